This is an optimization exercise on Yosys and OpenROAD, whose aim is small area, a short achievable clock period and few clock cycles per item, not a production implementation.
In this exercise RTL edits were held to simulation tests only and were not proved equivalent to the original.
Order is by start time. A run may have started before the one above it ended, and the first run may already hold edits.
The series may have gaps, and a smaller design here may also do less where the tests do not look.
Power is estimated from default activity; no workload was simulated.

<file path="design/flow/design.v">
module controller
(
	input start, reset, clk,
	input divisor_is_zero, divisor_msb, cnt_is_zero, dvsr_less_than_dvnd,
	output done, error,
	output init, left, right, sub
);
reg out_init;
reg out_left;
reg out_right;
reg out_sub;
reg out_error;
reg out_done;
parameter [3-1:0]
	ST_WAIT_FOR_START = 3'd0,
	ST_CHECK_DIVIDE_BY_0 = 3'd1,
	ST_ERROR = 3'd2,
	ST_SHIFT_LEFT = 3'd3,
	ST_SHIFT_RIGHT = 3'd4,
	ST_NO_ERROR = 3'd5;
reg [3-1:0] state, next_state;  
always @(posedge clk) begin
	if(reset)
		state <= ST_WAIT_FOR_START;
	else
		state <= next_state;  
end
always @(*)
begin
	out_init = 1'b0;
	out_left = 1'b0;
	out_right = 1'b0;
	out_sub = 1'b0;
	out_done = 1'b0;
	out_error = 1'b0;
	case(state)
	ST_WAIT_FOR_START:
	begin
		if(start)
		begin
			next_state <= ST_CHECK_DIVIDE_BY_0;
			out_init  <= 1;
		end
		else 
			next_state <= ST_WAIT_FOR_START;
	end
	ST_CHECK_DIVIDE_BY_0:
	begin
		if(divisor_is_zero)
			next_state <= ST_ERROR;
		else
			next_state <= ST_SHIFT_LEFT;
	end
	ST_ERROR:
	begin
		out_done <= 1;
		out_error <= 1;
		next_state <= ST_WAIT_FOR_START;
	end
	ST_SHIFT_LEFT:
	begin
		if(divisor_msb)
			next_state <= ST_SHIFT_RIGHT;
		else
		begin
			next_state <= ST_SHIFT_LEFT;
			out_left <= 1;
		end
	end
	ST_SHIFT_RIGHT:
	begin
		if(cnt_is_zero)
		begin
			next_state <= ST_NO_ERROR;
			out_right <= 0;
		end
		else 
		begin
			if ((dvsr_less_than_dvnd))
				out_sub	<= 1;
			out_right <= 1;
			next_state <= ST_SHIFT_RIGHT;
		end
	end
	ST_NO_ERROR:	
	begin
		out_error <= 0;
		out_done <= 1;
		next_state <= ST_WAIT_FOR_START;
	end
	default:
		next_state = ST_WAIT_FOR_START;
	endcase
end
	assign init = out_init;
	assign left = out_left;
	assign right = out_right;
	assign sub = out_sub;
	assign error = out_error;
	assign done = out_done;
endmodule
module datapath #(parameter size = 32)
(
	input init, left, right, sub, reset, clk,
	input [size-1:0] divisor,
	input [size-1:0] dividend,
	output [size-1:0] quotient,
	output [size-1:0] remainder,
	output cnt_is_zero, divisor_msb, divisor_is_zero, dvsr_less_than_dvnd
);
reg [$clog2(size):0] cnt;
wire out_divisor_msb;
reg [size-1:0] out_divisor;
reg [size-1:0] out_dividend;
reg [size-1:0] out_quotient;
reg [size-1:0] out_remainder;
assign cnt_is_zero = (cnt==0)?1:0;
assign divisor_is_zero = (out_divisor==0)?1:0;
assign divisor_msb = out_divisor[31];
assign dvsr_less_than_dvnd = (out_divisor<=out_dividend)?1:0;
assign quotient = out_quotient;
assign remainder = out_dividend;
always @(posedge clk)  
begin
	if(init)  
		out_divisor <= divisor;
	else if(left)
		out_divisor <= out_divisor << 1;
	else if(right)
		out_divisor <= out_divisor >> 1;
end
always @(posedge clk)  
begin
	if(init)  
		out_dividend <= dividend;
	else if(sub)
		out_dividend <= out_dividend - out_divisor;
end
always @(posedge clk)  
begin
	if(init)
		out_quotient <= 0;
	else if (sub)
		out_quotient <= (out_quotient << 1) + 1;
	else if (right)
		out_quotient <= out_quotient << 1;
end
always @(posedge clk)  
begin
	if(init)
		cnt <= 1;
	else if(left)
		cnt <= cnt + 1;
	else if(right)
		cnt <= cnt - 1;
end
endmodule
module divider #(parameter size=32)
(
	input [size-1:0] dividend, 
	input [size-1:0] divisor,
	input clk, reset, start,
	output [size-1:0] quotient, 
	output [size-1:0] remainder, 
	output error, 
	output done
);
wire divisor_is_zero, divisor_msb, cnt_is_zero, dvsr_less_than_dvnd, init, left, right, sub;
controller Controller (
	.start(start),
	.reset(reset),
	.clk(clk),
	.divisor_is_zero(divisor_is_zero),
	.divisor_msb(divisor_msb),
	.cnt_is_zero(cnt_is_zero),
	.dvsr_less_than_dvnd(dvsr_less_than_dvnd),
	.init(init),
	.left(left),
	.right(right),
	.sub(sub),
	.done(done),
	.error(error)
);
datapath Datapath (
	.reset(reset),
	.clk(clk),
	.divisor_is_zero(divisor_is_zero),
	.divisor_msb(divisor_msb),
	.cnt_is_zero(cnt_is_zero),
	.dvsr_less_than_dvnd(dvsr_less_than_dvnd),
	.init(init),
	.left(left),
	.right(right),
	.sub(sub),
	.divisor(divisor),
	.dividend(dividend),
	.quotient(quotient),
	.remainder(remainder)
);
endmodule
</file>
<file path="design/flow/run.sh">
#!/bin/bash
# synth_recipe.tcl (not shown) runs the flow's synth.tcl, then flattens the netlist and writes it again
# the make line also repeats each setting of config.mk as NAME=value (left out here)
make -C /OpenROAD-flow-scripts/flow DESIGN_CONFIG=/design/flow/config.mk WORK_HOME=/design/flow/orfs CLKGATE_MAP_FILE= SYNTH_SCRIPT=/design/flow/synth_recipe.tcl finish
</file>
<file path="design/flow/config.mk">
export PLATFORM = sky130hd
export DESIGN_NAME = divider
export DESIGN_NICKNAME = divider
export VERILOG_FILES = /design/flow/design.v
export SDC_FILE = /design/flow/constraint.sdc
export NUM_CORES = 4
export LEC_CHECK = 0
export CAP_MARGIN = 20
export CORE_MARGIN = 2
export CORE_UTILIZATION = 40
export SLEW_MARGIN = 20
</file>
<file path="design/flow/constraint.sdc">
create_clock -name core_clock -period 5.0 [get_ports {clk}]
set_input_delay 1.0000 -clock core_clock [delete_from_list [all_inputs] [get_ports {clk}]]
set_output_delay 1.0000 -clock core_clock [all_outputs]
set_load 0.01 [all_outputs]
</file>
==> out/results.txt, run 1 <==
Clock transition at the registers of the reported paths -> 0.07 ns
Synthesized instance count -> 761
Total global routing overflow -> 0
Slew margin rel. -> 30.0%
Initial antenna violation count -> 0
R2R setup slack -> 1.61 ns
Antenna cells -> 0
Post-CTS Setup Inserts -> 0
NetSw -> 0.00114 W
First-pass iteration count of the detailed router -> 5
H-tree Lvls -> 3
CTS tree -> done
Hold Fails Final Rpt -> 0
NumNets Final -> 972
Clock Power Share -> 21.0%
Via Count -> 5858
CTS hold repair buffers -> 0
Period minus WS final -> 3.39 ns
Max_cap viols -> 0
Largest net degree at the start of global routing -> 107
Syn nets -> 866
Critical path type -> reg2reg
Worst hold path class -> reg2reg
Internal Dissipation -> 0.00200 W
Outcome -> timing/DRC/antenna clean
Site Rows -> 46
Initial Util -> 41.1%
Total power -> 0.00314 W
Post-DP HPWL -> 13300 um
Cts bufs inserted -> 9
CTS Sinks -> 105
Combinational Power Share -> 41.7%
Total GRT Usage -> 21.0%
Layout Skew -> 0.00988 ns
Mean Syn Cell Area -> 8.57 um^2
Fraction of power spent switching nets -> 36.4%
Register share of total power -> 37.3%
Ys Warns -> 2
Crit share post-route -> 67.8%
Actual slew at the worst max-slew pin -> 1.05 ns
Register area share after synthesis -> 42.0%
Area Overhead vs Synth -> 26.0%
Fmax -> 295 MHz
Power per cell area -> 382 nW/um^2
WL final -> 18200 um
Resized Gates After CTS -> 0
Peak supply drop -> 0.188 mV
Antenna violation net count after detailed routing -> 0
Cell area after layout -> 8220 um^2
CP startpoint kind -> register
Most frequent cells in the layout -> nand2_1, clkdlybuf4s50_1, a21oi_1
Fin cells -> 1088
Max clock buf depth -> 2
Flops & latches, synth -> 105
Placed Instances -> 1072
Top_reg_cell synth -> edfxtp_1
Worst Path Arrival -> 3.46 ns
I/O Buffers -> 132
CP endpoint kind -> register
Synth unique cells -> 66
Global-route wire length before repair -> 29700 um
Final Max Slew Viols -> 0
Lkg Pwr -> 3.14 nW
Cell Area, Synth -> 6520 um^2
Data required, critical path -> 5.07 ns
Horiz. Die Dim -> 132 um
RSZ-0062 raised after global routing -> false
Die area -> 17300 um^2
Post-DP Area -> 7960 um^2
Vias per cell -> 5.38
Vias in the first global route -> 5770
# DRC -> 0
Die H -> 132 um
Most common cell after layout, fill and taps aside -> nand2_1
Hold Slack -> 0.470 ns
Root Buffer Master -> clkbuf_16
Io pins -> 133
Core Box Area -> 15900 um^2
Layout cell share with drive strength beyond 1 -> 4.93%
Routability-driven placement congestion ratio -> 0.895
CP Max Fanout -> 24
Routed len/inst -> 16.7 um
Final Setup Violations -> 0
DRT iter0 DRCs -> 412
Worst skew pair latency -> 0.35 ns
EDFF count, synth -> 64
Setup TNS -> 0 ns
Share of synthesized registers carrying an async set or reset -> 0%
==> layout make-up <==
class,count,area [um^2]
Fill cell,1559,7660
Clock inverter,6,35.0
Sequential cell,105,2740
Tap cell,216,270
Inverter,35,131
Clock buffer,10,229
Timing Repair Buffer,139,1370
Multi-Input combinational cell,577,3440
==> cell usage after synthesis, drive strengths merged, types with 8 or more instances <==
library cell | n | area share, %
a21oi | 83 | 6.7
buf | 11 | 1.2
clkbuf | 33 | 2.2
nand2 | 159 | 9.2
edfxtp | 64 | 29
nand2b | 8 | 0.77
xor2 | 13 | 1.7
ha | 36 | 6.9
inv | 35 | 2.0
o21ai | 31 | 2.4
nand3 | 11 | 0.84
a21o | 24 | 2.8
dfxtp | 41 | 13
nand4 | 11 | 1.1
xnor2 | 17 | 2.3
nor2 | 72 | 4.1
nor4 | 10 | 0.96
a31oi | 39 | 4.0
==> state kept, by name (all words and copies together) (netlist names) <==
signal,count
Datapath.cnt,6
Datapath.out_dividend,32
Datapath.out_divisor,32
Controller.state,3
Datapath.out_quotient,32
==> worst max-delay path: stages (launching register included) <==
cell	delay, ns
edfxtp_1	0.39
inv_1	0.07
ha_1	0.16
inv_1	0.06
fa_1	0.40
a21o_2	0.25
a221oi_2	0.34
nand2b_1	0.24
a31oi_1	0.13
o21ai_1	0.13
a21o_1	0.14
a21oi_1	0.08
or2_1	0.38
buf_4	0.32
==> routing by layer <==
| layer | GRT usage [%] | wire length (um) |
|---|---|---|
| met1 | 28.2 | 8470 |
| met2 | 33.7 | 8370 |
| met3 | 4.75 | 1120 |
| met4 | 6.40 | 261 |
| met5 | 0 | 0 |
==> logic make-up after synthesis <==
logic type | count (synthesis) | synth area share [%]
adder cells (fa/ha/maj) | 38 | 7.52
multiplexers | 2 | 0.307
flip-flops | 105 | 42.0
XOR/XNOR | 30 | 4.03
AO/OA/AOI/OAI | 209 | 20.9
buffers and inverters | 79 | 5.37
AND/OR/NAND/NOR | 298 | 19.9
==> power groups by stage <==
| stage | clock, W | combinational, W | sequential, W |
|---|---|---|---|
| after CTS | 0.000673 | 0.00131 | 0.00117 |
| after global placement | 0 | 0.00128 | 0.00119 |
| after global routing | 0.000713 | 0.00145 | 0.00119 |
| after detailed placement | 0 | 0.00130 | 0.00119 |
| final | 0.000659 | 0.00131 | 0.00117 |
| after floorplan | 0 | 0.000907 | 0.00119 |
==> path summary, 6_finish.rpt <==
| kind | startpoint | endpoint | cells after the start |
|---|---|---|---|
| hold / removal | Datapath.out_quotient[31]$_SDFFE_PP0P_ | Datapath.out_quotient[31]$_SDFFE_PP0P_ | 2 |
| setup / recovery | Datapath.out_dividend[0]$_DFFE_PP_ | Datapath.out_dividend[28]$_DFFE_PP_ | 13 |
| hold reg to reg | Datapath.out_quotient[31]$_SDFFE_PP0P_ | Datapath.out_quotient[31]$_SDFFE_PP0P_ | 2 |
| setup reg to reg | Datapath.out_dividend[0]$_DFFE_PP_ | Datapath.out_dividend[28]$_DFFE_PP_ | 13 |
==> through the flow <==
stage                     utilization, %  setup WS [ns]
final                               51.7           1.61
after floorplan                        -           1.85
after global routing                51.7           1.39
after global placement              50.1           1.43
after CTS                           51.7           1.58
after detailed placement            50.1           1.39
Testbench counts, summed over its fixed seeds: cycles 90,540, items 2,400.
==> run 2: changes to the inputs <==
==> design/flow/design.v (replaced) <==
module divider #(parameter size=32)
(
	input [size-1:0] dividend,
	input [size-1:0] divisor,
	input clk, reset, start,
	output [size-1:0] quotient,
	output [size-1:0] remainder,
	output error,
	output done
);
localparam [2:0] ST_IDLE = 3'd0, ST_ALIGN = 3'd1, ST_ITER = 3'd2,
                 ST_DONE = 3'd3, ST_ERR = 3'd4;
reg [2:0] state;
reg [31:0] rem_r, dvs_r, quo_r;
reg [4:0] cnt;
function [2:0] lz4(input [3:0] v);
	begin
		lz4[2] = ~|v;
		lz4[1] = ~|v[3:2];
		lz4[0] = v[3] ? 1'b0 : v[2] ? 1'b1 : ~v[1];
	end
endfunction
function [3:0] lz8(input [7:0] v);
	reg [2:0] h, l;
	begin
		h = lz4(v[7:4]);
		l = lz4(v[3:0]);
		lz8 = {h[2] & l[2], h[2], h[2] ? l[1:0] : h[1:0]};
	end
endfunction
function [4:0] lz16(input [15:0] v);
	reg [3:0] h, l;
	begin
		h = lz8(v[15:8]);
		l = lz8(v[7:0]);
		lz16 = {h[3] & l[3], h[3], h[3] ? l[2:0] : h[2:0]};
	end
endfunction
function [5:0] lz32(input [31:0] v);
	reg [4:0] h, l;
	begin
		h = lz16(v[31:16]);
		l = lz16(v[15:0]);
		lz32 = {h[4] & l[4], h[4], h[4] ? l[3:0] : h[3:0]};
	end
endfunction
wire [5:0] lz_a = lz32(dividend);
wire [5:0] lz_b = lz32(divisor);
wire [5:0] dsh  = {1'b0, lz_b[4:0]} - {1'b0, lz_a[4:0]};  
wire       b_zero = lz_b[5];
wire       q_zero = lz_a[5] | dsh[5];    
wire [32:0] diff = {1'b0, rem_r} - {1'b0, dvs_r};
wire        fits = ~diff[32];
always @(posedge clk) begin
	if (reset)
		state <= ST_IDLE;
	else case (state)
		ST_IDLE:  if (start) state <= b_zero ? ST_ERR : q_zero ? ST_DONE : ST_ALIGN;
		ST_ALIGN: state <= ST_ITER;
		ST_ITER:  if (cnt == 5'd0) state <= ST_DONE;
		default:  state <= ST_IDLE;
	endcase
end
always @(posedge clk) begin
	case (state)
	ST_IDLE: begin
		rem_r <= dividend;
		dvs_r <= divisor;
		quo_r <= 32'd0;
		cnt <= dsh[4:0];
	end
	ST_ALIGN:
		dvs_r <= dvs_r << cnt;
	ST_ITER: begin
		if (fits) rem_r <= diff[31:0];
		dvs_r <= dvs_r >> 1;
		quo_r <= {quo_r[30:0], fits};
		cnt <= cnt - 5'd1;
	end
	default: ;
	endcase
end
assign quotient  = quo_r;
assign remainder = rem_r;
assign error     = (state == ST_ERR);
assign done      = (state == ST_DONE) | (state == ST_ERR);
endmodule
==> run 2 against run 1 <==
  * Hold slack better by 0.12 ns
  * Largest cell class unchanged
  * Global-route usage rose by 5.4 points
  * Setup slack worse by 0.98 ns
  * Flip-flop and latch count fell by 1
  * Critical path type is now in2reg
==> out/results.txt, run 2 <==
Site Rows -> 53 (+15%)
Total global routing overflow -> 0 (unchanged)
Cts bufs inserted -> 9 (unchanged)
Final core utilization -> 49.5% (-2.3 points)
Worst skew pair latency -> 0.37 ns (+0.02 ns)
Top_reg_cell synth -> edfxtp_1
Peak supply drop -> 0.199 mV (+5.7%)
Antenna cells -> 0 (unchanged)
Ys Warns -> 1 (-1)
Horiz. Die Dim -> 151 um (+15%)
Slew margin rel. -> 29.8% (-0.21 points)
Core Box Area -> 21100 um^2 (+33%)
Flops & latches, synth -> 104 (-0.95%)
Lkg Pwr -> 4.11 nW (+31%)
First-pass iteration count of the detailed router -> 8 (+3)
Final Max Slew Viols -> 0 (unchanged)
Global-route wire length before repair -> 45300 um (+52%)
Max_cap viols -> 0 (unchanged)
Post-CTS Setup Inserts -> 0 (unchanged)
Hold Slack -> 0.586 ns (+0.117 ns)
Routed len/inst -> 22.3 um (+33%)
Synthesized instance count -> 968 (+27%)
Clock transition at the registers of the reported paths -> 0.08 ns (about the same)
CP startpoint kind -> input pin
# DRC -> 0 (unchanged)
Routability-driven placement congestion ratio -> 0.916 (+2.3%)
Layout Skew -> 0.0105 ns (+0.000640 ns)
Cell area after layout -> 10400 um^2 (+27%)
Io pins -> 133 (unchanged)
Area Overhead vs Synth -> 20.9%
Most frequent cell after synthesis -> nand2_1
Largest cells by area after synthesis -> edfxtp_1, mux4_2, ha_1, nand2_1, a21oi_1
DRT iter0 DRCs -> 903 (+120%)
Slowest CP cell -> clkdlybuf4s50_1
Setup TNS -> 0 ns (unchanged)
Most common cell after layout, fill and taps aside -> clkdlybuf4s50_1
Fmax -> 229 MHz (-22%)
CTS tree -> done
Critical path type -> in2reg
Cell Area, Synth -> 8640 um^2 (+32%)
Share of synthesized registers carrying an async set or reset -> 0% (unchanged)
I/O Buffers -> 132 (unchanged)
Critical Path, Cell by Cell -> clkdlybuf4s50_1, nor4_1, nand2_1, a21oi_1, o41ai_1, a211oi_1, o41ai_1, ha_1, nor2b_1, o21ai_0, a21boi_0, o21a_1, o22ai_1, nand3_1, a221oi_1
NumNets Final -> 1166 (+20%)
Die area -> 22800 um^2 (+31%)
Actual slew at the worst max-slew pin -> 1.05 ns (+0.00200 ns)
Period minus WS final -> 4.37 ns (+0.978 ns)
Post-DP HPWL -> 22700 um (+71%)
H-tree Lvls -> 3 (unchanged)
CTS Sinks -> 104 (-0.95%)
CP endpoint kind -> register
Mean Syn Cell Area -> 8.92 um^2 (+4.1%)
CTS hold repair buffers -> 0 (unchanged)
Resized Gates After CTS -> 0 (unchanged)
RSZ-0062 raised after global routing -> false
EDFF count, synth -> 101 (+58%)
Layout cell share with drive strength beyond 1 -> 7.81% (+2.9 points)
Total GRT Usage -> 26.5% (+5.4 points)
Biggest regs -> dvs_r (32), quo_r (32), rem_r (32)
Vias in the first global route -> 7821 (+36%)
Post-synth top cells -> nand2_1, edfxtp_1, a21oi_1
Synth unique cells -> 76 (+15%)
Initial Util -> 41.0% (-0.11 points)
Worst hold path class -> reg2reg
Register area share after synthesis -> 35.8% (-6.2 points)
Syn nets -> 1076 (+24%)
WL final -> 29900 um (+64%)
Post-synth top area share -> 35.1% (+5.7 points)
Max clock buf depth -> 2 (unchanged)
Crit share post-route -> 87.3% (+20 points)
Largest net degree at the start of global routing -> 69 (-36%)
Worst Path Arrival -> 4.64 ns (+1.18 ns)
Post-DP Area -> 10100 um^2 (+28%)
Final Setup Violations -> 0 (unchanged)
Die H -> 151 um (+15%)
Most frequent cells in the layout -> clkdlybuf4s50_1, nand2_1, edfxtp_1
Vias per cell -> 6.10 (+13%)
Antenna violation net count after detailed routing -> 0 (unchanged)
CP Max Fanout -> 4 (-83%)
Max stage delay on crit path -> 0.59 ns (+0.19 ns)
Initial antenna violation count -> 0 (unchanged)
Outcome -> timing/DRC/antenna clean
Root Buffer Master -> clkbuf_16
Most common cell type on the critical path -> o41ai_1
Fillers -> 2036 (+31%)
Cell taking the most area after synthesis -> edfxtp_1
Data required, critical path -> 5.27 ns (+0.20 ns)
Power per cell area -> 488 nW/um^2 (+28%)
Via Count -> 8168 (+39%)
Hold Fails Final Rpt -> 0 (unchanged)
==> run 2: cell count changes after synthesis, sizes merged, moves of 18 or more <==
cell,before,now
o21ai,31,82
dfxtp,41,3
nand2,159,121
edfxtp,64,101
a31oi,39,5
and3,7,38
inv,35,64
mux4,0,22
nor3,1,19
==> run 2: cell type report <==
| class | instances | area [um^2] | area share [%] |
|---|---|---|---|
| multi-input combinational | 732 | 5040 | 48.3 |
| sequential | 104 | 3090 | 29.6 |
| timing repair buffer | 146 | 1430 | 13.7 |
| tap | 275 | 344 | 3.30 |
| inverter | 65 | 244 | 2.34 |
| clock buffer | 9 | 225 | 2.16 |
| clock inverter | 7 | 65.1 | 0.623 |
==> run 2: kinds of logic after synthesis <==
group           Yosys count  share of synthesized area, %
compound gates          296                          22.9
xor+xnor                 29                          2.94
fa+ha+maj                41                          6.11
buf+inv                 132                          6.19
flops                   104                          35.8
mux                      42                          8.11
simple gates            324                          17.9
==> run 2: power breakdown <==
group	leakage, nW	total (W)	switching, W	internal [W]
clock	0.137	0.000736	0.000386	0.000350
combinational	2.86	0.00289	0.00168	0.00121
sequential	1.12	0.00147	0.000257	0.00121
==> run 2: routing by layer <==
layer	wire [um]	track usage [%]	share of wire, %
met1	13000	37.1	43
met4	918	10.5	3.1
met2	14000	42.0	47
met3	1940	2.86	6.5
met5	0	0	0
==> run 2: worst paths after layout <==
check / from / depth (start not counted) / slack (ns) / end
setup / recovery: divisor[15] / 15 / 0.63 / state[1]$_SDFFE_PP0P_
hold / removal: quo_r[28]$_SDFFCE_PN0P_ / 1 / 0.59 / quo_r[29]$_SDFFCE_PN0P_
setup reg to reg: dvs_r[10]$_DFFE_PP_ / 10 / 1.26 / rem_r[17]$_DFFE_PP_
hold reg to reg: quo_r[28]$_SDFFCE_PN0P_ / 1 / 0.59 / quo_r[29]$_SDFFCE_PN0P_
==> run 2: through the flow <==
stage / cells / worst slack [ns] / power [W]
2_1_floorplan: 968 / 0.977 / 0.00338
6_report: 1338 / 0.633 / 0.00509
4_1_cts: 1338 / 0.786 / 0.00506
3_5_place_dp: 1322 / 0.416 / 0.00431
5_1_grt: 1338 / 0.450 / 0.00542
3_3_place_gp: 1322 / 0.505 / 0.00431
==> run 2: worst max-delay path, delay by kind of cell <==
| family | cells | cell delay [ns] |
|---|---|---|
| adder cells (fa/ha/maj) | 1 | 0.33 |
| AND/OR/NAND/NOR | 4 | 0.44 |
| AO/OA/AOI/OAI | 9 | 2.26 |
| buffers and inverters | 1 | 0.59 |
Testbench counts for the RTL of run 2, summed over its fixed seeds: cycles 20,476, items 2,400.
==> run 3: changes to the inputs <==
==> design/flow/design.v (replaced) <==
module sub32 (input [31:0] a, input [31:0] b, output [31:0] d, output cout);
wire [31:0] nb = ~b;
wire [31:0] x = a ^ nb;
wire [31:0] g0 = a & nb;
wire [31:0] p0 = a | nb;
wire G_s0_1 = g0[1] | (p0[1] & p0[0]);
wire G_s0_3 = g0[3] | (p0[3] & g0[2]);
wire P_s0_3 = p0[3] & p0[2];
wire G_s0_5 = g0[5] | (p0[5] & g0[4]);
wire P_s0_5 = p0[5] & p0[4];
wire G_s0_7 = g0[7] | (p0[7] & g0[6]);
wire P_s0_7 = p0[7] & p0[6];
wire G_s0_9 = g0[9] | (p0[9] & g0[8]);
wire P_s0_9 = p0[9] & p0[8];
wire G_s0_11 = g0[11] | (p0[11] & g0[10]);
wire P_s0_11 = p0[11] & p0[10];
wire G_s0_13 = g0[13] | (p0[13] & g0[12]);
wire P_s0_13 = p0[13] & p0[12];
wire G_s0_15 = g0[15] | (p0[15] & g0[14]);
wire P_s0_15 = p0[15] & p0[14];
wire G_s0_17 = g0[17] | (p0[17] & g0[16]);
wire P_s0_17 = p0[17] & p0[16];
wire G_s0_19 = g0[19] | (p0[19] & g0[18]);
wire P_s0_19 = p0[19] & p0[18];
wire G_s0_21 = g0[21] | (p0[21] & g0[20]);
wire P_s0_21 = p0[21] & p0[20];
wire G_s0_23 = g0[23] | (p0[23] & g0[22]);
wire P_s0_23 = p0[23] & p0[22];
wire G_s0_25 = g0[25] | (p0[25] & g0[24]);
wire P_s0_25 = p0[25] & p0[24];
wire G_s0_27 = g0[27] | (p0[27] & g0[26]);
wire P_s0_27 = p0[27] & p0[26];
wire G_s0_29 = g0[29] | (p0[29] & g0[28]);
wire P_s0_29 = p0[29] & p0[28];
wire G_s0_31 = g0[31] | (p0[31] & g0[30]);
wire P_s0_31 = p0[31] & p0[30];
wire G_s1_2 = g0[2] | (p0[2] & G_s0_1);
wire G_s1_3 = G_s0_3 | (P_s0_3 & G_s0_1);
wire G_s1_6 = g0[6] | (p0[6] & G_s0_5);
wire P_s1_6 = p0[6] & P_s0_5;
wire G_s1_7 = G_s0_7 | (P_s0_7 & G_s0_5);
wire P_s1_7 = P_s0_7 & P_s0_5;
wire G_s1_10 = g0[10] | (p0[10] & G_s0_9);
wire P_s1_10 = p0[10] & P_s0_9;
wire G_s1_11 = G_s0_11 | (P_s0_11 & G_s0_9);
wire P_s1_11 = P_s0_11 & P_s0_9;
wire G_s1_14 = g0[14] | (p0[14] & G_s0_13);
wire P_s1_14 = p0[14] & P_s0_13;
wire G_s1_15 = G_s0_15 | (P_s0_15 & G_s0_13);
wire P_s1_15 = P_s0_15 & P_s0_13;
wire G_s1_18 = g0[18] | (p0[18] & G_s0_17);
wire P_s1_18 = p0[18] & P_s0_17;
wire G_s1_19 = G_s0_19 | (P_s0_19 & G_s0_17);
wire P_s1_19 = P_s0_19 & P_s0_17;
wire G_s1_22 = g0[22] | (p0[22] & G_s0_21);
wire P_s1_22 = p0[22] & P_s0_21;
wire G_s1_23 = G_s0_23 | (P_s0_23 & G_s0_21);
wire P_s1_23 = P_s0_23 & P_s0_21;
wire G_s1_26 = g0[26] | (p0[26] & G_s0_25);
wire P_s1_26 = p0[26] & P_s0_25;
wire G_s1_27 = G_s0_27 | (P_s0_27 & G_s0_25);
wire P_s1_27 = P_s0_27 & P_s0_25;
wire G_s1_30 = g0[30] | (p0[30] & G_s0_29);
wire P_s1_30 = p0[30] & P_s0_29;
wire G_s1_31 = G_s0_31 | (P_s0_31 & G_s0_29);
wire P_s1_31 = P_s0_31 & P_s0_29;
wire G_s2_4 = g0[4] | (p0[4] & G_s1_3);
wire G_s2_5 = G_s0_5 | (P_s0_5 & G_s1_3);
wire G_s2_6 = G_s1_6 | (P_s1_6 & G_s1_3);
wire G_s2_7 = G_s1_7 | (P_s1_7 & G_s1_3);
wire G_s2_12 = g0[12] | (p0[12] & G_s1_11);
wire P_s2_12 = p0[12] & P_s1_11;
wire G_s2_13 = G_s0_13 | (P_s0_13 & G_s1_11);
wire P_s2_13 = P_s0_13 & P_s1_11;
wire G_s2_14 = G_s1_14 | (P_s1_14 & G_s1_11);
wire P_s2_14 = P_s1_14 & P_s1_11;
wire G_s2_15 = G_s1_15 | (P_s1_15 & G_s1_11);
wire P_s2_15 = P_s1_15 & P_s1_11;
wire G_s2_20 = g0[20] | (p0[20] & G_s1_19);
wire P_s2_20 = p0[20] & P_s1_19;
wire G_s2_21 = G_s0_21 | (P_s0_21 & G_s1_19);
wire P_s2_21 = P_s0_21 & P_s1_19;
wire G_s2_22 = G_s1_22 | (P_s1_22 & G_s1_19);
wire P_s2_22 = P_s1_22 & P_s1_19;
wire G_s2_23 = G_s1_23 | (P_s1_23 & G_s1_19);
wire P_s2_23 = P_s1_23 & P_s1_19;
wire G_s2_28 = g0[28] | (p0[28] & G_s1_27);
wire P_s2_28 = p0[28] & P_s1_27;
wire G_s2_29 = G_s0_29 | (P_s0_29 & G_s1_27);
wire P_s2_29 = P_s0_29 & P_s1_27;
wire G_s2_30 = G_s1_30 | (P_s1_30 & G_s1_27);
wire P_s2_30 = P_s1_30 & P_s1_27;
wire G_s2_31 = G_s1_31 | (P_s1_31 & G_s1_27);
wire P_s2_31 = P_s1_31 & P_s1_27;
wire G_s3_8 = g0[8] | (p0[8] & G_s2_7);
wire G_s3_9 = G_s0_9 | (P_s0_9 & G_s2_7);
wire G_s3_10 = G_s1_10 | (P_s1_10 & G_s2_7);
wire G_s3_11 = G_s1_11 | (P_s1_11 & G_s2_7);
wire G_s3_12 = G_s2_12 | (P_s2_12 & G_s2_7);
wire G_s3_13 = G_s2_13 | (P_s2_13 & G_s2_7);
wire G_s3_14 = G_s2_14 | (P_s2_14 & G_s2_7);
wire G_s3_15 = G_s2_15 | (P_s2_15 & G_s2_7);
wire G_s3_24 = g0[24] | (p0[24] & G_s2_23);
wire P_s3_24 = p0[24] & P_s2_23;
wire G_s3_25 = G_s0_25 | (P_s0_25 & G_s2_23);
wire P_s3_25 = P_s0_25 & P_s2_23;
wire G_s3_26 = G_s1_26 | (P_s1_26 & G_s2_23);
wire P_s3_26 = P_s1_26 & P_s2_23;
wire G_s3_27 = G_s1_27 | (P_s1_27 & G_s2_23);
wire P_s3_27 = P_s1_27 & P_s2_23;
wire G_s3_28 = G_s2_28 | (P_s2_28 & G_s2_23);
wire P_s3_28 = P_s2_28 & P_s2_23;
wire G_s3_29 = G_s2_29 | (P_s2_29 & G_s2_23);
wire P_s3_29 = P_s2_29 & P_s2_23;
wire G_s3_30 = G_s2_30 | (P_s2_30 & G_s2_23);
wire P_s3_30 = P_s2_30 & P_s2_23;
wire G_s3_31 = G_s2_31 | (P_s2_31 & G_s2_23);
wire P_s3_31 = P_s2_31 & P_s2_23;
wire G_s4_16 = g0[16] | (p0[16] & G_s3_15);
wire G_s4_17 = G_s0_17 | (P_s0_17 & G_s3_15);
wire G_s4_18 = G_s1_18 | (P_s1_18 & G_s3_15);
wire G_s4_19 = G_s1_19 | (P_s1_19 & G_s3_15);
wire G_s4_20 = G_s2_20 | (P_s2_20 & G_s3_15);
wire G_s4_21 = G_s2_21 | (P_s2_21 & G_s3_15);
wire G_s4_22 = G_s2_22 | (P_s2_22 & G_s3_15);
wire G_s4_23 = G_s2_23 | (P_s2_23 & G_s3_15);
wire G_s4_24 = G_s3_24 | (P_s3_24 & G_s3_15);
wire G_s4_25 = G_s3_25 | (P_s3_25 & G_s3_15);
wire G_s4_26 = G_s3_26 | (P_s3_26 & G_s3_15);
wire G_s4_27 = G_s3_27 | (P_s3_27 & G_s3_15);
wire G_s4_28 = G_s3_28 | (P_s3_28 & G_s3_15);
wire G_s4_29 = G_s3_29 | (P_s3_29 & G_s3_15);
wire G_s4_30 = G_s3_30 | (P_s3_30 & G_s3_15);
wire G_s4_31 = G_s3_31 | (P_s3_31 & G_s3_15);
assign d[0] = ~x[0];
assign d[1] = x[1] ^ p0[0];
assign d[2] = x[2] ^ G_s0_1;
assign d[3] = x[3] ^ G_s1_2;
assign d[4] = x[4] ^ G_s1_3;
assign d[5] = x[5] ^ G_s2_4;
assign d[6] = x[6] ^ G_s2_5;
assign d[7] = x[7] ^ G_s2_6;
assign d[8] = x[8] ^ G_s2_7;
assign d[9] = x[9] ^ G_s3_8;
assign d[10] = x[10] ^ G_s3_9;
assign d[11] = x[11] ^ G_s3_10;
assign d[12] = x[12] ^ G_s3_11;
assign d[13] = x[13] ^ G_s3_12;
assign d[14] = x[14] ^ G_s3_13;
assign d[15] = x[15] ^ G_s3_14;
assign d[16] = x[16] ^ G_s3_15;
assign d[17] = x[17] ^ G_s4_16;
assign d[18] = x[18] ^ G_s4_17;
assign d[19] = x[19] ^ G_s4_18;
assign d[20] = x[20] ^ G_s4_19;
assign d[21] = x[21] ^ G_s4_20;
assign d[22] = x[22] ^ G_s4_21;
assign d[23] = x[23] ^ G_s4_22;
assign d[24] = x[24] ^ G_s4_23;
assign d[25] = x[25] ^ G_s4_24;
assign d[26] = x[26] ^ G_s4_25;
assign d[27] = x[27] ^ G_s4_26;
assign d[28] = x[28] ^ G_s4_27;
assign d[29] = x[29] ^ G_s4_28;
assign d[30] = x[30] ^ G_s4_29;
assign d[31] = x[31] ^ G_s4_30;
assign cout = G_s4_31;
endmodule
module divider #(parameter size=32)
(
	input [size-1:0] dividend,
	input [size-1:0] divisor,
	input clk, reset, start,
	output [size-1:0] quotient,
	output [size-1:0] remainder,
	output error,
	output done
);
localparam [2:0] ST_IDLE = 3'b000, ST_ALIGN = 3'b001, ST_ITER = 3'b010,
                 ST_DONE = 3'b100, ST_ERR = 3'b101;
reg [2:0] state;
reg [31:0] rem_r, dvs_r, quo_r;
reg [4:0] cnt;    
reg [4:0] lza_r;  
function [2:0] lz4(input [3:0] v);
	begin
		lz4[2] = ~|v;
		lz4[1] = ~|v[3:2];
		lz4[0] = v[3] ? 1'b0 : v[2] ? 1'b1 : ~v[1];
	end
endfunction
function [3:0] lz8(input [7:0] v);
	reg [2:0] h, l;
	begin
		h = lz4(v[7:4]);
		l = lz4(v[3:0]);
		lz8 = {h[2] & l[2], h[2], h[2] ? l[1:0] : h[1:0]};
	end
endfunction
function [4:0] lz16(input [15:0] v);
	reg [3:0] h, l;
	begin
		h = lz8(v[15:8]);
		l = lz8(v[7:0]);
		lz16 = {h[3] & l[3], h[3], h[3] ? l[2:0] : h[2:0]};
	end
endfunction
function [5:0] lz32(input [31:0] v);
	reg [4:0] h, l;
	begin
		h = lz16(v[31:16]);
		l = lz16(v[15:0]);
		lz32 = {h[4] & l[4], h[4], h[4] ? l[3:0] : h[3:0]};
	end
endfunction
function [31:0] smear(input [31:0] v);
	reg [31:0] s;
	begin
		s = v | (v >> 1);
		s = s | (s >> 2);
		s = s | (s >> 4);
		s = s | (s >> 8);
		smear = s | (s >> 16);
	end
endfunction
wire [5:0] lz_a = lz32(dividend);
wire [5:0] lz_b = lz32(divisor);
wire [4:0] dsh  = cnt - lza_r;                          
wire       b_zero = ~|divisor;
wire       q_zero = |(divisor & ~smear(dividend));       
wire [31:0] diff;
wire        fits;     
sub32 u_sub (.a(rem_r), .b(dvs_r), .d(diff), .cout(fits));
wire in_idle  = (state == ST_IDLE);
wire in_align = (state == ST_ALIGN);
wire in_iter  = (state == ST_ITER);
always @(posedge clk) begin
	if (reset)
		state <= ST_IDLE;
	else case (state)
		ST_IDLE:  if (start) state <= b_zero ? ST_ERR : q_zero ? ST_DONE : ST_ALIGN;
		ST_ALIGN: state <= ST_ITER;
		ST_ITER:  if (cnt == 5'd31) state <= ST_DONE;
		default:  state <= ST_IDLE;
	endcase
end
always @(posedge clk) begin
	if (in_idle) begin
		dvs_r <= divisor;
		quo_r <= 32'd0;
		cnt   <= lz_b[4:0];
	end else begin
		dvs_r <= in_align ? dvs_r << dsh : dvs_r >> 1;
		quo_r <= {quo_r[30:0], fits & in_iter};
		cnt   <= cnt + (in_align ? ~lza_r : 5'b11111);    
	end
end
always @(posedge clk)
	lza_r <= lz_a[4:0];
always @(posedge clk) begin
	if (in_idle)
		rem_r <= dividend;
	else if (in_iter & fits)
		rem_r <= diff;
end
assign quotient  = quo_r;
assign remainder = rem_r;
assign error     = state[2] & state[0];
assign done      = state[2];
endmodule
--- a/design/flow/config.mk
+++ b/design/flow/config.mk
@@ -8,4 +8,5 @@
 export CAP_MARGIN = 20
 export CORE_MARGIN = 2
 export CORE_UTILIZATION = 40
+export SETUP_SLACK_MARGIN = 2.5
 export SLEW_MARGIN = 20
==> run 3 against run 2 <==
  * Global-route usage down 0.62 points
  * Flip-flop and latch count is 5 higher
  * Die area fell by 2.6%
  * Hold slack worse by 0.12 ns
  * Wire length fell by 1.3%
  * Total power increased by 15%
  * Sequential power fell by 9.5%
  * Clock power up 3.7%
  * Clock skew increased by 0.0041 ns
==> out/results.txt, run 3 <==
Cts bufs inserted -> 9 (unchanged)
Critical path type -> reg2reg
Met3 Use GR -> 6.12% (+3.3 points)
Site Rows -> 53 (unchanged)
Worst hold path class -> reg2reg
Most frequent cells in the layout -> nor2_1, inv_1, nand2_1
Largest net degree at the start of global routing -> 110 (+59%)
Horiz. Die Dim -> 149 um (-1.3%)
CP Max Fanout -> 6 (+2)
Combinational Power Share -> 64.3% (+7.6 points)
Synth unique cells -> 74 (-2.6%)
I/O Buffers -> 132 (unchanged)
Initial antenna violation count -> 0 (unchanged)
Internal Dissipation -> 0.00323 W (+17%)
Core Box Area -> 20800 um^2 (-1.3%)
Fmax -> 331 MHz (+45%)
Period minus WS final -> 3.02 ns (-1.35 ns)
Total GRT Usage -> 25.8% (-0.62 points)
Most frequent cell after synthesis -> nor2_1
Largest cells by area after synthesis -> dfxtp_1, edfxtp_1, ha_1, mux4_2, nor2_1
Antenna cells -> 0 (unchanged)
Clock transition at the registers of the reported paths -> 0.09 ns (about the same)
EDFF count, synth -> 34 (-66%)
Routability-driven placement congestion ratio -> 0.957 (+4.4%)
CTS Sinks -> 109 (+4.8%)
Ys Warns -> 1 (unchanged)
Hold Slack -> 0.465 ns (-0.121 ns)
Layout Skew -> 0.0146 ns (+0.00406 ns)
Fraction of power spent switching nets -> 44.9% (-0.80 points)
Io pins -> 133 (unchanged)
Root Buffer Master -> clkbuf_16
Critical Path, Cell by Cell -> inv_2, ha_4, inv_2, fa_4, buf_12, mux4_2, mux2i_1, inv_1, mux2i_1, nand2_1, o311ai_2, nand3_1
Setup TNS -> 0 ns (unchanged)
Biggest regs -> dvs_r (32), quo_r (32), rem_r (32)
Worst Path Arrival -> 3.13 ns (-1.51 ns)
Slew margin rel. -> 43.8% (+14 points)
Final Max Slew Viols -> 0 (unchanged)
DRT iter0 DRCs -> 793 (-12%)
CP delay by family, top -> adder cells
Mean Syn Cell Area -> 8.54 um^2 (-4.3%)
Crit share post-route -> 60.4% (-27 points)
CP endpoint kind -> register
Lkg Pwr -> 4.90 nW (+19%)
Peak supply drop -> 0.220 mV (+10%)
Post-synth top area share -> 17.9% (-17 points)
Total global routing overflow -> 0 (unchanged)
Cell Area, Synth -> 8400 um^2 (-2.7%)
Actual slew at the worst max-slew pin -> 0.840 ns (-0.213 ns)
CTS hold repair buffers -> 0 (unchanged)
Worst skew pair latency -> 0.37 ns (about the same)
Routing usage on met2 -> 40.6% (-1.4 points)
First-pass iteration count of the detailed router -> 5 (-3)
Routed len/inst -> 20.5 um (-8.1%)
Post-synth top cells -> nor2_1, inv_1, nand2_1
Register share of total power -> 22.7% (-6.1 points)
Cell area after layout -> 11800 um^2 (+13%)
Data required, critical path -> 5.11 ns (-0.16 ns)
Met1 Use GR -> 35.6% (-1.5 points)
Post-DP Area -> 10000 um^2 (-1.1%)
NetSw -> 0.00263 W (+13%)
WL final -> 29500 um (-1.3%)
Register area share after synthesis -> 30.0% (-5.8 points)
Total power -> 0.00586 W (+15%)
Hold Fails Final Rpt -> 0 (unchanged)
Buf/Inv on CP -> 4 (+3)
H-tree Lvls -> 3 (unchanged)
Max_cap viols -> 0 (unchanged)
Initial Util -> 40.4% (-0.60 points)
Flops & latches, synth -> 109 (+4.8%)
Vias in the first global route -> 7918 (+1.2%)
NumNets Final -> 1300 (+11%)
Slowest CP cell -> fa_4
Antenna violation net count after detailed routing -> 0 (unchanged)
Via Count -> 8322 (+1.9%)
Vias per cell -> 5.79 (-5.1%)
Global-route wire length before repair -> 44400 um (-1.9%)
# DRC -> 0 (unchanged)
Layout cell share with drive strength beyond 1 -> 24.8% (+17 points)
Most common cell after layout, fill and taps aside -> nor2_1
Share of synthesized registers carrying an async set or reset -> 0% (unchanged)
Power per cell area -> 497 nW/um^2 (+2.0%)
Die area -> 22200 um^2 (-2.6%)
RSZ-0062 raised after global routing -> true
Max stage delay on crit path -> 0.81 ns (+0.22 ns)
CP startpoint kind -> register
Cell taking the most area after synthesis -> dfxtp_1
Top_reg_cell synth -> dfxtp_1
Synthesized instance count -> 984 (+1.7%)
Busiest layer in global routing -> met2
Die H -> 149 um (-1.3%)
Area Overhead vs Synth -> 40.1%
Final core utilization -> 56.6% (+7.1 points)
Outcome -> timing/DRC/antenna clean
Post-DP HPWL -> 20400 um (-10%)
Max clock buf depth -> 2 (unchanged)
Syn nets -> 1127 (+4.7%)
Final Setup Violations -> 0 (unchanged)
CTS tree -> done
Clock Power Share -> 13.0% (-1.5 points)
==> run 3: cell count changes in the layout (fill, tap and decap cells not counted), moves of 30 or more <==
| cell | change |
|---|---|
| nand2_1 | -30 |
| inv_1 | +31 |
| clkdlybuf4s50_1 | -49 |
| buf_4 | +38 |
| nor2b_1 | +35 |
| nor2_1 | +39 |
| o21ai_0 | -44 |
| dfxtp_1 | +57 |
| edfxtp_1 | -67 |
==> run 3: final cells by class <==
cell class	instances	area [um^2]
Inverter	101	383
Fill cell	1922	9050
Clock inverter	7	88.8
Timing Repair Buffer	205	1990
Multi-Input combinational cell	731	6200
Clock buffer	9	225
Tap cell	275	344
Sequential cell	109	2550
==> run 3: cell families (layout without fill, tap and decap cells) <==
family | Yosys count | after routing | share of synthesized area [%]
buffers and inverters | 145 | 322 | 6.86
AND/OR/NAND/NOR | 328 | 328 | 18.7
flip-flops | 109 | 109 | 30.0
multiplexers | 51 | 51 | 9.86
XOR/XNOR | 33 | 33 | 3.44
adder cells (fa/ha/maj) | 76 | 76 | 11.9
AO/OA/AOI/OAI | 242 | 243 | 19.2
==> run 3: repair_timing <==
item | CTS | global route
resized for setup | 194 | 107
setup endpoints to repair | 95 | 99
pin swaps | 57 | 53
gates cloned | 1 | 2
setup buffers | 37 | 25
==> run 3: metrics by stage <==
step	worst slack [ns]	std cells
3_3_place_gp	1.54	1356
4_1_cts	2.06	1410
2_1_floorplan	2.31	984
5_1_grt	1.81	1437
6_report	1.98	1437
3_5_place_dp	1.52	1356
==> run 3: path summary, 6_finish.rpt <==
check	start	to	slack, ns	cells past startpoint
setup / recovery	cnt[0]$_DFF_P_	dvs_r[30]$_DFFE_PP_	1.98	12
hold / removal	quo_r[24]$_SDFF_PP0_	quo_r[25]$_SDFF_PP0_	0.47	1
setup reg to reg	cnt[0]$_DFF_P_	dvs_r[30]$_DFFE_PP_	1.98	12
hold reg to reg	quo_r[24]$_SDFF_PP0_	quo_r[25]$_SDFF_PP0_	0.47	1
==> run 3: per-layer routing <==
layer	share of wire [%]	vias up
met5	0	-
met4	2.4	0
met3	9.2	63
met2	46	449
met1	42	3968
li1	-	3842
==> run 3: power by group through the flow <==
stage,sequential (W),clock (W),combinational [W]
5_1_grt,0.00135,0.000810,0.00403
3_5_place_dp,0.00134,0,0.00273
6_report,0.00133,0.000763,0.00377
2_1_floorplan,0.00130,0,0.00195
3_3_place_gp,0.00133,0,0.00272
4_1_cts,0.00132,0.000778,0.00323
Testbench counts for the RTL of run 3, summed over its fixed seeds: cycles 20,476, items 2,400.
==> run 4: changes to the inputs <==
==> design/flow/flow/run.sh (new file) <==
#!/bin/bash
# Layout flow: the standard flow (standard.sh, unchanged synthesis and
# steps), except that the port buffers that global placement inserts are
# sky130_fd_sc_hd__buf_1 cells instead of the default choice. Every input and
# output port still gets its own buffer, and timing repair may resize them.
set -euo pipefail
bash standard.sh "BUFFER_PORTS_ARGS=-buffer_cell sky130_fd_sc_hd__buf_1" finish > standard.log 2>&1
==> design/flow/standard.sh (new file) <==
#!/bin/bash
# synth_recipe.tcl (not shown) runs the flow's synth.tcl, then flattens the netlist and writes it again
# the make line also repeats each setting of config.mk as NAME=value (left out here)
make -C /OpenROAD-flow-scripts/flow DESIGN_CONFIG=/design/flow/config.mk WORK_HOME=/design/flow/orfs CLKGATE_MAP_FILE= SYNTH_SCRIPT=/design/flow/synth_recipe.tcl "${@:-finish}"
removed: design/flow/run.sh
==> run 4 against run 3 <==
  * Still clean
  * Non-clock buffer count down 2
  * Setup slack lost 0.11 ns
  * Critical path depth is the same
  * Global-route usage grew 0.51 points
  * Critical path type unchanged
==> out/results.txt, run 4 <==
Routability-driven placement congestion ratio -> 0.925 (-3.4%)
Actual slew at the worst max-slew pin -> 0.841 ns (+0.00120 ns)
Period minus WS final -> 3.13 ns (+0.106 ns)
Post-synth top area share -> 17.9% (unchanged)
Root Buffer Master -> clkbuf_16
Horiz. Die Dim -> 149 um (unchanged)
Area Overhead vs Synth -> 31.9%
Critical Path, Cell by Cell -> inv_2, ha_4, inv_2, fa_4, buf_4, clkbuf_16, mux4_2, mux2i_1, nand2_1, nand3_1, a311oi_1, a21o_1
Initial antenna violation count -> 0 (unchanged)
Fillers -> 1984 (+3.2%)
Post-synth top cells -> nor2_1, inv_1, nand2_1
Clock transition at the registers of the reported paths -> 0.09 ns (about the same)
DRT iter0 DRCs -> 988 (+25%)
Layout cell share with drive strength beyond 1 -> 24.6% (-0.15 points)
Cell Area, Synth -> 8400 um^2 (unchanged)
Slew margin rel. -> 43.9% (+0.13 points)
RSZ-0062 raised after global routing -> true
Slowest CP cell -> fa_4
Synthesized instance count -> 984 (unchanged)
Buf/Inv on CP -> 4 (unchanged)
CP delay by family, top -> adder cells
Worst Path Arrival -> 3.39 ns (+0.26 ns)
Vias in the first global route -> 8001 (+1.0%)
Vias per cell -> 5.87 (+1.4%)
Layout Skew -> 0.0105 ns (-0.00412 ns)
Register area share after synthesis -> 30.0% (unchanged)
Site Rows -> 53 (unchanged)
Setup TNS -> 0 ns (unchanged)
CTS hold repair buffers -> 0 (unchanged)
Cell taking the most area after synthesis -> dfxtp_1
Die area -> 22200 um^2 (unchanged)
Most frequent cells in the layout -> buf_1, nor2_1, inv_1
CP Max Fanout -> 5 (-1)
Global-route wire length before repair -> 45100 um (+1.5%)
Biggest regs -> dvs_r (32), quo_r (32), rem_r (32)
Max_cap viols -> 0 (unchanged)
Post-DP HPWL -> 19800 um (-2.9%)
Via Count -> 8431 (+1.3%)
Crit share post-route -> 62.5% (+2.1 points)
Largest net degree at the start of global routing -> 76 (-31%)
Critical path type -> reg2reg
Antenna violation net count after detailed routing -> 0 (unchanged)
Antenna cells -> 0 (unchanged)
Outcome -> timing/DRC/antenna clean
Largest cells by area after synthesis -> dfxtp_1, edfxtp_1, ha_1, mux4_2, nor2_1
Data required, critical path -> 5.27 ns (+0.16 ns)
Register area -> 2550 um^2 (about the same)
Most common cell type on the critical path -> inv_2
Hold Fails Final Rpt -> 0 (unchanged)
Hold Slack -> 0.466 ns (+0.00118 ns)
Io pins -> 133 (unchanged)
Total GRT Usage -> 26.3% (+0.51 points)
Initial Util -> 40.4% (unchanged)
Max clock buf depth -> 2 (unchanged)
Routed len/inst -> 21.0 um (+2.2%)
Max stage delay on crit path -> 0.80 ns (about the same)
Cts bufs inserted -> 9 (unchanged)
I/O Buffers -> 132 (unchanged)
Die H -> 149 um (unchanged)
Met2 routed wirelength -> 14400 um (+5.6%)
Fmax -> 320 MHz (-3.4%)
Highest Signal Layer -> met4
Top_reg_cell synth -> dfxtp_1
CTS tree -> done
Worst hold path class -> reg2reg
Core Box Area -> 20800 um^2 (unchanged)
Mean Syn Cell Area -> 8.54 um^2 (unchanged)
Power per cell area -> 536 nW/um^2 (+7.8%)
NumNets Final -> 1299 (-0.077%)
Lkg Pwr -> 4.51 nW (-8.1%)
Total global routing overflow -> 0 (unchanged)
DRT met1 WL -> 12200 um (-2.3%)
CP endpoint kind -> register
Worst skew pair latency -> 0.37 ns (about the same)
Flops & latches, synth -> 109 (unchanged)
Most frequent cell after synthesis -> nor2_1
H-tree Lvls -> 3 (unchanged)
Share of synthesized registers carrying an async set or reset -> 0% (unchanged)
CP startpoint kind -> register
CTS Sinks -> 109 (unchanged)
# DRC -> 0 (unchanged)
Synth unique cells -> 74 (unchanged)
Wire length on met3 -> 2540 um (-6.2%)
Ys Warns -> 1 (unchanged)
Most common cell after layout, fill and taps aside -> buf_1
First-pass iteration count of the detailed router -> 6 (+1)
WL final -> 30100 um (+2.1%)
Final Max Slew Viols -> 0 (unchanged)
Peak supply drop -> 0.299 mV (+36%)
EDFF count, synth -> 34 (unchanged)
Syn nets -> 1127 (unchanged)
Final Setup Violations -> 0 (unchanged)
Multi-input gate area -> 6200 um^2 (unchanged)
==> run 4: cell count changes in the layout (fill, tap and decap cells not counted), moves of 5 or more <==
cell	before	now
dlymetal6s2s_1	7	0
buf_6	13	20
buf_4	52	43
buf_1	0	121
dlygate4sd2_1	23	0
clkdlybuf4s50_1	83	0
dfxtp_2	13	18
==> run 4: layout make-up <==
class	instances	share of cell area, %
multi-input combinational	732	55.9
sequential	109	23.0
timing repair buffer	203	11.6
inverter	101	3.46
tap	275	3.11
clock buffer	9	2.03
clock inverter	7	0.847
==> run 4: logic make-up (layout without fill, tap and decap cells) <==
| group | Yosys count | count (layout) | synth area share, % |
|---|---|---|---|
| AO/OA/AOI/OAI | 242 | 244 | 19.2 |
| XOR/XNOR | 33 | 33 | 3.44 |
| adder cells (fa/ha/maj) | 76 | 76 | 11.9 |
| buffers and inverters | 145 | 320 | 6.86 |
| flip-flops | 109 | 109 | 30.0 |
| multiplexers | 51 | 51 | 9.86 |
| AND/OR/NAND/NOR | 328 | 328 | 18.7 |
==> run 4: worst paths after layout <==
path,start,to,slack [ns],cells after the start
worst min register to register,quo_r[11]$_SDFF_PP0_,quo_r[12]$_SDFF_PP0_,0.47,1
worst max register to register,cnt[0]$_DFF_P_,dvs_r[24]$_DFF_P_,1.87,12
worst min-delay path,quo_r[11]$_SDFF_PP0_,quo_r[12]$_SDFF_PP0_,0.47,1
worst max-delay path,cnt[0]$_DFF_P_,dvs_r[24]$_DFF_P_,1.87,12
==> run 4: power breakdown <==
part           switching (W)  total [W]  internal [W]
Combinational        0.00210    0.00384       0.00174
Clock               0.000418   0.000787      0.000369
Sequential          0.000206    0.00132       0.00111
Total                0.00272    0.00594       0.00322
==> run 4: what timing repair did <==
action | 4_1_cts | 5_1_grt
resized for setup | 118 | 113
cloned | 3 | 2
pin swaps | 47 | 61
setup endpoints to repair | 89 | 99
setup buffers | 43 | 16
==> run 4: layer usage <==
layer / track usage, % / vias to the layer above
met5: 0 / -
met1: 35.3 / 4065
li1: - / 3851
met2: 42.4 / 430
met3: 5.20 / 85
met4: 9.52 / 0
==> run 4: through the flow <==
step	area, um^2	setup WS [ns]	instances	util [%]	power (W)
2_1_floorplan	8490	2.31	984	-	0.00325
3_3_place_gp	9200	1.47	1356	44.2	0.00389
3_5_place_dp	9200	1.52	1356	44.2	0.00390
4_1_cts	10500	1.99	1418	50.4	0.00541
5_1_grt	11100	1.79	1436	53.2	0.00627
6_report	11100	1.87	1436	53.2	0.00594
==> run 5: changes to the inputs <==
==> design/flow/design.v (replaced) <==
module sub32 (input [31:0] a, input [31:0] b, output [31:0] d, output cout);
assign {cout, d} = {1'b1, a} - {1'b0, b};
endmodule
module divider #(parameter size=32)
(
	input [size-1:0] dividend,
	input [size-1:0] divisor,
	input clk, reset, start,
	output [size-1:0] quotient,
	output [size-1:0] remainder,
	output error,
	output done
);
localparam [2:0] ST_IDLE = 3'b000, ST_ALIGN = 3'b001, ST_ITER = 3'b010,
                 ST_DONE = 3'b100, ST_ERR = 3'b101;
reg [2:0] state;
reg [31:0] rem_r, dvs_r, quo_r;
reg [4:0] cnt;    
reg [4:0] lza_r;  
function [2:0] lz4(input [3:0] v);
	begin
		lz4[2] = ~|v;
		lz4[1] = ~|v[3:2];
		lz4[0] = v[3] ? 1'b0 : v[2] ? 1'b1 : ~v[1];
	end
endfunction
function [3:0] lz8(input [7:0] v);
	reg [2:0] h, l;
	begin
		h = lz4(v[7:4]);
		l = lz4(v[3:0]);
		lz8 = {h[2] & l[2], h[2], h[2] ? l[1:0] : h[1:0]};
	end
endfunction
function [4:0] lz16(input [15:0] v);
	reg [3:0] h, l;
	begin
		h = lz8(v[15:8]);
		l = lz8(v[7:0]);
		lz16 = {h[3] & l[3], h[3], h[3] ? l[2:0] : h[2:0]};
	end
endfunction
function [5:0] lz32(input [31:0] v);
	reg [4:0] h, l;
	begin
		h = lz16(v[31:16]);
		l = lz16(v[15:0]);
		lz32 = {h[4] & l[4], h[4], h[4] ? l[3:0] : h[3:0]};
	end
endfunction
function [31:0] smear(input [31:0] v);
	reg [31:0] s;
	begin
		s = v | (v >> 1);
		s = s | (s >> 2);
		s = s | (s >> 4);
		s = s | (s >> 8);
		smear = s | (s >> 16);
	end
endfunction
wire [5:0] lz_a = lz32(dividend);
wire [5:0] lz_b = lz32(divisor);
wire [4:0] dsh  = cnt - lza_r;                          
wire       b_zero = ~|divisor;
wire       q_zero = |(divisor & ~smear(dividend));       
wire [31:0] diff;
wire        fits;     
sub32 u_sub (.a(rem_r), .b(dvs_r), .d(diff), .cout(fits));
wire in_idle  = (state == ST_IDLE);
wire in_align = (state == ST_ALIGN);
wire in_iter  = (state == ST_ITER);
always @(posedge clk) begin
	if (reset)
		state <= ST_IDLE;
	else case (state)
		ST_IDLE:  if (start) state <= b_zero ? ST_ERR : q_zero ? ST_DONE : ST_ALIGN;
		ST_ALIGN: state <= ST_ITER;
		ST_ITER:  if (cnt == 5'd31) state <= ST_DONE;
		default:  state <= ST_IDLE;
	endcase
end
always @(posedge clk) begin
	if (in_idle) begin
		dvs_r <= divisor;
		quo_r <= 32'd0;
		cnt   <= lz_b[4:0];
	end else begin
		dvs_r <= in_align ? dvs_r << dsh : dvs_r >> 1;
		quo_r <= {quo_r[30:0], fits & in_iter};
		cnt   <= cnt + (in_align ? ~lza_r : 5'b11111);    
	end
end
always @(posedge clk)
	lza_r <= lz_a[4:0];
always @(posedge clk) begin
	if (in_idle)
		rem_r <= dividend;
	else if (in_iter & fits)
		rem_r <= diff;
end
assign quotient  = quo_r;
assign remainder = rem_r;
assign error     = state[2] & state[0];
assign done      = state[2];
endmodule
--- a/design/flow/config.mk
+++ b/design/flow/config.mk
@@ -5,6 +5,7 @@
 export SDC_FILE = /design/flow/constraint.sdc
 export NUM_CORES = 4
 export LEC_CHECK = 0
+export ABC_AREA = 1
 export CAP_MARGIN = 20
 export CORE_MARGIN = 2
 export CORE_UTILIZATION = 40
==> run 5 against run 4 <==
  * Hold slack worse by 0.040 ns
  * Cell area is 6.4% lower
  * Setup slack better by 0.55 ns
  * Critical path type unchanged
==> out/results.txt, run 5 <==
Worst flop-to-flop path startpoint -> cnt[0]$_DFF_P_
Power per cell area -> 554 nW/um^2 (+3.4%)
Peak supply drop -> 0.246 mV (-18%)
CTS Sinks -> 109 (unchanged)
Vias in the first global route -> 9364 (+17%)
Fmax -> 388 MHz (+21%)
Data required, critical path -> 5.31 ns (+0.04 ns)
RSZ-0062 raised after global routing -> true
Post-DP HPWL -> 25900 um (+31%)
Total global routing overflow -> 0 (unchanged)
Crit share post-route -> 51.6% (-11 points)
Antenna violation net count after detailed routing -> 0 (unchanged)
CP Max Fanout -> 22 (+17)
Largest cells by area after synthesis -> dfxtp_1, nand2_1, edfxtp_1, inv_1, nand3_1
Wire length on met3 -> 2870 um (+13%)
Syn nets -> 1533 (+36%)
Die area -> 23300 um^2 (+5.1%)
Synthesized instance count -> 1423 (+45%)
Cell Area, Synth -> 8840 um^2 (+5.3%)
Final Setup Violations -> 0 (unchanged)
Highest Signal Layer -> met5
Most frequent cell after synthesis -> nand2_1
Setup TNS -> 0 ns (unchanged)
Share of synthesized registers carrying an async set or reset -> 0% (unchanged)
Lkg Pwr -> 4.48 nW (-0.51%)
Critical path type -> reg2reg
Reg2reg end -> dvs_r[28]$_DFF_P_
Max clock buf depth -> 2 (unchanged)
Most common cell after layout, fill and taps aside -> nand2_1
CTS hold repair buffers -> 0 (unchanged)
Root Buffer Master -> clkbuf_16
Worst Path Arrival -> 2.89 ns (-0.50 ns)
Mean Syn Cell Area -> 6.22 um^2 (-27%)
Largest net degree at the start of global routing -> 115 (+51%)
Post-place setup slack -> 1.52 ns (-0.000660 ns)
Met2 routed wirelength -> 15700 um (+9.3%)
I/O Buffers -> 132 (unchanged)
CP startpoint kind -> register
WL final -> 34400 um (+14%)
Biggest regs -> dvs_r (32), quo_r (32), rem_r (32)
Post-synth top cells -> nand2_1, inv_1, nor2_1
Slew margin rel. -> 36.7% (-7.3 points)
Vias per cell -> 5.55 (-5.5%)
Cts bufs inserted -> 9 (unchanged)
Max_cap viols -> 0 (unchanged)
Global-route wire length before repair -> 51900 um (+15%)
Final Max Slew Viols -> 0 (unchanged)
Routed len/inst -> 18.7 um (-11%)
H-tree Lvls -> 3 (unchanged)
Total GRT Usage -> 28.6% (+2.3 points)
Layout Skew -> 0.0148 ns (+0.00434 ns)
CTS tree -> done
Hold Fails Final Rpt -> 0 (unchanged)
Period minus WS final -> 2.58 ns (-0.548 ns)
Synth unique cells -> 49 (-34%)
# DRC -> 0 (unchanged)
Outcome -> timing/DRC/antenna clean
First-pass iteration count of the detailed router -> 7 (+1)
Worst skew pair latency -> 0.39 ns (+0.02 ns)
Initial Util -> 40.7% (+0.30 points)
Hold path cells -> 2 (+1)
Final WS setup -> 2.42 ns (+0.548 ns)
DRT met1 WL -> 14500 um (+19%)
Core Box Area -> 21800 um^2 (+4.5%)
Layout cell share with drive strength beyond 1 -> 6.95% (-18 points)
DRT iter0 DRCs -> 1037 (+5.0%)
Cell taking the most area after synthesis -> dfxtp_1
Most frequent cells in the layout -> nand2_1, inv_1, nor2_1
Hold Path End -> quo_r[30]$_SDFF_PP0_
Area Overhead vs Synth -> 17.3%
Actual slew at the worst max-slew pin -> 0.945 ns (+0.104 ns)
Ys Warns -> 1 (unchanged)
NumNets Final -> 1659 (+28%)
Die H -> 153 um (+2.5%)
Flops & latches, synth -> 109 (unchanged)
Site Rows -> 54 (+1.9%)
Horiz. Die Dim -> 153 um (+2.5%)
CP endpoint kind -> register
Min-delay src -> quo_r[29]$_SDFF_PP0_
Top_reg_cell synth -> dfxtp_1
EDFF count, synth -> 34 (unchanged)
Routability-driven placement congestion ratio -> 0.970 (+4.9%)
Initial antenna violation count -> 2 (+2)
Via Count -> 10.2k (+21%)
Clock transition at the registers of the reported paths -> 0.09 ns (about the same)
Worst hold path class -> reg2reg
Worst reg2reg path depth -> 12 (unchanged)
Register area share after synthesis -> 28.5% (-1.5 points)
Io pins -> 133 (unchanged)
Post-synth top area share -> 17.0% (-0.89 points)
R2R setup slack -> 2.42 ns (+0.55 ns)
[run 5: cell type report]
class                      instances  area [um^2]
timing repair buffer             158          757
clock inverter                     7          101
multi-input combinational       1088         5680
antenna                            1         2.50
inverter                         181          716
sequential                       109         2520
tap                              280          350
fill                            2363        11400
timing repair inverter             2         22.5
clock buffer                       9          225
[run 5: through the flow]
step	power, W	area (um^2)	cells	hold slack (ns)	util (%)
finish	0.00575	10400	1835	0.426	47.7
CTS	0.00549	10100	1818	0.427	46.6
detailed placement	0.00448	9550	1791	0.415	43.9
global route	0.00617	10400	1835	0.445	47.7
floorplan	0.00365	8850	1423	0.453	-
global placement	0.00449	9550	1791	0.409	43.9
[run 5: worst max path at each step]
| stage | start | end | slack (ns) | depth (start not counted) |
|---|---|---|---|---|
| finish | cnt[0]$_DFF_P_ | dvs_r[28]$_DFF_P_ | 2.42 | 12 |
| global route | cnt[0]$_DFF_P_ | dvs_r[28]$_DFF_P_ | 2.39 | 12 |
| CTS | cnt[0]$_DFF_P_ | dvs_r[30]$_DFFE_PP_ | 2.49 | 13 |
| detailed placement | cnt[0]$_DFF_P_ | dvs_r[30]$_DFFE_PP_ | 1.52 | 13 |
| global placement | cnt[0]$_DFF_P_ | dvs_r[30]$_DFFE_PP_ | 1.54 | 13 |
| floorplan | rem_r[0]$_DFFE_PP_ | rem_r[0]$_DFFE_PP_ | 2.61 | 16 |
[run 5: per-layer routing]
metal	vias up	GRT usage, %
met4	2	11.7
met5	-	0
met1	4690	38.5
met3	80	3.73
li1	4947	-
met2	465	46.3
[run 5: power breakdown]
group / switching (W) / leakage, nW / total (W) / internal (W)
sequential: 0.000154 / 0.969 / 0.00128 / 0.00113
clock: 0.000451 / 0.157 / 0.000825 / 0.000374
combinational: 0.00240 / 3.36 / 0.00364 / 0.00125
total: 0.00300 / 4.48 / 0.00575 / 0.00275
[run 5: cells by family after synthesis]
| logic type | Yosys count | share of synthesized area [%] |
|---|---|---|
| AOI/OAI and AO/OA | 297 | 18.8 |
| xor gates and xnor gates | 16 | 1.75 |
| adders and majority gates | 43 | 6.34 |
| buffers and inverters | 230 | 10.2 |
| DFF | 109 | 28.5 |
| muxes | 2 | 0.226 |
| and+or+nand+nor | 726 | 34.2 |
[run 5: repair_timing]
action | in CTS | in global routing
setup buffers | 6 | 14
endpoints found under the setup margin | 68 | 67
pin swaps | 5 | 9
gates cloned | 5 | 2
gates resized for setup | 26 | 36
[run 5: critical path, cell delays in order, from the launching register on]
cell and delay [ns]:
dfxtp_2 0.34, inv_2 0.07, ha_4 0.12, inv_1 0.06, fa_2 0.42, xor2_4 0.28
buf_4 0.32, nand2_1 0.08, o21ai_1 0.25, nand2_1 0.14, nand3_1 0.12, nand3_1 0.11
a21oi_1 0.18
Testbench counts for the RTL of run 5, summed over its fixed seeds: cycles 20,476, items 2,400.
==> run 6: changes to the inputs <==
--- a/design/flow/design.v
+++ b/design/flow/design.v
@@ -15,8 +15,9 @@
                  ST_DONE = 3'b100, ST_ERR = 3'b101;
 reg [2:0] state;
 reg [31:0] rem_r, dvs_r, quo_r;
-reg [4:0] cnt;    
-reg [4:0] lza_r;  
+reg [4:0] cnt;
+reg [2:0] lza_r;
+reg       brw_r;
 function [2:0] lz4(input [3:0] v);
 	begin
 		lz4[2] = ~|v;
@@ -60,7 +61,13 @@
 endfunction
 wire [5:0] lz_a = lz32(dividend);
 wire [5:0] lz_b = lz32(divisor);
-wire [4:0] dsh  = cnt - lza_r;                          
+wire [2:0] d_lo = {1'b0, lz_b[1:0]} - {1'b0, lz_a[1:0]};    
+wire [2:0] hp = cnt[4:2] ^ ~lza_r;
+wire [2:0] hg = cnt[4:2] & ~lza_r;
+wire       hc0 = ~brw_r;
+wire       hc1 = hg[0] | (hp[0] & hc0);
+wire       hc2 = hg[1] | (hp[1] & hg[0]) | (hp[1] & hp[0] & hc0);
+wire [4:0] dsh = {hp[2] ^ hc2, hp[1] ^ hc1, hp[0] ^ hc0, cnt[1:0]};  
 wire       b_zero = ~|divisor;
 wire       q_zero = |(divisor & ~smear(dividend));       
 wire [31:0] diff;
@@ -83,15 +90,17 @@
 	if (in_idle) begin
 		dvs_r <= divisor;
 		quo_r <= 32'd0;
-		cnt   <= lz_b[4:0];
+		cnt   <= {lz_b[4:2], d_lo[1:0]};
 	end else begin
 		dvs_r <= in_align ? dvs_r << dsh : dvs_r >> 1;
 		quo_r <= {quo_r[30:0], fits & in_iter};
-		cnt   <= cnt + (in_align ? ~lza_r : 5'b11111);    
+		cnt   <= (in_align ? dsh : cnt) - 5'd1;    
 	end
 end
-always @(posedge clk)
-	lza_r <= lz_a[4:0];
+always @(posedge clk) begin
+	lza_r <= lz_a[4:2];
+	brw_r <= d_lo[2];
+end
 always @(posedge clk) begin
 	if (in_idle)
 		rem_r <= dividend;
==> run 6 against run 5 <==
  * Global-route usage rose by 0.81 points
  * Clock-buffer cell count did not move
  * Via count fell by 2.1%
  * Hold slack barely moved
  * First-iteration DRC count fell by 1.3%
  * Non-clock buffer count rose by 38
  * Largest power group unchanged
  * Still clean on timing, DRC and antenna
  * Critical path depth rose by 5
  * Total power fell by 7.1%
  * Setup slack improved by 0.037 ns
  * Flip-flop and latch count fell by 1
  * Clock skew fell by 0.0051 ns
  * Final cell count fell by 0.54%
==> out/results.txt, run 6 <==
Die area -> 23000 um^2 (-1.3%)
Core Box Area -> 21600 um^2 (-0.62%)
Slew margin rel. -> 38.4% (+1.8 points)
CTS Sinks -> 108 (-0.92%)
Synthesized instance count -> 1376 (-3.3%)
Max_cap viols -> 0 (unchanged)
Post-synth top cells -> nand2_1, nor2_1, inv_1
Worst reg2reg path depth -> 17 (+5)
Period minus WS final -> 2.54 ns (-0.0370 ns)
Lkg Pwr -> 4.63 nW (+3.4%)
Hold Fails Final Rpt -> 0 (unchanged)
RSZ-0062 raised after global routing -> true
H-tree Lvls -> 3 (unchanged)
Post-synth top area share -> 17.0% (about the same)
Actual slew at the worst max-slew pin -> 0.923 ns (-0.0216 ns)
Largest net degree at the start of global routing -> 69 (-40%)
Power per cell area -> 497 nW/um^2 (-10%)
CP Max Fanout -> 8 (-64%)
Horiz. Die Dim -> 152 um (-0.64%)
Area Overhead vs Synth -> 23.1%
Syn nets -> 1484 (-3.2%)
Outcome -> timing/DRC/antenna clean
Setup TNS -> 0 ns (unchanged)
Total GRT Usage -> 29.4% (+0.81 points)
Hold path cells -> 2 (unchanged)
Final Max Slew Viols -> 0 (unchanged)
Cell Area, Synth -> 8730 um^2 (-1.3%)
Crit path from -> rem_r[0]$_DFFE_PP_
Total global routing overflow -> 0 (unchanged)
Top_reg_cell synth -> dfxtp_1
Min-delay src -> quo_r[8]$_SDFF_PP0_
Worst hold path class -> reg2reg
Fmax -> 394 MHz (+1.5%)
Data required, critical path -> 5.10 ns (-0.21 ns)
CP startpoint kind -> register
CTS tree -> done
Io pins -> 133 (unchanged)
EDFF count, synth -> 34 (unchanged)
WL final -> 35000 um (+1.7%)
Vias in the first global route -> 8689 (-7.2%)
Critical Path, Cell by Cell -> inv_1, ha_2, inv_2, fa_2, nand3_2, nand2_4, nand2_2, o211ai_1, nand2_1, nand2_2, nand2_2, nand2_4, nand3_2, nand2_2, nand2_4, buf_12, nand2_8
Max stage delay on crit path -> 0.40 ns (-0.02 ns)
Cell taking the most area after synthesis -> dfxtp_1
Biggest regs -> dvs_r (32), quo_r (32), rem_r (32)
Largest cells by area after synthesis -> dfxtp_1, nand2_1, edfxtp_1, o21ai_0, nor2_1
Routed len/inst -> 19.2 um (+2.2%)
Via Count -> 9973 (-2.1%)
Vias per cell -> 5.46 (-1.5%)
Peak supply drop -> 0.236 mV (-3.9%)
Share of synthesized registers carrying an async set or reset -> 0% (unchanged)
Mean Syn Cell Area -> 6.34 um^2 (+2.1%)
Root Buffer Master -> clkbuf_16
CP endpoint kind -> register
Routability-driven placement congestion ratio -> 1.01 (+4.5%)
Worst flop-to-flop path startpoint -> rem_r[0]$_DFFE_PP_
CTS hold repair buffers -> 0 (unchanged)
Max clock buf depth -> 2 (unchanged)
Layout cell share with drive strength beyond 1 -> 15.8% (+8.8 points)
DRT iter0 DRCs -> 1024 (-1.3%)
Post-DP Area -> 9400 um^2 (-1.5%)
Crit share post-route -> 50.8% (-0.74 points)
Ys Warns -> 1 (unchanged)
Antenna violation net count after detailed routing -> 0 (unchanged)
Hold Slack -> 0.426 ns (-0.000356 ns)
Most common cell after layout, fill and taps aside -> nand2_1
Final Setup Violations -> 0 (unchanged)
NumNets Final -> 1648 (-0.66%)
Flops & latches, synth -> 108 (-0.92%)
Worst skew pair latency -> 0.38 ns (about the same)
Antenna cells -> 0 (-1)
Most frequent cells in the layout -> nand2_1, nor2_1, inv_1
Cts bufs inserted -> 9 (unchanged)
Reg2reg end -> rem_r[27]$_DFFE_PP_
Critical path type -> reg2reg
R2R setup slack -> 2.46 ns (+0.04 ns)
Slowest CP cell -> edfxtp_1
Most frequent cell after synthesis -> nand2_1
Initial Util -> 40.4% (-0.28 points)
Post-DP HPWL -> 26100 um (+0.75%)
Synth unique cells -> 55 (+12%)
Die H -> 152 um (-0.64%)
Site Rows -> 54 (unchanged)
Hold Path End -> quo_r[9]$_SDFF_PP0_
Initial antenna violation count -> 0 (-2)
Global-route wire length before repair -> 50500 um (-2.6%)
Clock transition at the registers of the reported paths -> 0.09 ns (about the same)
I/O Buffers -> 132 (unchanged)
Most common cell type on the critical path -> nand2_2
# DRC -> 0 (unchanged)
Worst Path Arrival -> 2.64 ns (-0.25 ns)
Register area share after synthesis -> 28.7% (+0.15 points)
Layout Skew -> 0.00970 ns (-0.00511 ns)
First-pass iteration count of the detailed router -> 8 (+1)
Cell area after layout -> 10700 um^2 (+3.6%)
## run 6: worst max-delay path by stage
stage                                to  slack, ns  depth (start not counted)
finish              rem_r[27]$_DFFE_PP_       2.46                         17
global route        rem_r[27]$_DFFE_PP_       2.33                         17
CTS                 rem_r[27]$_DFFE_PP_       2.46                         17
detailed placement       cnt[1]$_DFF_P_       1.76                         12
global placement         cnt[1]$_DFF_P_       1.79                         12
floorplan                cnt[1]$_DFF_P_       2.38                         14
## run 6: what timing repair did
item | CTS | global route
gates resized for setup | 70 | 130
setup buffers | 28 | 29
cloned | 5 | 1
endpoints found under the setup margin | 78 | 68
pin swaps | 18 | 36
## run 6: power by group
group	switching [W]	total, W	internal [W]
clock	0.000427	0.000792	0.000365
sequential	0.000151	0.00127	0.00112
combinational	0.00214	0.00328	0.00113
## run 6: critical path: cells and delay by family (launching register included)
| family | cells | cell delay (ns) |
|---|---|---|
| AOI/OAI and AO/OA | 1 | 0.12 |
| buffers and inverters | 3 | 0.26 |
| DFF | 1 | 0.40 |
| and+or+nand+nor | 11 | 0.93 |
| adders and majority gates | 2 | 0.53 |
## run 6: logic make-up (layout without fill, tap and decap cells)
kind of cell / after synthesis / count (layout) / synth area share (%)
XOR/XNOR: 17 / 17 / 1.79
AO/OA/AOI/OAI: 311 / 311 / 20.1
multiplexers: 11 / 11 / 1.26
adder cells (fa/ha/maj): 41 / 41 / 6.13
flip-flops: 108 / 108 / 28.7
buffers and inverters: 233 / 398 / 10.9
AND/OR/NAND/NOR: 655 / 659 / 31.1
## run 6: area by class of cell
class                           count  area (um^2)
Clock inverter                      7         83.8
Timing Repair Buffer              196         1140
Inverter                          185          719
Sequential cell                   108         2510
Timing Repair inverter              1         7.51
Clock buffer                        9          225
Multi-Input combinational cell   1039         5710
Tap cell                          280          350
Fill cell                        2360        10900
## run 6: metrics by stage
stage	setup WS, ns	std cells	util, %	total power [W]
2_1_floorplan	2.38	1376	-	0.00334
3_3_place_gp	1.79	1746	43.5	0.00413
3_5_place_dp	1.76	1746	43.5	0.00413
4_1_cts	2.46	1795	47.3	0.00512
5_1_grt	2.33	1825	49.7	0.00573
6_report	2.46	1825	49.7	0.00534
## run 6: metal layers
| layer | share of wire (%) | vias to the layer above | track usage (%) |
|---|---|---|---|
| li1 | - | 4870 | - |
| met1 | 47 | 4554 | 44.2 |
| met2 | 42 | 502 | 42.5 |
| met3 | 9.0 | 47 | 5.06 |
| met4 | 2.6 | 0 | 8.84 |
| met5 | 0 | - | 0 |
Testbench counts for the RTL of run 6, summed over its fixed seeds: cycles 20,476, items 2,400.
==> run 7: changes to the inputs <==
--- a/design/flow/config.mk
+++ b/design/flow/config.mk
@@ -8,6 +8,6 @@
 export ABC_AREA = 1
 export CAP_MARGIN = 20
 export CORE_MARGIN = 2
-export CORE_UTILIZATION = 40
+export CORE_UTILIZATION = 55
 export SETUP_SLACK_MARGIN = 2.5
 export SLEW_MARGIN = 20
==> run 7 against run 6 <==
  * Register-to-register slack worse by 0.02 ns
  * Utilization up 17 points
  * Hold slack worse by 0.00065 ns
  * Setup slack worse by 0.019 ns
  * Synthesized cell count unchanged
  * Flip-flop and latch count unchanged
  * Critical path depth down 1
  * Combinational power down 2%
  * Clock skew up 0.0010 ns
  * Via count up 0.45%
  * Global-route usage up 7.2 points
  * Still clean
  * Wire length down 8.8%
==> out/results.txt, run 7 <==
Routability-driven placement congestion ratio -> 1.01 (-0.36%)
Critical Path, Cell by Cell -> inv_1, ha_1, inv_2, fa_2, nand3_2, nand2_2, nand2_1, o211ai_1, nand2_1, nand2_4, nand2_4, nand2_4, nand3_4, nand2_4, nand2_8, nand2_8
Crit path from -> rem_r[0]$_DFFE_PP_
Synthesized instance count -> 1376 (unchanged)
Vias in the first global route -> 8396 (-3.4%)
Largest net degree at the start of global routing -> 69 (unchanged)
Critical path type -> reg2reg
CP Max Fanout -> 8 (unchanged)
Outcome -> timing/DRC/antenna clean
Multi-input gate area -> 5700 um^2 (-0.26%)
Post-synth top area share -> 17.0% (unchanged)
Flops & latches, synth -> 108 (unchanged)
CTS tree -> done
Post-DP Area -> 9320 um^2 (-0.85%)
Share of synthesized registers carrying an async set or reset -> 0% (unchanged)
Final core utilization -> 66.8% (+17 points)
Max stage delay on crit path -> 0.40 ns (about the same)
Period minus WS final -> 2.56 ns (+0.0190 ns)
Biggest regs -> dvs_r (32), quo_r (32), rem_r (32)
First-pass iteration count of the detailed router -> 6 (-2)
Initial Util -> 55.6% (+15 points)
Register area share after synthesis -> 28.7% (unchanged)
Post-synth top cells -> nand2_1, nor2_1, inv_1
RSZ-0062 raised after global routing -> true
Power per cell area -> 500 nW/um^2 (+0.56%)
Actual slew at the worst max-slew pin -> 0.862 ns (-0.0614 ns)
Routed len/inst -> 18.2 um (-4.7%)
Initial antenna violation count -> 0 (unchanged)
Via Count -> 10.0k (+0.45%)
Most frequent cells in the layout -> nand2_1, nor2_1, inv_1
Total GRT Usage -> 36.6% (+7.2 points)
Global-route wire length before repair -> 46700 um (-7.5%)
Min-delay src -> quo_r[1]$_SDFF_PP0_
Slew margin rel. -> 42.5% (+4.1 points)
Layout Skew -> 0.0107 ns (+0.00102 ns)
Most frequent cell after synthesis -> nand2_1
Total global routing overflow -> 0 (unchanged)
EDFF count, synth -> 34 (unchanged)
Setup TNS -> 0 ns (unchanged)
NumNets Final -> 1634 (-0.85%)
Register area -> 2510 um^2 (unchanged)
Cts bufs inserted -> 9 (unchanged)
Die area -> 16900 um^2 (-27%)
Cell area after layout -> 10500 um^2 (-2.3%)
Cell taking the most area after synthesis -> dfxtp_1
# DRC -> 0 (unchanged)
Layout cell share with drive strength beyond 1 -> 14.4% (-1.4 points)
Worst skew pair latency -> 0.37 ns (about the same)
Antenna cells -> 0 (unchanged)
Ys Warns -> 1 (unchanged)
Clock transition at the registers of the reported paths -> 0.09 ns (about the same)
Lkg Pwr -> 4.53 nW (-2.3%)
CTS Sinks -> 108 (unchanged)
Mean Syn Cell Area -> 6.34 um^2 (unchanged)
Horiz. Die Dim -> 130 um (-14%)
Syn nets -> 1484 (unchanged)
Data required, critical path -> 5.08 ns (-0.02 ns)
Site Rows -> 46 (-15%)
CP startpoint kind -> register
DRT iter0 DRCs -> 1409 (+38%)
Hold Fails Final Rpt -> 0 (unchanged)
Final Max Slew Viols -> 0 (unchanged)
Most common cell after layout, fill and taps aside -> nand2_1
Fin cells -> 1747 (-4.3%)
H-tree Lvls -> 3 (unchanged)
Synth unique cells -> 55 (unchanged)
Fillers -> 1534 (-35%)
WL final -> 31900 um (-8.8%)
Cell Area, Synth -> 8730 um^2 (unchanged)
Slowest CP cell -> fa_2
Post-DP HPWL -> 24000 um (-8.2%)
Area Overhead vs Synth -> 20.3%
Most common cell type on the critical path -> nand2_4
Worst flop-to-flop path startpoint -> rem_r[0]$_DFFE_PP_
Largest cells by area after synthesis -> dfxtp_1, nand2_1, edfxtp_1, o21ai_0, nor2_1
Root Buffer Master -> clkbuf_16
I/O Buffers -> 132 (unchanged)
Max clock buf depth -> 2 (unchanged)
Peak supply drop -> 0.244 mV (+3.2%)
Worst hold path class -> reg2reg
Io pins -> 133 (unchanged)
Core Box Area -> 15700 um^2 (-27%)
CP endpoint kind -> register
Die H -> 130 um (-14%)
Crit share post-route -> 51.2% (+0.38 points)
Antenna violation net count after detailed routing -> 0 (unchanged)
Final Setup Violations -> 0 (unchanged)
Vias per cell -> 5.73 (+4.9%)
Placed Instances -> 1682 (-3.7%)
Top_reg_cell synth -> dfxtp_1
Worst Path Arrival -> 2.64 ns (about the same)
Max_cap viols -> 0 (unchanged)
Fmax -> 391 MHz (-0.74%)
## run 7: cell counts after synthesis
Identical to the previous run, type by type.
## run 7: per-stage QoR
step                hold slack [ns]  setup WS [ns]  power (W)
floorplan                     0.453           2.38    0.00334
global placement              0.408           1.86    0.00406
detailed placement            0.414           1.77    0.00407
CTS                           0.419           2.49    0.00501
global route                  0.432           2.33    0.00561
finish                        0.425           2.44    0.00525
## run 7: layer usage
metal	track usage, %	up-vias	part of all wire, %
met2	53.7	629	42
met5	0	-	0
li1	-	4836	-
met1	53.7	4504	43
met3	6.48	49	11
met4	13.3	0	3.2
## run 7: cell type report
cell class / instances / area share (%)
Timing Repair Buffer: 183 / 9.58
Clock buffer: 10 / 2.28
Timing Repair inverter: 1 / 0.0715
Tap cell: 216 / 2.57
Clock inverter: 6 / 0.596
Inverter: 185 / 6.76
Multi-Input combinational cell: 1038 / 54.3
Sequential cell: 108 / 23.9
## run 7: kinds of logic (layout without fill, tap and decap cells)
kind of cell    after synthesis  count (layout)  share of synthesized area (%)
buf+inv                     233             385                           10.9
flops                       108             108                           28.7
xor+xnor                     17              17                           1.79
fa+ha+maj                    41              41                           6.13
simple gates                655             658                           31.1
compound gates              311             311                           20.1
mux                          11              11                           1.26
## run 7: repair_timing
item	CTS	global route
setup endpoints to repair	76	71
pin swaps	15	37
setup buffers	17	27
resized for setup	70	101
hold buffers	0	0
gates cloned	5	0
## run 7: worst max-delay path, delay by kind of cell, from the launching register on
family / cells / cell delay, ns
buffers and inverters: 2 / 0.12
and+or+nand+nor: 11 / 1.07
DFF: 1 / 0.38
AOI/OAI and AO/OA: 1 / 0.14
adders and majority gates: 2 / 0.55
## run 7: final timing paths
kind                                             to  slack [ns]  cells after the start
worst min register to register  quo_r[2]$_SDFF_PP0_        0.42                      2
worst min-delay path            quo_r[2]$_SDFF_PP0_        0.42                      2
worst max register to register   rem_r[2]$_DFFE_PP_        2.44                     16
worst max-delay path             rem_r[2]$_DFFE_PP_        2.44                     16
## run 7: where the power goes
group | leakage, nW | internal (W) | switching, W
logic | 3.42 | 0.00113 | 0.00210
registers | 0.961 | 0.00112 | 0.000140
clock network | 0.149 | 0.000367 | 0.000390
total | 4.53 | 0.00262 | 0.00263

[afterwards: timing with drivers on the ports]
Ports are ideal in the flow. The routed layouts listed here were re-timed in OpenROAD. Step 1 (the two cells are an assumption about what drives the block):
set clk [get_ports {clk}]
set_driving_cell -lib_cell sky130_fd_sc_hd__clkbuf_16 $clk
set_driving_cell -lib_cell sky130_fd_sc_hd__buf_2 [delete_from_list [all_inputs] $clk]
Step 2 times the ports against the registers' clock, not the clock port: input delays grow and output delays shrink by t, the midpoint of the rising clock arrivals with the driver on. Three values: ideal, step 1, step 2; two values: the first two.
run | t, ns | slack for setup (ns) | slew at the worst register clock pin (ns)
run 1 | 0.385 | 1.611 / 1.611 / 1.416 | 0.08 / 0.08
run 2 | 0.412 | 0.633 / 0.656 / 0.244 | 0.08 / 0.08
run 3 | 0.410 | 1.981 / 1.981 / 1.981 | 0.09 / 0.09
run 4 | 0.415 | 1.874 / 1.874 / 1.874 | 0.09 / 0.09
run 5 | 0.431 | 2.422 / 2.422 / 2.302 | 0.10 / 0.10
run 6 | 0.421 | 2.459 / 2.459 / 2.087 | 0.09 / 0.09
run 7 | 0.413 | 2.440 / 2.440 / 2.083 | 0.09 / 0.09
After both steps every run listed still meets setup and hold. The setup slack of run 2, which loses most, moves by +0.023 ns with the drivers and by -0.389 ns with both steps.
